This design comes from an exercise in tuning for small area on the open sky130 flow, not from production work. At most, simulation tests tie the RTL to the original design; equivalence was not proved. The runs stand in the order in which they began. Some may have run side by side, so a run need not build on the results above it, and the first need not be the original design. Some runs may be left out. An edit can pass the tests and still lose a function that they never use. Only the layout flow was run in runs 1 to 3; the RTL was not checked for function there. Power is estimated from default activity; no workload was simulated.

$ cat flow/design.v
module fifo(clk, rst, sft_rst, wr_en, rd_en, data_in, data_out, full, empty);
  input clk, rst, sft_rst, wr_en, rd_en;
  input [7:0] data_in;
  output reg [7:0] data_out;
  output full, empty;
  reg [4:0] ptr;
  reg [7:0] mem [0:15];
  integer i;
  assign empty = ptr[4];
  assign full  = (ptr == 5'd15);
  wire we = wr_en & ~full;
  wire re = rd_en & ~empty;
  always @(posedge clk) begin
    if (!rst || sft_rst)
      ptr <= 5'd31;
    else if (we & ~re)
      ptr <= ptr + 5'd1;
    else if (re & ~we)
      ptr <= ptr - 5'd1;
  end
  always @(posedge clk)
    if (we) begin
      mem[0] <= data_in;
      for (i = 1; i < 16; i = i + 1)
        mem[i] <= mem[i-1];
    end
  always @(posedge clk) begin
    if (!rst || sft_rst)
      data_out <= 8'd0;
    else if (re)
      data_out <= mem[ptr[3:0]];
  end
endmodule
module fsm(clk, rst, pkt_valid, data_in, full_0, full_1, full_2, empty_0, empty_1, empty_2,
           soft_reset_0, soft_reset_1, soft_reset_2, busy, err, write_en, dout);
  input clk, rst, pkt_valid;
  input [7:0] data_in;
  input full_0, full_1, full_2, empty_0, empty_1, empty_2;
  input soft_reset_0, soft_reset_1, soft_reset_2;
  output busy;
  output reg err;
  output [2:0] write_en;
  output reg [7:0] dout;
  localparam DA  = 3'd0, LFD = 3'd1, LD  = 3'd2, FFS = 3'd3,
             LAF = 3'd4, LP  = 3'd5, CPE = 3'd6, WTE = 3'd7;
  reg [2:0] st, nst;
  reg [1:0] addr;
  reg [7:0] ffb, acc;
  reg parity_done, low_packet_valid;
  wire da  = (st == DA);
  wire lfd = (st == LFD);
  wire ld  = (st == LD);
  wire laf = (st == LAF);
  reg fifo_full, fifo_empty, sft;
  always @(*) begin
    case (addr)
      2'd0: begin fifo_full = full_0; fifo_empty = empty_0; sft = soft_reset_0; end
      2'd1: begin fifo_full = full_1; fifo_empty = empty_1; sft = soft_reset_1; end
      2'd2: begin fifo_full = full_2; fifo_empty = empty_2; sft = soft_reset_2; end
      default: begin fifo_full = 1'b0; fifo_empty = 1'b0; sft = 1'b0; end
    endcase
  end
  reg new_empty;
  always @(*) begin
    case (data_in[1:0])
      2'd0: new_empty = empty_0;
      2'd1: new_empty = empty_1;
      2'd2: new_empty = empty_2;
      default: new_empty = 1'b0;
    endcase
  end
  always @(*) begin
    case (st)
      DA:  nst = (pkt_valid && data_in[1:0] != 2'd3) ? (new_empty ? LFD : WTE) : DA;
      LFD: nst = LD;
      LD:  nst = fifo_full ? FFS : (!pkt_valid ? LP : LD);
      FFS: nst = fifo_full ? FFS : LAF;
      LAF: nst = parity_done ? DA : (low_packet_valid ? LP : LD);
      LP:  nst = fifo_full ? LP : CPE;
      CPE: nst = fifo_full ? CPE : DA;
      default: nst = fifo_empty ? LFD : WTE;
    endcase
  end
  always @(posedge clk) begin
    if (!rst || sft)
      st <= DA;
    else
      st <= nst;
  end
  always @(posedge clk)
    if (da)
      addr <= data_in[1:0];
  assign busy = !(da || ld);
  wire wr = ld || laf || (st == LP);
  assign write_en = wr ? {addr == 2'd2, addr == 2'd1, addr == 2'd0} : 3'b000;
  always @(posedge clk) begin
    if (da || (ld && !fifo_full))
      dout <= data_in;
    else if (laf)
      dout <= ffb;
  end
  always @(posedge clk)
    if (ld && fifo_full)
      ffb <= data_in;
  always @(posedge clk) begin
    if (!rst || st == CPE)
      low_packet_valid <= 1'b0;
    else if (ld && !pkt_valid)
      low_packet_valid <= 1'b1;
  end
  wire par_ld  = ld && !pkt_valid && !fifo_full;
  wire par_laf = laf && !parity_done && low_packet_valid;
  always @(posedge clk) begin
    if (!rst || da)
      parity_done <= 1'b0;
    else if (par_ld || par_laf)
      parity_done <= 1'b1;
  end
  always @(posedge clk) begin
    if (da)
      acc <= data_in;
    else if (ld && (pkt_valid || !fifo_full))
      acc <= acc ^ data_in;
    else if (par_laf)
      acc <= acc ^ ffb;
  end
  always @(posedge clk)
    err <= rst && parity_done && (acc != 8'd0);
endmodule
module router_synchronizer(clock, resetn, vld, rd, soft_reset);
  input clock, resetn, vld, rd;
  output soft_reset;
  reg [4:0] count;
  assign soft_reset = &count;
  always @(posedge clock) begin
    if (!resetn || soft_reset || !vld || rd)
      count <= 5'd0;
    else
      count <= count + 5'd1;
  end
endmodule
module router_top(clock,resetn,pkt_valid,read_enb_0,read_enb_1,read_enb_2,data_in,
                  busy,err,vld_out_0,vld_out_1,vld_out_2,data_out_0,data_out_1,data_out_2);
  input [7:0] data_in;
  input pkt_valid, clock, resetn, read_enb_0, read_enb_1, read_enb_2;
  output [7:0] data_out_0, data_out_1, data_out_2;
  output vld_out_0, vld_out_1, vld_out_2, err, busy;
  wire full_0, full_1, full_2, empty_0, empty_1, empty_2;
  wire soft_reset_0, soft_reset_1, soft_reset_2;
  wire [2:0] write_en;
  wire [7:0] d;
  fifo fifo_0(clock, resetn, soft_reset_0, write_en[0], read_enb_0, d, data_out_0, full_0, empty_0);
  fifo fifo_1(clock, resetn, soft_reset_1, write_en[1], read_enb_1, d, data_out_1, full_1, empty_1);
  fifo fifo_2(clock, resetn, soft_reset_2, write_en[2], read_enb_2, d, data_out_2, full_2, empty_2);
  assign vld_out_0 = !empty_0;
  assign vld_out_1 = !empty_1;
  assign vld_out_2 = !empty_2;
  router_synchronizer timeout_0(clock, resetn, vld_out_0, read_enb_0, soft_reset_0);
  router_synchronizer timeout_1(clock, resetn, vld_out_1, read_enb_1, soft_reset_1);
  router_synchronizer timeout_2(clock, resetn, vld_out_2, read_enb_2, soft_reset_2);
  fsm ctrl(clock, resetn, pkt_valid, data_in, full_0, full_1, full_2, empty_0, empty_1, empty_2,
           soft_reset_0, soft_reset_1, soft_reset_2, busy, err, write_en, d);
endmodule
$ cat flow/run.sh
#!/bin/bash
# synth_recipe.tcl (not shown) runs the flow's synth.tcl, then flattens the netlist and writes it again
# the make line also repeats each setting of config.mk as NAME=value (left out here)
make -C /OpenROAD-flow-scripts/flow DESIGN_CONFIG=/design/flow/config.mk WORK_HOME=/design/flow/orfs CLKGATE_MAP_FILE= SYNTH_SCRIPT=/design/flow/synth_recipe.tcl finish
$ cat flow/config.mk
export PLATFORM = sky130hd
export DESIGN_NAME = router_top
export DESIGN_NICKNAME = router_top
export VERILOG_FILES = /design/flow/design.v
export SDC_FILE = /design/flow/constraint.sdc
export NUM_CORES = 4
export LEC_CHECK = 0
export CAP_MARGIN = 20
export CORE_MARGIN = 2
export CORE_UTILIZATION = 40
export SLEW_MARGIN = 20
$ cat flow/constraint.sdc
create_clock -name core_clock -period 5.0 [get_ports {clock}]
set_input_delay 1.0000 -clock core_clock [delete_from_list [all_inputs] [get_ports {clock}]]
set_output_delay 1.0000 -clock core_clock [all_outputs]
set_load 0.01 [all_outputs]
==> results of run 1 <==
power by group:
group | switching [mW] | leakage (nW) | internal (mW) | total (mW)
sequential | 0.346 | 4.22 | 4.94 | 5.29
combinational | 1.19 | 2.64 | 0.660 | 1.85
clock | 1.49 | 0.713 | 1.91 | 3.40
sequential cells by signal (all words and copies together) (netlist names):
register,count
ctrl.acc,8
ctrl.addr,2
ctrl.dout,8
ctrl.err,1
ctrl.ffb,8
ctrl.low_packet_valid,1
ctrl.parity_done,1
ctrl.st,3
fifo_0.data_out,8
fifo_0.mem,128
fifo_0.ptr,5
fifo_1.data_out,8
fifo_1.mem,128
fifo_1.ptr,5
fifo_2.data_out,8
fifo_2.mem,128
fifo_2.ptr,5
timeout_0.count,5
timeout_1.count,5
timeout_2.count,5
per-stage QoR:
| step | hold slack [ps] | util | TNS, ps |
|---|---|---|---|
| after global routing | 446.1 | 0.4612 | 0 |
| after CTS | 443.3 | 0.4606 | 0 |
| final | 440.9 | 0.4612 | 0 |
| after detailed placement | 428.6 | 0.4297 | 0 |
| after global placement | 418.4 | 0.4297 | 0 |
| after floorplan | 416.8 | - | -156740 |
cell type report:
cell class / instances / area [µm²] / share of cell area
inverter: 24 / 90.09 / 0.004082
sequential: 470 / 13520 / 0.6125
timing repair buffer: 63 / 589.3 / 0.02671
multi-input combinational: 807 / 5623 / 0.2548
clock buffer: 66 / 1320 / 0.05982
tap: 615 / 769.5 / 0.03487
clock inverter: 24 / 160.2 / 0.007257
kinds of logic after synthesis:
logic type / Yosys count / share of synthesized area
flip-flops: 470 / 0.6960
AO/OA/AOI/OAI: 333 / 0.1194
multiplexers: 84 / 0.04698
adder cells (fa/ha/maj): 21 / 0.01469
AND/OR/NAND/NOR: 351 / 0.09261
XOR/XNOR: 18 / 0.008120
buffers and inverters: 100 / 0.02223
worst max-delay path: cells and delay by family (launching register included):
| family | cells | cell delay (ps) |
|---|---|---|
| buffers and inverters | 2 | 1420 |
| AND/OR/NAND/NOR | 3 | 770 |
| flip-flops | 1 | 640 |
placed cells by master, fill, tap and decap left out, types with 8 or more instances in the layout:
master           netlist  routed
or3_1                 10      10
nor2_1                69      68
a31oi_1               14      14
nor4_1                 9       8
o21ai_1                4       8
clkbuf_16              0      49
clkinv_1               2       9
edfxtp_1             410     410
a22o_1                23      23
o21ai_0               60      56
nor3_1                25      24
ha_1                  18      13
nand3_1               45      45
buf_4                  2      19
nand2_1               78      78
a32oi_1                8       8
dfxtp_1               60      58
nand2b_1              23      23
clkdlybuf4s50_1        0      42
a22oi_1               26      26
xor2_1                12      12
a32o_1                 8       8
a21oi_1               74      71
and2_1                11      11
nor2b_1               35      35
a211oi_1              13      13
a221oi_1              22      22
clkinv_2               0       8
mux2_2                18      18
mux2i_1               54      54
clkbuf_1              39      14
o211ai_1              12      12
inv_1                 22      19
o22ai_1                8       8
and3_1                14      14
mux2_1                 9       9
worst max-delay path by stage:
| stage | slack (ps) | depth (start not counted) | to | startpoint |
|---|---|---|---|---|
| after floorplan | -2100 | 13 | fifo_0.ptr[4]$_SDFFE_PP1P_ | ctrl.st[2]$_SDFF_PP0_ |
| after global placement | 1280 | 12 | fifo_0.ptr[4]$_SDFFE_PP1P_ | read_enb_0 |
| after detailed placement | 1210 | 12 | fifo_0.ptr[4]$_SDFFE_PP1P_ | read_enb_0 |
| after CTS | 1640 | 5 | fifo_0.mem[11][0]$_DFFE_PP_ | ctrl.st[1]$_SDFF_PP0_ |
| after global routing | 1450 | 5 | fifo_2.mem[13][1]$_DFFE_PP_ | ctrl.st[1]$_SDFF_PP0_ |
| final | 1700 | 5 | fifo_2.mem[15][1]$_DFFE_PP_ | ctrl.st[1]$_SDFF_PP0_ |
layer usage:
layer | GRT usage | vias up | part of all wire
met5 | 0 | - | 0.00027
met4 | 0.05704 | 2 | 0.022
met3 | 0.02547 | 75 | 0.063
met2 | 0.2746 | 414 | 0.46
met1 | 0.2594 | 5977 | 0.46
li1 | - | 5460 | -
==> impl_results.md, run 1 <==
- Hold_sp: fifo_2.mem[0][5]$_DFFE_PP_
- # diodes: 0
- Post-synth ARST share: 0
- WL final: 44600 µm
- Crit path cell chain: nor3b_4 > nor2_4 > nor4bb_4 > buf_4 > buf_4
- Final Net Count: 1449
- Status: no timing/DRC/antenna violations
- CTS root buf: clkbuf_16
- CP required: 5190 ps
- Die W: 224.3 µm
- Die height: roughly 220 µm
- Worst hold-check path type: reg -> reg
- Non-filler instance count after layout: 2069
- Reg2reg setup slack: 1700 ps
- Remaining routing DRC violations: 0
- Fin Clk Skew: 20.12 ps
- DRT antenna net count: 0
- # hold bufs at CTS: 0
- Endpoints failing setup: 0
- Register area share after synthesis: 0.6960
- Worst slack, placed: 1213 ps
- Placement row count: 80
- Distinct cells, synth: 82
- Synthesis warning total: 4
- CP peak stage delay: 870 ps
- CP endpoint kind: register
- Pwr Total: between 10 and 15 mW
- Dominant cell type by area after synthesis: edfxtp_1
- Maximum VDD drop: 0.3428 mV
- Routed WL per cell: 21.56 µm
- Via count: 11928
- Fin. Hold Viols: 0
- First-pass GRT wire length: 69350 µm
- HPWL Detailed: ~28000 µm
- Post-synth EDFFs: between 400 and 500
- Seq cells post-synth: 470
- R2R Path End: fifo_2.mem[15][1]$_DFFE_PP_
- CP Max Fanout: 80
- Initial DRC Count: 1209
- Tmin final: 3297 ps
- Crit Reg-Reg Startpoint: ctrl.st[1]$_SDFF_PP0_
- Yosys top cell area share: 0.6341
- Antenna violations before repair: 1
- Port bufs: 42
- TritonCTS clock tree: done
- Final worst slack: 1703 ps
- RSZ-0062 raised after global routing: false
- Setup bufs post-CTS: 0
- H-tree levels: 2
- Num CTS Buffers: 48
- Area after DPL: 20560 µm²
- CORE AREA: approximately 48000 µm²
- Clock latency on the worst-skew pair: 580 ps
- Hold Crit Depth: 0
- Area grow syn2layout: 13.66%
- Final Cell Area: approximately 22000 µm²
- Layout cells sized above 1: 0.09835
- Io pins: 43
- Pwr/cell area: 477.6 nW/µm²
- Fmax: 303.3 MHz
- Post-synth top cells: edfxtp_1, nand2_1, a21oi_1, nor2_1
- CTS Buffer Depth: 3
- Slew HR: 0.2617
- Most used cell, CP: buf_4
- Largest net degree at the start of global routing: 90
- GRT Overall Usage: 0.1776
- Least-Margin Pin Slew: 1107 ps
- Leakage: 7.575 nW
- R2R depth: 5
- Post_cts resized: 0
- Mapped Cells: 1377
- Most numerous cell in the Yosys netlist: edfxtp_1
- Routability Congestion: 0.8066
- CP Data Arrival Time: 3490 ps
- Gr ovfl total: 0
- Placed insts: 1978
- Clk sinks: 470
- Syn_area_per_cell: 14.10 µm²
- Max_cap viols: 0
- Initial Util: 0.4058
- Crit Path Category: reg -> reg
- Filler Cell Count: 4222
- Slew Viols, Final: 0
- Clk slew on worst S/H paths: 60 ps
- Number of global-route vias before repair: 11848
- Post-Syn Area: 19410 µm²
- Vias per inst: 5.765
- TritonRoute pass-1 iters: 5
- Worst Hold Endpoint: fifo_2.mem[1][5]$_DFFE_PP_
- Die ar.: 50320 µm²
- Syn Nets: around 1400
- Top FF cell, synth: edfxtp_1
- Final worst path period share: 0.6594
- Critical-path cell with the highest stage delay: buf_4
- CP startpoint kind: register
- Main area contributors after synthesis: edfxtp_1, dfxtp_1, mux2i_1, a21oi_1, o21ai_0
==> run 2: changes to the inputs <==
--- a/flow/design.v
+++ b/flow/design.v
@@ -6,6 +6,12 @@
   reg [4:0] ptr;
   reg [7:0] mem [0:15];
   integer i;
+  reg [7:0] rd_mux;
+  always @(*) begin
+    rd_mux = 8'd0;
+    for (i = 0; i < 16; i = i + 1)
+      rd_mux = rd_mux | (mem[i] & {8{ptr[3:0] == i}});
+  end
   assign empty = ptr[4];
   assign full  = (ptr == 5'd15);
   wire we = wr_en & ~full;
@@ -28,7 +34,7 @@
     if (!rst || sft_rst)
       data_out <= 8'd0;
     else if (re)
-      data_out <= mem[ptr[3:0]];
+      data_out <= rd_mux;
   end
 endmodule
 module fsm(clk, rst, pkt_valid, data_in, full_0, full_1, full_2, empty_0, empty_1, empty_2,
--- a/flow/config.mk
+++ b/flow/config.mk
@@ -5,7 +5,9 @@
 export SDC_FILE = /design/flow/constraint.sdc
 export NUM_CORES = 4
 export LEC_CHECK = 0
+export ABC_AREA = 1
 export CAP_MARGIN = 20
 export CORE_MARGIN = 2
 export CORE_UTILIZATION = 40
+export CTS_BUF_LIST = sky130_fd_sc_hd__clkbuf_2 sky130_fd_sc_hd__clkbuf_8
 export SLEW_MARGIN = 20
==> impl_results.md, run 2 <==
- Fin. Hold Viols: 0
- Worst slack, placed: 1588 ps
- CTS Buffer Depth: 3
- TNS Setup: 0 ps
- Pwr/cell area: between 400 and 500 nW/µm²
- Max_cap viols: 0
- Gr ovfl total: 0
- Routability Congestion: 0.8155
- Filler Cell Count: 4085
- CP Data Arrival Time: 3670 ps
- Port bufs: 42
- Syn_area_per_cell: about 12 µm²
- H-tree levels: 3
- Reg area: between 10000 and 15000 µm²
- Routed WL per cell: 19.21 µm
- Via count: 11972
- CP endpoint kind: register
- Crit Path Category: reg -> reg
- Leakage: a little under 8 nW
- Antenna violations before repair: 0
- Largest net degree at the start of global routing: just under 90
- Mapped Cells: around 1500
- Maximum VDD drop: 0.1777 mV
- Vias per inst: 5.260
- Endpoints failing setup: 0
- CP required: 5240 ps
- Number of global-route vias before repair: 12026
- # hold bufs at CTS: 0
- Initial DRC Count: between 1000 and 1500
- Worst hold-check path type: reg -> reg
- Fin Clk Skew: 31.75 ps
- HPWL Detailed: approximately 27000 µm
- Tmin final: 3437 ps
- Register area share after synthesis: 0.7277
- Slew HR: 0.1929
- Placement row count: 78
- Top FF cell, synth: edfxtp_1
- Yosys top cell area share: 0.6630
- Seq cells post-synth: 470
- Main area contributors after synthesis: edfxtp_1, nand2_1, dfxtp_1, nor2_1, a22o_1
- First-pass GRT wire length: 67980 µm
- Fin util: 0.4705
- Final worst slack: 1563 ps
- Largest regs: fifo_0.mem (128), fifo_1.mem (128), fifo_2.mem (128)
- Area after DPL: 19920 µm²
- Post-synth ARST share: 0
- Initial Util: 0.4075
- Final Net Count: ~1700
- Die W: between 200 and 250 µm
- # diodes: 0
- CP Max Fanout: 87
- CORE AREA: between 40000 and 50000 µm²
- Layout cells sized above 1: 0.1199
- GRT Overall Usage: 0.1861
- CP startpoint kind: register
- Post-synth top cells: edfxtp_1, nand2_1, nor2_1, inv_1, nand3_1
- CTS root buf: clkbuf_8
- Dominant cell type by area after synthesis: edfxtp_1
- Fmax: about 290 MHz
- Area of the multi-input gates: approximately 4700 µm²
- Least-Margin Pin Slew: 1206 ps
- Commonest non-fill, non-tap cell in the layout: edfxtp_1
- Io pins: 43
- Clk slew on worst S/H paths: 60 ps
- DRT antenna net count: 0
- Post-synth EDFFs: 410
- Die height: 219.5 µm
- Post-Syn Area: roughly 19000 µm²
- Final Cell Area: 21440 µm²
- Clk sinks: 470
- Synthesis warning total: 4
- Clock latency on the worst-skew pair: 640 ps
- Die ar.: a little under 50000 µm²
- Remaining routing DRC violations: 0
- WL final: 43720 µm
- Syn Nets: approximately 1500
- Most numerous cell in the Yosys netlist: edfxtp_1
- RSZ-0062 raised after global routing: false
- Setup bufs post-CTS: 0
- Status: no timing/DRC/antenna violations
- Area grow syn2layout: 15.47%
- TritonCTS clock tree: done
- Pwr Total: around 9.0 mW
- Commonest cells after routing, fill and taps aside: edfxtp_1, nand2_1, nor2_1, inv_1, clkbuf_8
- Slew Viols, Final: 0
- Num CTS Buffers: 79
- Distinct cells, synth: 47
- TritonRoute pass-1 iters: 5
- Final worst path period share: 0.6875
- Post_cts resized: 0
## run 2: cell count changes after synthesis, sizes merged, moves of 34 or more
cell   previous run  this run
inv              22       112
nand3            45        94
nor2             69       152
nand2            79       380
nor2b            35         1
mux2i            54         0
buf              36         2
## run 2: cell families after synthesis
| family | share of synthesized area |
|---|---|
| and+or+nand+nor | 0.1645 |
| DFF | 0.7277 |
| AOI/OAI and AO/OA | 0.06664 |
| buffers and inverters | 0.02540 |
| adders and majority gates | 0.01536 |
| xor gates and xnor gates | 0.0004717 |
## run 2: area by class of cell
| class | instances | area share |
|---|---|---|
| sequential | 470 | 0.6305 |
| multi-input combinational | 897 | 0.2196 |
| clock buffer | 116 | 0.06220 |
| tap | 600 | 0.03501 |
| timing repair buffer | 55 | 0.02492 |
| inverter | 113 | 0.02001 |
| clock inverter | 25 | 0.007819 |
## run 2: per-layer routing
layer / track usage / vias to the layer above / share of wire
met2: 0.2874 / 392 / 0.46
met5: 0 / - / 0
met4: 0.07905 / 0 / 0.029
met1: 0.2576 / 5916 / 0.44
met3: 0.03616 / 84 / 0.065
li1: - / 5580 / -
## run 2: worst paths after layout
path / slack [ps] / startpoint / to / cells past startpoint
min: 440 / fifo_1.mem[1][4]$_DFFE_PP_ / fifo_1.mem[2][4]$_DFFE_PP_ / 0
min reg2reg: 440 / fifo_1.mem[1][4]$_DFFE_PP_ / fifo_1.mem[2][4]$_DFFE_PP_ / 0
max reg2reg: 1560 / ctrl.st[0]$_SDFF_PP0_ / fifo_1.mem[14][4]$_DFFE_PP_ / 9
max: 1560 / ctrl.st[0]$_SDFF_PP0_ / fifo_1.mem[14][4]$_DFFE_PP_ / 9
## run 2: report_power, final
part           leakage (nW)  total (mW)  internal (mW)  switching, mW
clock                 0.821        3.32           1.80           1.52
sequential             4.22        4.81           4.61          0.197
combinational          2.71       0.826          0.254          0.572
total                  7.74        8.96           6.67           2.29
## run 2: per-stage QoR
stage / instances / hold WS (ps)
after floorplan: 1489 / 417.5
after global placement: 2133 / 427.3
after detailed placement: 2134 / 432.5
after CTS: 2275 / 441.5
after global routing: 2276 / 444.0
final: 2276 / 436.4
## run 2: critical path, stage by stage, from the launching register on
cell       delay (ps)
dfxtp_2           340
inv_2              90
nand2_2            80
nor2_4            390
inv_2             100
nand2_2           110
nor2_4             60
a2111oi_4         370
buf_4             520
buf_4             950
==> run 3: changes to the inputs <==
--- a/flow/config.mk
+++ b/flow/config.mk
@@ -9,5 +9,6 @@
 export CAP_MARGIN = 20
 export CORE_MARGIN = 2
 export CORE_UTILIZATION = 40
-export CTS_BUF_LIST = sky130_fd_sc_hd__clkbuf_2 sky130_fd_sc_hd__clkbuf_8
+export CTS_BUF_LIST = sky130_fd_sc_hd__clkbuf_4
+export CTS_CLUSTER_SIZE = 30
 export SLEW_MARGIN = 20
==> impl_results.md, run 3 <==
- Setup bufs post-CTS: 0
- First-pass GRT wire length: just under 70000 µm
- CP required: 5450 ps
- Fin util: 0.4721
- Commonest non-fill, non-tap cell in the layout: edfxtp_1
- Pwr/cell area: 416.7 nW/µm²
- Gr ovfl total: 0
- Initial Util: 0.4075
- Die W: 219.5 µm
- Max_cap viols: 0
- CORE AREA: 45580 µm²
- Non-filler instance count after layout: roughly 2400
- Final Net Count: 1690
- Slew HR: 0.2140
- TritonRoute pass-1 iters: 5
- Die ar.: 48160 µm²
- CP endpoint kind: register
- # hold bufs at CTS: 0
- Fmax: 292.6 MHz
- Post-synth top cells: edfxtp_1, nand2_1, nor2_1, inv_1, nand3_1
- Dominant cell type by area after synthesis: edfxtp_1
- Yosys top cell area share: 0.6630
- Final worst path period share: 0.6835
- Commonest cells after routing, fill and taps aside: edfxtp_1, nand2_1, clkbuf_4, nor2_1, inv_1
- Area grow syn2layout: 15.87%
- DRT antenna net count: 0
- Distinct cells, synth: 47
- Mapped Cells: 1489
- Synthesis warning total: 4
- Crit Path Category: reg -> reg
- Routability Congestion: 0.8155
- Seq cells post-synth: 470
- Top FF cell, synth: edfxtp_1
- Layout cells sized above 1: 0.1569
- Simple-Gate Fraction of Synth Area: 0.1645
- Largest regs: fifo_0.mem (128), fifo_1.mem (128), fifo_2.mem (128)
- Remaining routing DRC violations: 0
- Post-synth ARST share: 0
- Most numerous cell in the Yosys netlist: edfxtp_1
- Num CTS Buffers: 119
- Syn Nets: 1524
- Complex-gate fraction of the synthesized area: 0.06664
- Routed WL per cell: 18.61 µm
- Post-Syn Area: about 19000 µm²
- Vias per inst: 5.163
- Fin Clk Skew: 41.34 ps
- Maximum VDD drop: 0.1983 mV
- Clock latency on the worst-skew pair: roughly 840 ps
- Number of global-route vias before repair: 12373
- CTS Buffer Depth: 3
- Io pins: between 40 and 50
- HPWL Detailed: 27290 µm
- Initial DRC Count: 1163
- Post-Synth Adder-Cell Area: 0.01536
- Post-synthesis xor/xnor area fraction: 0.0004716
- Register area share after synthesis: 0.7277
- Status: no timing/DRC/antenna violations
- CTS root buf: clkbuf_4
- RSZ-0062 raised after global routing: false
- Syn_area_per_cell: about 12 µm²
- H-tree levels: 3
- TritonCTS clock tree: done
- Endpoints failing setup: 0
- Via count: between 10000 and 15000
- Placement row count: 78
- Fin. Hold Viols: 0
- Largest net degree at the start of global routing: slightly below 90
- Largest family of logic cells by synthesized area: simple AND/OR/NAND/NOR gates
- CP Max Fanout: 87
- Worst hold-check path type: reg -> reg
- Antenna violations before repair: 1
- Tmin final: 3417 ps
- Leakage: 7.876 nW
- Port bufs: 42
- Mux cell area share after synthesis: 0
- Die height: 219.5 µm
- Final Cell Area: around 22000 µm²
- Least-Margin Pin Slew: 1175 ps
- Post_cts resized: 0
- GRT Overall Usage: 0.1866
- Clk slew on worst S/H paths: 70 ps
- Main area contributors after synthesis: edfxtp_1, nand2_1, dfxtp_1, nor2_1, a22o_1
- CP startpoint kind: register
- Slew Viols, Final: 0
- Placed insts: 2134
- Post-synth EDFFs: 410
- WL final: 43930 µm
- Clk sinks: 470
- CP Data Arrival Time: 3870 ps
- Area after DPL: 19920 µm²
-- run 3: cell type report --
class                   count  area, µm²
fillers                  4162      24060
diodes                      1      2.502
clock buffers             197       1479
well taps                 600      750.7
inverters                 113      429.2
multi-input cells         897       4708
repair buffers             54      518.0
clock inverters            28      111.4
flip-flops and latches    470      13520
-- run 3: power breakdown --
part	switching (mW)	internal, mW	leakage, nW
Clock	1.56	1.77	0.959
Sequential	0.197	4.61	4.22
Combinational	0.572	0.252	2.70
-- run 3: worst paths after layout --
kind                               start                          end  slack (ps)  cells after the start
max reg2reg        ctrl.st[0]$_SDFF_PP0_  fifo_1.mem[14][3]$_DFFE_PP_        1580                      9
min          fifo_0.mem[13][7]$_DFFE_PP_  fifo_0.mem[14][7]$_DFFE_PP_         430                      0
max                ctrl.st[0]$_SDFF_PP0_  fifo_1.mem[14][3]$_DFFE_PP_        1580                      9
min reg2reg  fifo_0.mem[13][7]$_DFFE_PP_  fifo_0.mem[14][7]$_DFFE_PP_         430                      0
-- run 3: critical path, stage by stage (launching register included) --
cell	delay, ps
dfxtp_2	340
inv_2	90
nand2_2	80
nor2_4	390
inv_2	100
nand2_2	110
nor2_4	60
a2111oi_4	360
buf_4	520
buf_4	950
-- run 3: kinds of logic (layout without fill, tap and decap cells) --
group,count (synthesis),count (layout)
AO/OA/AOI/OAI,183,183
XOR/XNOR,1,1
adder cells (fa/ha/maj),21,21
buffers and inverters,122,392
flip-flops,470,470
other,0,1
AND/OR/NAND/NOR,692,692
-- run 3: metal layers --
| layer | part of all wire | wire (µm) | GRT usage | up-vias |
|---|---|---|---|---|
| met5 | 0 | 0 | 0 | - |
| met4 | 0.032 | 1427 | 0.08896 | 0 |
| met3 | 0.070 | 3086 | 0.04017 | 92 |
| met2 | 0.46 | 20060 | 0.2856 | 457 |
| met1 | 0.44 | 19350 | 0.2540 | 5891 |
| li1 | - | - | - | 5745 |
-- run 3: per-stage QoR --
| stage | setup TNS, ps | hold WS [ps] | power [mW] | setup WS [ps] |
|---|---|---|---|---|
| after global routing | 0 | 432.9 | 9.394 | 1384 |
| final | 0 | 432.3 | 8.967 | 1583 |
| after CTS | 0 | 422.8 | 9.061 | 1588 |
| after detailed placement | 0 | 432.5 | 5.711 | 1588 |
| after floorplan | -92180 | 417.5 | 5.393 | -1876 |
| after global placement | 0 | 427.3 | 5.686 | 1605 |
==> run 4: changes to the inputs <==
--- a/flow/design.v
+++ b/flow/design.v
@@ -6,18 +6,13 @@
   reg [4:0] ptr;
   reg [7:0] mem [0:15];
   integer i;
-  reg [7:0] rd_mux;
-  always @(*) begin
-    rd_mux = 8'd0;
-    for (i = 0; i < 16; i = i + 1)
-      rd_mux = rd_mux | (mem[i] & {8{ptr[3:0] == i}});
-  end
   assign empty = ptr[4];
   assign full  = (ptr == 5'd15);
+  wire clr = !rst || sft_rst;
   wire we = wr_en & ~full;
   wire re = rd_en & ~empty;
   always @(posedge clk) begin
-    if (!rst || sft_rst)
+    if (clr)
       ptr <= 5'd31;
     else if (we & ~re)
       ptr <= ptr + 5'd1;
@@ -30,12 +25,15 @@
       for (i = 1; i < 16; i = i + 1)
         mem[i] <= mem[i-1];
     end
-  always @(posedge clk) begin
-    if (!rst || sft_rst)
-      data_out <= 8'd0;
-    else if (re)
+  wire [15:0] sel = clr ? 16'd0 : (16'd1 << ptr[3:0]);
+  wire [7:0] rd_mux =
+      (mem[0]  & {8{sel[0]}})  | (mem[1]  & {8{sel[1]}})  | (mem[2]  & {8{sel[2]}})  | (mem[3]  & {8{sel[3]}})  |
+      (mem[4]  & {8{sel[4]}})  | (mem[5]  & {8{sel[5]}})  | (mem[6]  & {8{sel[6]}})  | (mem[7]  & {8{sel[7]}})  |
+      (mem[8]  & {8{sel[8]}})  | (mem[9]  & {8{sel[9]}})  | (mem[10] & {8{sel[10]}}) | (mem[11] & {8{sel[11]}}) |
+      (mem[12] & {8{sel[12]}}) | (mem[13] & {8{sel[13]}}) | (mem[14] & {8{sel[14]}}) | (mem[15] & {8{sel[15]}});
+  always @(posedge clk)
+    if (clr || re)
       data_out <= rd_mux;
-  end
 endmodule
 module fsm(clk, rst, pkt_valid, data_in, full_0, full_1, full_2, empty_0, empty_1, empty_2,
            soft_reset_0, soft_reset_1, soft_reset_2, busy, err, write_en, dout);
@@ -81,7 +79,7 @@
       LFD: nst = LD;
       LD:  nst = fifo_full ? FFS : (!pkt_valid ? LP : LD);
       FFS: nst = fifo_full ? FFS : LAF;
-      LAF: nst = parity_done ? DA : (low_packet_valid ? LP : LD);
+      LAF: nst = low_packet_valid ? LP : LD;    
       LP:  nst = fifo_full ? LP : CPE;
       CPE: nst = fifo_full ? CPE : DA;
       default: nst = fifo_empty ? LFD : WTE;
@@ -115,7 +113,7 @@
       low_packet_valid <= 1'b1;
   end
   wire par_ld  = ld && !pkt_valid && !fifo_full;
-  wire par_laf = laf && !parity_done && low_packet_valid;
+  wire par_laf = laf && low_packet_valid;
   always @(posedge clk) begin
     if (!rst || da)
       parity_done <= 1'b0;
@@ -125,10 +123,8 @@
   always @(posedge clk) begin
     if (da)
       acc <= data_in;
-    else if (ld && (pkt_valid || !fifo_full))
+    else if (ld && !(fifo_full && pkt_valid && low_packet_valid))
       acc <= acc ^ data_in;
-    else if (par_laf)
-      acc <= acc ^ ffb;
   end
   always @(posedge clk)
     err <= rst && parity_done && (acc != 8'd0);
--- a/flow/config.mk
+++ b/flow/config.mk
@@ -9,6 +9,7 @@
 export CAP_MARGIN = 20
 export CORE_MARGIN = 2
 export CORE_UTILIZATION = 40
-export CTS_BUF_LIST = sky130_fd_sc_hd__clkbuf_4
-export CTS_CLUSTER_SIZE = 30
+export CTS_BUF_LIST = sky130_fd_sc_hd__clkbuf_16
+export CTS_CLUSTER_DIAMETER = 60
+export CTS_CLUSTER_SIZE = 32
 export SLEW_MARGIN = 20
==> impl_results.md, run 4 <==
- Status: no timing/DRC/antenna violations
- Routability Congestion: ~0.8
- Commonest cells after routing, fill and taps aside: edfxtp_1, nand2_1, nor2_1, nand3_1, inv_1
- Critical-path cell with the highest stage delay: buf_4
- Max_cap viols: 0
- H-tree levels: 1
- Fin Clk Skew: 33.64 ps
- CTS Buffer Depth: 3
- # hold bufs at CTS: 0
- Dominant cell type by area after synthesis: edfxtp_1
- RSZ-0062 raised after global routing: false
- Post_cts resized: 0
- Non-filler instance count after layout: 2111
- Most numerous cell in the Yosys netlist: edfxtp_1
- Crit path depth: 16
- CP top delay family: buffers and inverters
- Io pins: 43
- Post-synth top cells: edfxtp_1, nand2_1, nor2_1, nand3_1, inv_1
- Final Net Count: 1521
- Routed WL per cell: 18.49 µm
- DRT antenna net count: 0
- Die W: 219.4 µm
- Die height: 219.4 µm
- Final worst path period share: 0.6285
- GRT Overall Usage: 0.1644
- Largest regs: fifo_0.mem (128), fifo_1.mem (128), fifo_2.mem (128)
- Via count: 10816
- Initial Util: 0.4070
- Gr ovfl total: 0
- CP endpoint kind: register
- Seq cells post-synth: 470
- CP required: 5520 ps
- Post-Syn Area: approximately 19000 µm²
- Crit Path Category: reg -> reg
- Area grow syn2layout: 12.88%
- Remaining routing DRC violations: 0
- CTS root buf: clkbuf_16
- Die ar.: 48120 µm²
- # diodes: 0
- HPWL Detailed: 25840 µm
- Synthesis warning total: 4
- Top FF cell, synth: edfxtp_1
- Fin. Hold Viols: 0
- CP Data Arrival Time: 3660 ps
- CP peak stage delay: just under 600 ps
- Tmin final: 3142 ps
- Commonest non-fill, non-tap cell in the layout: edfxtp_1
- Num CTS Buffers: 31
- Main area contributors after synthesis: edfxtp_1, nand2_1, dfxtp_1, nand3_1, nor2_1
- Endpoints failing setup: 0
- Fin util: 0.4595
- Clk slew on worst S/H paths: 100 ps
- Fmax: 318.2 MHz
- Port bufs: 42
- Placement row count: 78
- Leakage: 7.138 nW
- Least-Margin Pin Slew: 1061 ps
- Number of global-route vias before repair: 10455
- Final Cell Area: 20940 µm²
- Slew HR: 0.2925
- CP startpoint kind: register
- Crit path cell chain: nand2_2 > nor2_2 > inv_1 > nand2_2 > a21oi_4 > a211oi_4 > buf_4 > ha_1 > inv_2 > fa_2 > nand2_1 > nand2_1 > a21oi_2 > xor2_1 > nand2_1 > o211ai_1
- CP Max Fanout: 55
- Setup bufs post-CTS: 0
- Slew Viols, Final: 0
- TNS Setup: 0 ps
- Placed insts: 2053
- Yosys top cell area share: 0.7025
- WL final: ~39000 µm
- Register area share after synthesis: 0.7414
- Worst hold-check path type: reg -> reg
- WP buf/inv: 3
- Post-synth ARST share: 0
- Mapped Cells: 1408
- Largest net degree at the start of global routing: 90
- Clock latency on the worst-skew pair: 610 ps
- Maximum VDD drop: 0.4351 mV
- Layout cells sized above 1: 0.1026
- Area after DPL: 19840 µm²
- Most used cell, CP: nand2_1
- Clk sinks: 470
- Initial DRC Count: 1019
- TritonCTS clock tree: done
- First-pass GRT wire length: between 60000 and 70000 µm
- Distinct cells, synth: 41
- Post-synth EDFFs: 434
- Syn Nets: 1443
- R2R depth: 16
- Pwr Total: 9.549 mW
- TritonRoute pass-1 iters: 5
- CORE AREA: 45580 µm²
- Syn_area_per_cell: 13.18 µm²
- Pwr/cell area: 456.0 nW/µm²
- Vias per inst: 5.124
- Antenna violations before repair: 0
- Hold Crit Depth: 0
==> run 4: routing by layer <==
metal / part of all wire / up-vias / track usage
met3: 0.058 / 60 / 0.02273
met2: 0.46 / 299 / 0.2581
met1: 0.46 / 5299 / 0.2394
li1: - / 5158 / -
met4: 0.021 / 0 / 0.04572
met5: 0 / - / 0
==> run 4: layout make-up <==
class                           instances  area [µm²]
Tap cell                              600       750.7
Multi-Input combinational cell        849        4548
Fill cell                            4033       24630
Timing Repair Buffer                   48       469.2
Inverter                               86       325.3
Clock inverter                         27       317.8
Sequential cell                       470       13750
Clock buffer                           31       775.7
==> run 4: stage by stage <==
| step | hold WS, ps | setup WS (ps) |
|---|---|---|
| global placement | 428.6 | 1936 |
| CTS | 443.0 | 1854 |
| global route | 448.5 | 1645 |
| finish | 438.9 | 1858 |
| floorplan | 412.7 | -670.9 |
| detailed placement | 431.9 | 1885 |
==> run 4: power breakdown <==
part           internal, mW  total, mW  switching (mW)
Sequential             4.97       5.33           0.356
Combinational         0.471       1.44           0.966
Clock                  1.33       2.78            1.46
Total                  6.77       9.55            2.78
==> run 4: worst paths after layout <==
kind	startpoint	end	slack, ps
max reg2reg	ctrl.st[1]$_SDFF_PP0_	fifo_2.ptr[4]$_SDFFE_PP1P_	1860
min	fifo_0.mem[9][5]$_DFFE_PP_	fifo_0.mem[10][5]$_DFFE_PP_	440
max	ctrl.st[1]$_SDFF_PP0_	fifo_2.ptr[4]$_SDFFE_PP1P_	1860
min reg2reg	fifo_0.mem[9][5]$_DFFE_PP_	fifo_0.mem[10][5]$_DFFE_PP_	440
==> run 4: cells by family after synthesis <==
group	after synthesis	share of synthesized area
buf+inv	89	0.01868
compound gates	84	0.03109
fa+ha+maj	21	0.01538
flops	470	0.7414
simple gates	725	0.1845
xor+xnor	19	0.008970
==> run 5: changes to the inputs <==
--- a/flow/config.mk
+++ b/flow/config.mk
@@ -10,6 +10,6 @@
 export CORE_MARGIN = 2
 export CORE_UTILIZATION = 40
 export CTS_BUF_LIST = sky130_fd_sc_hd__clkbuf_16
-export CTS_CLUSTER_DIAMETER = 60
-export CTS_CLUSTER_SIZE = 32
+export CTS_CLUSTER_DIAMETER = 80
+export CTS_CLUSTER_SIZE = 25
 export SLEW_MARGIN = 20
==> impl_results.md, run 5 <==
- Post-synth ARST share: 0
- # hold bufs at CTS: 0
- Clock latency on the worst-skew pair: 580 ps
- Routability Congestion: 0.8077
- Number of global-route vias before repair: approximately 10000
- Dominant cell type by area after synthesis: edfxtp_1
- Syn Nets: 1443
- Yosys top cell area share: 0.7025
- # diodes: 0
- Crit Path Category: reg -> reg
- Placement row count: 78
- GRT Overall Usage: 0.1639
- Vias per inst: 5.117
- Leakage: approximately 7.0 nW
- TritonCTS clock tree: done
- Largest regs: fifo_0.mem (128), fifo_1.mem (128), fifo_2.mem (128)
- Worst hold-check path type: reg -> reg
- Post_cts resized: 0
- Filler Cell Count: 4061
- Placed insts: 2053
- Most used cell, CP: nand2_1
- Die ar.: 48120 µm²
- Crit path cell chain: nand2_2 > nor2_2 > inv_1 > nand2_2 > a21oi_4 > a211oi_4 > buf_4 > ha_1 > inv_2 > fa_2 > nand2_1 > nand2_1 > a21oi_2 > xor2_1 > nand2_1 > o211ai_1
- Routed WL per cell: 18.59 µm
- Remaining routing DRC violations: 0
- Final worst path period share: 0.6271
- RSZ-0062 raised after global routing: false
- Clk slew on worst S/H paths: roughly 100 ps
- Register area share after synthesis: 0.7414
- CP Data Arrival Time: around 3600 ps
- Final Net Count: 1515
- Post-Syn Area: 18550 µm²
- CTS Buffer Depth: 3
- Commonest non-fill, non-tap cell in the layout: edfxtp_1
- TritonRoute pass-1 iters: 5
- Slew HR: 0.2938
- CTS root buf: clkbuf_16
- Fmax: 318.9 MHz
- CP Max Fanout: 55
- HPWL Detailed: 25840 µm
- Gr ovfl total: 0
- Layout cells sized above 1: 0.08812
- Pwr/cell area: between 400 and 500 nW/µm²
- R2R depth: 16
- Max_cap viols: 0
- Mapped Cells: around 1400
- Setup bufs post-CTS: 0
- Initial Util: 0.4070
- Most numerous cell in the Yosys netlist: edfxtp_1
- Clk sinks: 470
- Die W: 219.4 µm
- R2R Path End: fifo_2.ptr[4]$_SDFFE_PP1P_
- CP required: 5480 ps
- WL final: 39000 µm
- Post-synth EDFFs: 434
- Distinct cells, synth: 41
- First-pass GRT wire length: 60610 µm
- Area grow syn2layout: 11.14%
- H-tree levels: 1
- Seq cells post-synth: 470
- Largest net degree at the start of global routing: 90
- Critical-path cell with the highest stage delay: buf_4
- Main area contributors after synthesis: edfxtp_1, nand2_1, dfxtp_1, nand3_1, nor2_1
- Port bufs: 42
- Maximum VDD drop: around 0.25 mV
- Synthesis warning total: 4
- Num CTS Buffers: 25
- Fin. Hold Viols: 0
- CP endpoint kind: register
- Non-filler instance count after layout: between 2000 and 2500
- Post-synth top cells: edfxtp_1, nand2_1, nor2_1, nand3_1, inv_1
- Syn_area_per_cell: 13.18 µm²
- Least-Margin Pin Slew: approximately 1100 ps
- CP startpoint kind: register
- Commonest cells after routing, fill and taps aside: edfxtp_1, nand2_1, nor2_1, inv_1, nand3_1
- Endpoints failing setup: 0
- Crit Reg-Reg Startpoint: ctrl.st[1]$_SDFF_PP0_
- Io pins: 43
- Fin Clk Skew: between 30 and 40 ps
- Antenna violations before repair: 0
- Final worst slack: 1864 ps
- Reg2reg setup slack: roughly 1900 ps
- Initial DRC Count: just over 1000
- CP peak stage delay: 590 ps
- Slew Viols, Final: 0
- Die height: 219.4 µm
- Status: no timing/DRC/antenna violations
- WHS: approximately 450 ps
- Via count: 10735
- Worst slack, placed: 1885 ps
- TNS Setup: 0 ps
- CORE AREA: 45580 µm²
- Top FF cell, synth: edfxtp_1
- Tmin final: 3136 ps
- DRT antenna net count: 0
- Hold_sp: fifo_0.mem[10][1]$_DFFE_PP_
- Worst Hold Endpoint: fifo_0.mem[11][1]$_DFFE_PP_
- Hold Crit Depth: 0
-- run 5: where the power goes --
part / leakage, nW / internal [mW] / switching (mW)
logic: 2.33 / 0.471 / 0.969
clock network: 0.420 / 0.956 / 1.29
registers: 4.27 / 4.97 / 0.355
-- run 5: kinds of logic after synthesis --
group                      count (synthesis)  share of synthesized area
and+or+nand+nor                          725                     0.1845
DFF                                      470                     0.7414
buffers and inverters                     89                    0.01868
AOI/OAI and AO/OA                         84                    0.03109
adders and majority gates                 21                    0.01538
xor gates and xnor gates                  19                   0.008970
-- run 5: per-layer routing --
| metal | GRT usage | wire (µm) | part of all wire |
|---|---|---|---|
| met5 | 0 | 0 | 0 |
| met4 | 0.04595 | 835 | 0.021 |
| met3 | 0.02134 | 2101 | 0.054 |
| met2 | 0.2577 | 18000 | 0.46 |
| met1 | 0.2394 | 18060 | 0.46 |
-- run 5: how the worst max path moves through the flow --
stage | startpoint | end | slack (ps) | cells past startpoint
final | ctrl.st[1]$_SDFF_PP0_ | fifo_2.ptr[4]$_SDFFE_PP1P_ | 1860 | 16
after global routing | ctrl.st[1]$_SDFF_PP0_ | fifo_2.ptr[4]$_SDFFE_PP1P_ | 1640 | 16
after CTS | ctrl.st[1]$_SDFF_PP0_ | fifo_2.ptr[4]$_SDFFE_PP1P_ | 1860 | 16
after detailed placement | ctrl.st[0]$_SDFF_PP0_ | fifo_2.ptr[4]$_SDFFE_PP1P_ | 1880 | 17
after global placement | resetn | fifo_2.data_out[5]$_DFFE_PP_ | 1940 | 9
after floorplan | ctrl.st[0]$_SDFF_PP0_ | fifo_1.ptr[4]$_SDFFE_PP1P_ | -670 | 16
-- run 5: worst max-delay path, delay by kind of cell, from the launching register on --
kind	cells	cell delay, ps
XOR/XNOR	1	170
buffers and inverters	3	770
adder cells (fa/ha/maj)	2	680
flip-flops	1	400
AND/OR/NAND/NOR	6	570
AO/OA/AOI/OAI	4	490
-- run 5: area by class of cell --
class,instances,area (µm²),share of cell area
clock buffers,25,625.6,0.03034
multi-input cells,849,4548,0.2206
well taps,600,750.7,0.03641
inverters,86,325.3,0.01578
clock inverters,20,145.1,0.007039
repair buffers,48,469.2,0.02276
flip-flops and latches,470,13750,0.6671
-- run 5: metrics by stage --
step	power [mW]	instance area, µm²	utilization
final	9.009	20620	0.4524
after global routing	9.437	20620	0.4524
after CTS	9.102	20610	0.4523
after detailed placement	6.870	19840	0.4354
after global placement	6.836	19840	0.4354
after floorplan	6.263	18650	-
==> run 6: changes to the inputs <==
--- a/flow/config.mk
+++ b/flow/config.mk
@@ -11,5 +11,6 @@
 export CORE_UTILIZATION = 40
 export CTS_BUF_LIST = sky130_fd_sc_hd__clkbuf_16
 export CTS_CLUSTER_DIAMETER = 80
-export CTS_CLUSTER_SIZE = 25
+export CTS_CLUSTER_SIZE = 30
+export SETUP_SLACK_MARGIN = -0.9
 export SLEW_MARGIN = 20
==> impl_results.md, run 6 <==
- Num CTS Buffers: 21
- Crit Path Category: reg -> reg
- Number of global-route vias before repair: 10361
- TNS Setup: 0 ps
- Clk sinks: 470
- Fin Clk Skew: 36.98 ps
- Status: no timing/DRC/antenna violations
- RSZ-0062 raised after global routing: false
- Post_cts resized: 0
- Largest net degree at the start of global routing: 92
- M1 GR Usage: 0.2315
- CP Data Arrival Time: 3730 ps
- Mapped Cells: 1408
- Commonest non-fill, non-tap cell in the layout: edfxtp_1
- Post-synth ARST share: 0
- Final worst path period share: 0.6487
- Setup bufs post-CTS: 0
- First-pass GRT wire length: 59580 µm
- Leakage: 6.909 nW
- CORE AREA: 45580 µm²
- Final Cell Area: 20430 µm²
- Placement row count: between 70 and 80
- Distinct cells, synth: 41
- Area of the multi-input gates: 4489 µm²
- DRT antenna net count: 0
- Final worst slack: approximately 1800 ps
- Max_cap viols: 0
- Io pins: 43
- CP endpoint kind: register
- CP Max Fanout: 44
- Post-synth top cells: edfxtp_1, nand2_1, nor2_1, nand3_1, inv_1
- Syn Nets: 1443
- Critical-path cell with the highest stage delay: buf_4
- Via count: 10690
- CTS Buffer Depth: 3
- Clk slew on worst S/H paths: 110 ps
- Routability Congestion: 0.8044
- Vias per inst: 5.132
- TritonRoute pass-1 iters: 5
- Register area share after synthesis: 0.7414
- WL final: 38330 µm
- TritonCTS clock tree: done
- Pwr/cell area: 428.0 nW/µm²
- Gr busiest metal: met2
- CP required: 5480 ps
- Fin. Hold Viols: 0
- Post-Syn Area: 18550 µm²
- H-tree levels: 1
- Area after DPL: slightly below 20000 µm²
- Worst slack, placed: 1802 ps
- Reg2reg setup slack: 1760 ps
- HPWL Detailed: 24950 µm
- CP top delay family: buffers and inverters
- WP buf/inv: 4
- Fin util: 0.4482
- Maximum VDD drop: roughly 0.32 mV
- Endpoints failing setup: 0
- # hold bufs at CTS: 0
- Slew HR: 0.2901
- Main area contributors after synthesis: edfxtp_1, nand2_1, dfxtp_1, nand3_1, nor2_1
- Met3 usage: 0.01996
- Most used cell, CP: nand2_1
- Routing usage on met2: 0.2536
- Dominant cell type by area after synthesis: edfxtp_1
- Gr ovfl total: 0
- CP peak stage delay: 500 ps
- # diodes: 0
- CTS root buf: clkbuf_16
- Final Net Count: 1511
- Yosys top cell area share: 0.7025
- CP startpoint kind: register
- Most numerous cell in the Yosys netlist: edfxtp_1
- Die W: ~220 µm
- Routed WL per cell: 18.40 µm
- GRT Overall Usage: 0.1598
- Antenna violations before repair: 0
- Least-Margin Pin Slew: approximately 1100 ps
- Port bufs: 42
- Initial Util: 0.4070
- Top FF cell, synth: edfxtp_1
- Die height: 219.4 µm
- Area grow syn2layout: 10.10%
- Syn_area_per_cell: approximately 13 µm²
- Crit path cell chain: inv_1 > nand2_1 > nor2_1 > inv_1 > nand2_1 > a21oi_1 > a211oi_4 > buf_4 > ha_1 > inv_1 > fa_1 > nand2_1 > nand2_1 > a21oi_1 > xor2_1 > nand2_1 > o211ai_1
- Fmax: around 300 MHz
- Largest regs: fifo_0.mem (128), fifo_1.mem (128), fifo_2.mem (128)
- Commonest cells after routing, fill and taps aside: edfxtp_1, nand2_1, nor2_1, nand3_1, inv_1
- Seq cells post-synth: 470
- Filler Cell Count: 4057
- Worst hold-check path type: reg -> reg
- Post-synth EDFFs: 434
- Slew Viols, Final: 0
- Tmin final: 3244 ps
- Layout cells sized above 1: 0.07283
- Synthesis warning total: 4
- Clock latency on the worst-skew pair: 560 ps
- Die ar.: 48120 µm²
- Reg area: 13750 µm²
- WHS: 440.5 ps
- Remaining routing DRC violations: 0
- Initial DRC Count: 1066
run 6: cells by family (layout without fill, tap and decap cells):
family,after synthesis,in the layout,share of synthesized area
simple gates,725,725,0.1845
flops,470,470,0.7414
buf+inv,89,164,0.01868
compound gates,84,84,0.03109
fa+ha+maj,21,21,0.01538
xor+xnor,19,19,0.008970
run 6: worst paths after layout:
check / start / endpoint / depth (start not counted)
worst max-delay path: ctrl.st[0]$_SDFF_PP0_ / fifo_1.ptr[4]$_SDFFE_PP1P_ / 17
worst min-delay path: fifo_2.mem[4][0]$_DFFE_PP_ / fifo_2.mem[5][0]$_DFFE_PP_ / 0
worst max register to register: ctrl.st[0]$_SDFF_PP0_ / fifo_1.ptr[4]$_SDFFE_PP1P_ / 17
worst min register to register: fifo_2.mem[4][0]$_DFFE_PP_ / fifo_2.mem[5][0]$_DFFE_PP_ / 0
run 6: layer usage:
layer / wire length, µm / vias up
met1: 17610 / 5202
met4: 958 / 0
met5: 0 / -
met2: 17710 / 328
li1: - / 5108
met3: 2057 / 52
run 6: metrics by stage:
stage,std cells,total power [mW]
global route,2083,9.155
global placement,2053,6.806
detailed placement,2053,6.841
CTS,2083,8.845
floorplan,1408,6.247
finish,2083,8.743
run 6: power breakdown:
group	internal (mW)	switching [mW]
clock network	0.804	1.20
logic	0.457	0.961
registers	4.97	0.353
run 6: area by class of cell:
class | instances | share of cell area
sequential | 470 | 0.6733
clock inverter | 9 | 0.005329
inverter | 86 | 0.01593
timing repair buffer | 48 | 0.02315
tap | 600 | 0.03675
clock buffer | 21 | 0.02573
multi-input combinational | 849 | 0.2198
==> run 7: changes to the inputs <==
--- a/flow/config.mk
+++ b/flow/config.mk
@@ -11,6 +11,6 @@
 export CORE_UTILIZATION = 40
 export CTS_BUF_LIST = sky130_fd_sc_hd__clkbuf_16
 export CTS_CLUSTER_DIAMETER = 80
-export CTS_CLUSTER_SIZE = 30
+export CTS_CLUSTER_SIZE = 25
 export SETUP_SLACK_MARGIN = -0.9
 export SLEW_MARGIN = 20
==> impl_results.md, run 7 <==
- Post-synth top cells: edfxtp_1, nand2_1, nor2_1, nand3_1, inv_1
- Pwr Total: between 8 and 9 mW
- CTS Buffer Depth: 3
- Most numerous cell in the Yosys netlist: edfxtp_1
- Tmin final: roughly 3200 ps
- # hold bufs at CTS: 0
- WL final: about 38000 µm
- M1 GR Usage: 0.2328
- Crit Path Category: reg -> reg
- Post-Syn Area: roughly 19000 µm²
- Final worst path period share: 0.6472
- Max_cap viols: 0
- Largest family of logic cells by synthesized area: simple AND/OR/NAND/NOR gates
- CP Launch Point: ctrl.st[0]$_SDFF_PP0_
- Post_cts resized: 0
- Sequential share of power: 0.605
- Fin Clk Skew: slightly below 20 ps
- Die ar.: 48120 µm²
- Fin. Hold Viols: 0
- Clk slew on worst S/H paths: 100 ps
- Post-synthesis xor/xnor area fraction: 0.008970
- Complex-gate fraction of the synthesized area: 0.03109
- Initial Util: 0.4070
- CP startpoint kind: register
- Gr busiest metal: met2
- Simple-Gate Fraction of Synth Area: 0.1845
- Layout cells sized above 1: 0.07358
- Remaining routing DRC violations: 0
- Switching portion of total power: 0.2853
- Crit Reg-Reg Startpoint: ctrl.st[0]$_SDFF_PP0_
- Die height: ~220 µm
- Distinct cells, synth: 41
- DRT antenna net count: 0
- Pwr/cell area: 429.8 nW/µm²
- Commonest cells after routing, fill and taps aside: edfxtp_1, nand2_1, nor2_1, inv_1, nand3_1
- Largest net degree at the start of global routing: 92
- Status: no timing/DRC/antenna violations
- Maximum VDD drop: 0.3028 mV
- TNS Setup: 0 ps
- Worst hold-check path type: reg -> reg
- GRT Overall Usage: 0.1600
- Post-Synth Adder-Cell Area: 0.01538
- Dominant cell type by area after synthesis: edfxtp_1
- Filler Cell Count: 4069
- Non-filler instance count after layout: 2095
- Slew HR: 0.2940
- CTS root buf: clkbuf_16
- Pint: ~6.3 mW
- Vias per inst: 5.090
- Post-synth ARST share: 0
- Least-Margin Pin Slew: 1059 ps
- CP required: between 5000 and 6000 ps
- RSZ-0062 raised after global routing: false
- Mux cell area share after synthesis: 0
- Port bufs: 42
- Num CTS Buffers: 23
- Final Net Count: 1513
- Final worst slack: approximately 1800 ps
- Clock power share: 0.234
- Psw: between 2 and 3 mW
- Commonest non-fill, non-tap cell in the layout: edfxtp_1
- Setup bufs post-CTS: 0
- Via count: approximately 11000
- Post-synth EDFFs: 434
- Io pins: 43
- Routability Congestion: just over 0.8
- Fmax: 309.0 MHz
- Met3 usage: 0.02176
- Placed insts: 2053
- CORE AREA: 45580 µm²
- Endpoints failing setup: 0
- Clock latency on the worst-skew pair: between 500 and 600 ps
- Largest regs: fifo_0.mem (128), fifo_1.mem (128), fifo_2.mem (128)
- TritonCTS clock tree: done
- WHS: between 400 and 500 ps
- Syn_area_per_cell: 13.18 µm²
- First-pass GRT wire length: 59670 µm
- Leakage: between 6 and 7 nW
- Syn Nets: 1443
- Main area contributors after synthesis: edfxtp_1, nand2_1, dfxtp_1, nand3_1, nor2_1
- HPWL Detailed: 24950 µm
- # diodes: 0
- Area of the multi-input gates: 4489 µm²
- Number of global-route vias before repair: 10346
- Register area share after synthesis: 0.7414
- Antenna violations before repair: 0
- Reg area: 13750 µm²
- CP Max Fanout: 44
- Die W: 219.4 µm
- Mapped Cells: 1408
- TritonRoute pass-1 iters: 7
- CP endpoint kind: register
- Hold_sp: fifo_2.mem[3][2]$_DFFE_PP_
- Slew Viols, Final: 0
- Routing usage on met2: 0.2516
- Initial DRC Count: 1102
- Clk sinks: 470
- CP Data Arrival Time: 3730 ps
- Synthesis warning total: 4
- Top FF cell, synth: edfxtp_1
- Seq cells post-synth: 470
- Routed WL per cell: ~18 µm
- Comb power frac: 0.161
- Area grow syn2layout: 10.32%
- Placement row count: 78
- Gr ovfl total: 0
- Worst slack, placed: 1802 ps
- Yosys top cell area share: 0.7025
- H-tree levels: 1
## run 7: cell counts after synthesis
No cell type changed its count.
## run 7: cell families (layout without fill, tap and decap cells)
family                   Yosys count  in the layout
adder cells (fa/ha/maj)           21             21
XOR/XNOR                          19             19
flip-flops                       470            470
AND/OR/NAND/NOR                  725            725
AO/OA/AOI/OAI                     84             84
buffers and inverters             89            176
## run 7: worst paths after layout
check / slack [ps] / endpoint / cells after the start
max: 1760 / fifo_1.ptr[4]$_SDFFE_PP1P_ / 17
min reg2reg: 440 / fifo_2.mem[4][2]$_DFFE_PP_ / 0
max reg2reg: 1760 / fifo_1.ptr[4]$_SDFFE_PP1P_ / 17
min: 440 / fifo_2.mem[4][2]$_DFFE_PP_ / 0
## run 7: area by class of cell
type,count,share of cell area
multi-input combinational,849,0.2194
timing repair buffer,48,0.02311
clock inverter,19,0.004830
tap,600,0.03668
inverter,86,0.01590
clock buffer,23,0.02812
sequential,470,0.6720
## run 7: through the flow
stage / util / cell area (µm²)
after global routing: 0.4490 / 20470
after detailed placement: 0.4341 / 19780
final: 0.4490 / 20470
after floorplan: - / 18570
after global placement: 0.4341 / 19780
after CTS: 0.4489 / 20460
## run 7: power groups by stage
stage	clock network (mW)	registers, mW	logic, mW
2_1_floorplan	0	5.33	0.915
3_3_place_gp	0	5.41	1.39
3_5_place_dp	0	5.42	1.43
4_1_cts	2.13	5.33	1.43
5_1_grt	2.27	5.38	1.58
6_report	2.06	5.32	1.42
## run 7: metal layers
| layer | up-vias | share of wire |
|---|---|---|
| met5 | - | 0 |
| met3 | 51 | 0.053 |
| met2 | 289 | 0.46 |
| met1 | 5197 | 0.47 |
| met4 | 0 | 0.023 |
| li1 | 5127 | - |
## run 7: critical path: stages, from the launching register on
cell      delay (ps)
dfxtp_1          360
inv_1            100
nand2_1           70
nor2_1           220
inv_1            100
nand2_1           80
a21oi_1          150
a211oi_4         220
buf_4            500
ha_1             280
inv_1            110
fa_1             390
nand2_1           90
nand2_1           50
a21oi_1          160
xor2_1           160
nand2_1           60
o211ai_1          70
==> run 8: changes to the inputs <==
--- a/flow/design.v
+++ b/flow/design.v
@@ -133,12 +133,13 @@
   input clock, resetn, vld, rd;
   output soft_reset;
   reg [4:0] count;
-  assign soft_reset = &count;
+  wire low_zero = (count[3:0] == 4'd0);
+  assign soft_reset = count[4] & low_zero;
   always @(posedge clock) begin
     if (!resetn || soft_reset || !vld || rd)
       count <= 5'd0;
     else
-      count <= count + 5'd1;
+      count <= {count[3:0], count[4] ^ count[2] ^ low_zero};
   end
 endmodule
 module router_top(clock,resetn,pkt_valid,read_enb_0,read_enb_1,read_enb_2,data_in,
==> flow/flow/run.sh (new file) <==
#!/bin/bash
# Own layout flow: the standard synthesis, then the combinational logic
# between the (unchanged) registers is mapped again with a stronger ABC
# script, then the standard layout from the new netlist. Ports are
# buffered with the smallest buffer.
set -euo pipefail
HERE=$(pwd)
R=$HERE/orfs/results/$FLOW_PLATFORM/router_top/base
LIB=$FLOW_HOME/platforms/$FLOW_PLATFORM/lib/sky130_fd_sc_hd__tt_025C_1v80.lib
YOSYS=$(command -v yosys || echo "$FLOW_HOME/../tools/install/yosys/bin/yosys")

bash standard.sh synth > synth.log 2>&1

cp "$R/1_2_yosys.v" "$HERE/std_synth.v"
sed -e "s|@LIB@|$LIB|g" -e "s|@IN@|$HERE/std_synth.v|g" -e "s|@OUT@|$HERE/remapped.v|g" \
    -e "s|@ABC@|$HERE/flow/remap.abc|g" flow/remap.ys.in > remap.ys
"$YOSYS" -s remap.ys > remap.log 2>&1

cp "$HERE/remapped.v" "$R/1_2_yosys.v"
rm -f "$R/1_synth.odb" "$R/1_synth.sdc"

export BUFFER_PORTS_ARGS="-buffer_cell sky130_fd_sc_hd__buf_1"
bash standard.sh finish > layout.log 2>&1
==> flow/flow/remap.abc (new file) <==
strash
&get -n
&fraig -x
&put
scorr
dc2
strash
&get -n
&deepsyn -T 60
&dch -f
&nf -R 1000
&put
strash
&get -n
&dch -f
&nf -R 1000
&put
==> flow/flow/remap.ys.in (new file) <==
read_liberty -ignore_miss_func @LIB@
read_verilog @IN@
hierarchy -top router_top
setattr -mod -set keep_hierarchy 1 sky130_fd_sc_hd__df* sky130_fd_sc_hd__edf*
flatten
opt_clean
abc -liberty @LIB@ -dont_use sky130_fd_sc_hd__lpflow_* -dont_use sky130_fd_sc_hd__probe* -script @ABC@
read_liberty -overwrite -lib @LIB@
splitnets
opt_clean -purge router_top
hilomap -singleton -hicell sky130_fd_sc_hd__conb_1 HI -locell sky130_fd_sc_hd__conb_1 LO
insbuf -buf sky130_fd_sc_hd__buf_4 A X
opt_clean -purge router_top
check -assert router_top
rename -hide w:*$func$*
stat -liberty @LIB@ router_top
select router_top
write_verilog -noattr -nohex -nodec -selected @OUT@
==> flow/standard.sh (new file) <==
#!/bin/bash
# synth_recipe.tcl (not shown) runs the flow's synth.tcl, then flattens the netlist and writes it again
# the make line also repeats each setting of config.mk as NAME=value (left out here)
make -C /OpenROAD-flow-scripts/flow DESIGN_CONFIG=/design/flow/config.mk WORK_HOME=/design/flow/orfs CLKGATE_MAP_FILE= SYNTH_SCRIPT=/design/flow/synth_recipe.tcl "${@:-finish}"
removed: flow/run.sh
==> impl_results.md, run 8 <==
- Worst hold-check path type: reg -> reg
- TritonCTS clock tree: done
- DRT antenna net count: 0
- Via count: 9485
- Crit Reg-Reg Startpoint: ctrl.st[2]$_SDFF_PP0_
- Gr busiest metal: met2
- R2R depth: 11
- Leakage: just under 6 nW
- Vias per inst: 5.902
- RSZ-0062 raised after global routing: false
- Syn Nets: 976
- Port bufs: 42
- Initial Util: 0.4040
- Io pins: between 40 and 50
- R2R Path End: fifo_2.ptr[3]$_SDFFE_PP1P_
- Pwr Total: around 10 mW
- Largest net degree at the start of global routing: 93
- Maximum VDD drop: 0.2690 mV
- Fin Clk Skew: 32.26 ps
- CTS root buf: clkbuf_16
- Num CTS Buffers: 24
- M1 GR Usage: 0.2517
- Largest regs: fifo_0.mem (128), fifo_1.mem (128), fifo_2.mem (128)
- TritonRoute pass-1 iters: 6
- Commonest non-fill, non-tap cell in the layout: edfxtp_1
- Max_cap viols: 0
- Mapped Cells: between 900 and 1000
- Area grow syn2layout: 11.03%
- Fmax: 328.0 MHz
- Die height: 209.6 µm
- Die W: approximately 210 µm
- CP Data Arrival Time: 3510 ps
- Met3 usage: 0.02663
- Antenna violations before repair: 0
- Die ar.: 43930 µm²
- Placement row count: 75
- Layout cells sized above 1: 0.06461
- Remaining routing DRC violations: 0
- Setup bufs post-CTS: 0
- Final worst path period share: 0.6097
- GRT Overall Usage: 0.1682
- Post_cts resized: 0
- Reg2reg setup slack: 1950 ps
- # diodes: 0
- Endpoints failing setup: 0
- Slew HR: 0.2524
- Routed WL per cell: ~23 µm
- HPWL Detailed: around 23000 µm
- CTS Buffer Depth: 3
- Slew Viols, Final: 0
- CP endpoint kind: register
- Initial DRC Count: 1233
- First-pass GRT wire length: 56290 µm
- # hold bufs at CTS: 0
- Clock latency on the worst-skew pair: roughly 570 ps
- CP Max Fanout: 71
- Routability Congestion: roughly 0.82
- WHS: between 400 and 500 ps
- H-tree levels: 1
- TNS Setup: 0 ps
- Least-Margin Pin Slew: 1117 ps
- Status: no timing/DRC/antenna violations
- CP startpoint kind: register
- WL final: roughly 38000 µm
- Commonest cells after routing, fill and taps aside: edfxtp_1, nand2_1, a222oi_1, nor2_1, buf_1
- Pwr/cell area: roughly 560 nW/µm²
- Crit Path Category: reg -> reg
- Syn_area_per_cell: 17.58 µm²
- Clk sinks: 470
- Gr ovfl total: 0
- CP Launch Point: ctrl.st[2]$_SDFF_PP0_
- Post-Syn Area: 16910 µm²
- CP required: 5460 ps
- Clk slew on worst S/H paths: 100 ps
- Crit path to: fifo_2.ptr[3]$_SDFFE_PP1P_
- Final Net Count: 1064
- Tmin final: 3049 ps
- Synthesis warning total: 4
- Routing usage on met2: 0.2525
- CORE AREA: 41850 µm²
- Number of global-route vias before repair: 9245
- Fin. Hold Viols: 0
-- run 8: how the worst min path moves through the flow --
stage / start / endpoint / cells after the start / slack, ps
floorplan: ctrl.parity_done$_SDFFE_PP0P_ / ctrl.err$_DFF_P_ / 2 / 420
global placement: fifo_2.mem[9][7]$_DFFE_PP_ / fifo_2.mem[10][7]$_DFFE_PP_ / 0 / 430
detailed placement: fifo_2.mem[13][3]$_DFFE_PP_ / fifo_2.mem[14][3]$_DFFE_PP_ / 0 / 430
CTS: fifo_1.mem[14][2]$_DFFE_PP_ / fifo_1.mem[15][2]$_DFFE_PP_ / 0 / 450
global route: fifo_0.mem[3][1]$_DFFE_PP_ / fifo_0.mem[4][1]$_DFFE_PP_ / 0 / 460
finish: fifo_0.mem[7][1]$_DFFE_PP_ / fifo_0.mem[8][1]$_DFFE_PP_ / 0 / 450
-- run 8: through the flow --
stage	util	instances	setup WS, ps	instance area, µm²
2_1_floorplan	-	962	-2307	16920
3_3_place_gp	0.4292	1561	2022	17960
3_5_place_dp	0.4292	1561	1956	17960
4_1_cts	0.4474	1605	1958	18720
5_1_grt	0.4485	1607	1619	18770
6_report	0.4485	1607	1951	18770
-- run 8: critical path, cell delays in order (launching register included) --
cell and delay, ps:
dfxtp_1 370, nor2_1 250, clkinv_1 170, a21o_1 340
nor3_4 190, buf_4 690, nor2_1 140, a21oi_1 270
nor3_1 100, a21oi_1 230, xnor2_1 140, nand2_1 60
-- run 8: routing by layer --
metal  share of wire  wire length, µm
met1            0.44            16410
met2            0.45            16780
met3           0.092             3447
met4           0.027             1019
met5               0                0
-- run 8: final cells by class --
type / count / area [µm²]
Fill cell: 3609 / 23080
Clock buffer: 26 / 650.6
Multi-Input combinational cell: 484 / 3222
Sequential cell: 470 / 13750
Timing Repair Buffer: 62 / 331.6
Clock inverter: 18 / 110.1
Inverter: 8 / 30.03
Tap cell: 539 / 674.4
-- run 8: power breakdown --
group | total [mW] | internal [mW] | switching, mW | leakage [nW]
Clock | 2.20 | 0.965 | 1.23 | 0.414
Sequential | 6.10 | 5.53 | 0.571 | 4.29
Combinational | 2.13 | 0.679 | 1.45 | 1.11
==> run 9: changes to the inputs <==
--- a/flow/config.mk
+++ b/flow/config.mk
@@ -6,11 +6,12 @@
 export NUM_CORES = 4
 export LEC_CHECK = 0
 export ABC_AREA = 1
-export CAP_MARGIN = 20
+export CAP_MARGIN = 10
 export CORE_MARGIN = 2
-export CORE_UTILIZATION = 40
+export CORE_UTILIZATION = 65
 export CTS_BUF_LIST = sky130_fd_sc_hd__clkbuf_16
 export CTS_CLUSTER_DIAMETER = 80
 export CTS_CLUSTER_SIZE = 25
+export PLACE_DENSITY = 0.75
 export SETUP_SLACK_MARGIN = -0.9
-export SLEW_MARGIN = 20
+export SLEW_MARGIN = 10
==> impl_results.md, run 9 <==
- Status: no timing/DRC/antenna violations
- CP peak stage delay: about 740 ps
- Critical-path cell with the highest stage delay: nor2_4
- Remaining routing DRC violations: 0
- Worst hold-check path type: reg -> reg
- Placed insts: 1361
- Largest net degree at the start of global routing: 132
- Crit Path Category: reg -> reg
- Initial DRC Count: about 1700
- WP buf/inv: 1
- Syn Nets: 976
- Slew HR: 0.2028
- Clk sinks: 470
- CP startpoint kind: register
- Filler Cell Count: approximately 1600
- Crit path cell chain: nor2_1 > clkinv_1 > a21o_1 > nor2_4 > nor2_1 > o21ai_0 > or2_0 > nand2_1 > o22ai_1 > xnor2_1 > nand2_1
- Mapped Cells: 962
- Port bufs: 42
- Final worst slack: around 1700 ps
- Final Net Count: around 1100
- Synthesis warning total: 4
- Fin Clk Skew: approximately 11 ps
- # hold bufs at CTS: 0
- Die ar.: 27320 µm²
- Maximum VDD drop: 0.3766 mV
- CTS Buffer Depth: 3
- Antenna violations before repair: 1
- Gr ovfl total: 0
- Met3 usage: 0.04296
- Routability Congestion: 0.8725
- Vias per inst: 6.927
- WL final: between 30000 and 40000 µm
- Via count: 9712
- CP top delay family: simple AND/OR/NAND/NOR gates
- CTS root buf: clkbuf_16
- Initial Util: 0.6563
- Least-Margin Pin Slew: 1186 ps
- Max_cap viols: 0
- Clock latency on the worst-skew pair: 550 ps
- CP required: 5450 ps
- DRT antenna net count: 0
- Commonest non-fill, non-tap cell in the layout: edfxtp_1
- H-tree levels: 1
- Fmax: 307.3 MHz
- Area grow syn2layout: 8.570%
- CP Max Fanout: 34
- Post-Syn Area: 16910 µm²
- Clk slew on worst S/H paths: 100 ps
- CORE AREA: 25760 µm²
- Number of global-route vias before repair: 9401
- Final worst path period share: 0.6509
- Pwr/cell area: 554.5 nW/µm²
- Worst slack, placed: 1821 ps
- Non-filler instance count after layout: 1402
- Die W: 165.3 µm
- Layout cells sized above 1: 0.04972
- Syn_area_per_cell: 17.58 µm²
- TNS Setup: 0 ps
- Die height: 165.3 µm
- CP Data Arrival Time: 3700 ps
- Pwr Total: 10.18 mW
- HPWL Detailed: about 22000 µm
- WHS: 452.3 ps
- Io pins: 43
- Post_cts resized: 0
- Setup bufs post-CTS: 0
- RSZ-0062 raised after global routing: false
- GRT Overall Usage: 0.2703
- Fin. Hold Viols: 0
- First-pass GRT wire length: between 50000 and 60000 µm
- Commonest cells after routing, fill and taps aside: edfxtp_1, nand2_1, a222oi_1, nor2_1, buf_1
- Largest regs: fifo_0.mem (128), fifo_1.mem (128), fifo_2.mem (128)
- Slew Viols, Final: 0
- Endpoints failing setup: 0
- TritonRoute pass-1 iters: 8
- Placement row count: 59
- Leakage: 5.759 nW
- Routing usage on met2: 0.4165
- Num CTS Buffers: 22
- Tmin final: 3255 ps
- Gr busiest metal: met2
- CP endpoint kind: register
- TritonCTS clock tree: done
- M1 GR Usage: 0.4044
- Routed WL per cell: 25.74 µm
## run 9: path summary, 6_finish.rpt
check	start	endpoint	slack (ps)	cells past startpoint
worst min register to register	fifo_1.mem[7][1]$_DFFE_PP_	fifo_1.mem[8][1]$_DFFE_PP_	450	0
worst min-delay path	fifo_1.mem[7][1]$_DFFE_PP_	fifo_1.mem[8][1]$_DFFE_PP_	450	0
worst max-delay path	ctrl.st[2]$_SDFF_PP0_	fifo_0.ptr[3]$_SDFFE_PP1P_	1750	11
worst max register to register	ctrl.st[2]$_SDFF_PP0_	fifo_0.ptr[3]$_SDFFE_PP1P_	1750	11
## run 9: power breakdown
group          internal, mW  total [mW]  leakage [nW]  switching (mW)
logic                 0.665        2.09          1.10            1.42
clock network         0.842        1.99         0.369            1.15
registers              5.53        6.10          4.29           0.569
## run 9: stage by stage
stage,utilization,cell area [µm²]
global route,0.7124,18350
detailed placement,0.6874,17710
floorplan,-,16920
CTS,0.7124,18350
global placement,0.6874,17710
finish,0.7125,18360
## run 9: metal layers
layer | vias to the layer above | part of all wire
li1 | 4207 | -
met1 | 4775 | 0.39
met2 | 646 | 0.46
met3 | 84 | 0.11
met4 | 0 | 0.032
met5 | - | 0
## run 9: cell type report
class | count | area, µm² | area share
Antenna cell | 1 | 2.502 | 0.0001363
Clock buffer | 23 | 575.6 | 0.03135
Clock inverter | 17 | 67.56 | 0.003681
Inverter | 8 | 30.03 | 0.001636
Multi-Input combinational cell | 484 | 3173 | 0.1729
Sequential cell | 470 | 13750 | 0.7492
Tap cell | 335 | 419.2 | 0.02283
Timing Repair Buffer | 64 | 335.3 | 0.01827
==> run 10: changes to the inputs <==
==> flow/config.mk (replaced) <==
export PLATFORM = sky130hd
export DESIGN_NAME = router_top
export DESIGN_NICKNAME = router_top
export VERILOG_FILES = /design/flow/design.v
export SDC_FILE = /design/flow/constraint.sdc
export NUM_CORES = 4
export LEC_CHECK = 0
export ABC_AREA = 1
export CAP_MARGIN = 20
export CORE_MARGIN = 2
export CORE_UTILIZATION = 40
export CTS_BUF_LIST = sky130_fd_sc_hd__clkbuf_8
export CTS_CLUSTER_DIAMETER = 50
export CTS_CLUSTER_SIZE = 14
export SETUP_SLACK_MARGIN = -0.9
export SLEW_MARGIN = 20
==> impl_results.md, run 10 <==
- Status: no timing/DRC/antenna violations
- Clock power share: 0.230
- HPWL Detailed: about 23000 µm
- Post_cts resized: 0
- Sequential share of power: 0.571
- Psw: around 3.4 mW
- Pwr/cell area: about 560 nW/µm²
- Worst hold-check path type: reg -> reg
- Non-filler instance count after layout: 1648
- Remaining routing DRC violations: 0
- Endpoints failing setup: 0
- CP peak stage delay: slightly below 700 ps
- Switching portion of total power: 0.3169
- Final Net Count: roughly 1100
- Commonest non-fill, non-tap cell in the layout: edfxtp_1
- Largest net degree at the start of global routing: 93
- CORE AREA: around 42000 µm²
- RSZ-0062 raised after global routing: false
- Routability Congestion: 0.8210
- Via count: around 9700
- Reg2reg setup slack: 1990 ps
- Syn_area_per_cell: 17.58 µm²
- Least-Margin Pin Slew: 1088 ps
- Critical-path cell with the highest stage delay: buf_4
- CP startpoint kind: register
- Vias per inst: 5.856
- H-tree levels: 2
- Fin Clk Skew: 52.12 ps
- Mapped Cells: 962
- Area grow syn2layout: 12.15%
- Tmin final: 3010 ps
- Number of global-route vias before repair: around 9400
- CP required: 5550 ps
- WHS: 438.1 ps
- Placed insts: 1561
- Maximum VDD drop: between 0.3 and 0.4 mV
- Layout cells sized above 1: 0.08845
- Post-Syn Area: 16910 µm²
- Clock latency on the worst-skew pair: 660 ps
- Final worst path period share: 0.6021
- Port bufs: 42
- Synthesis warning total: 4
- Initial Util: 0.4040
- CTS root buf: clkbuf_8
- CP top delay family: buffers and inverters
- Fin. Hold Viols: 0
- Die ar.: 43930 µm²
- CP endpoint kind: register
- Crit Path Category: reg -> reg
- Io pins: 43
- Commonest cells after routing, fill and taps aside: edfxtp_1, nand2_1, a222oi_1, nor2_1, clkbuf_8
- Slew HR: 0.2720
- Die W: 209.6 µm
- Max_cap viols: 0
- Placement row count: 75
- Clk sinks: 470
- TritonCTS clock tree: done
- Initial DRC Count: 1380
- Setup bufs post-CTS: 0
- Routed WL per cell: 23.15 µm
- Num CTS Buffers: 45
- DRT antenna net count: 0
- CTS Buffer Depth: 3
- # hold bufs at CTS: 0
- Comb power frac: 0.199
- Slew Viols, Final: 0
- Die height: 209.6 µm
- Clk slew on worst S/H paths: 100 ps
- First-pass GRT wire length: 57180 µm
- Gr ovfl total: 0
- WP buf/inv: 2
- CP Max Fanout: between 70 and 80
- Syn Nets: 976
- GRT Overall Usage: 0.1739
- Fmax: 332.2 MHz
- CP Data Arrival Time: 3560 ps
- Crit path cell chain: nor2_1 > clkinv_1 > a21o_1 > nor3_4 > buf_4 > nor2_1 > a21oi_1 > nor3_1 > a21oi_1 > xnor2_1 > nand2_1
- Largest regs: fifo_0.mem (128), fifo_1.mem (128), fifo_2.mem (128)
- WL final: around 38000 µm
- Pint: 7.304 mW
- Antenna violations before repair: 0
- TritonRoute pass-1 iters: 7
- Leakage: 5.951 nW
-- run 10: power by group through the flow --
| stage | combinational (mW) | sequential, mW | clock, mW |
|---|---|---|---|
| final | 2.13 | 6.10 | 2.46 |
| after global routing | 2.33 | 6.20 | 2.69 |
| after CTS | 2.10 | 6.11 | 2.54 |
| after detailed placement | 2.09 | 6.18 | 0 |
| after global placement | 2.07 | 6.16 | 0 |
| after floorplan | 1.39 | 6.04 | 0 |
-- run 10: per-layer routing --
metal  global-route usage  share of wire
met1               0.2531           0.43
met2               0.2517           0.44
met4              0.07655          0.029
met3              0.03905          0.094
met5                    0              0
-- run 10: layout make-up --
type | instances | area (µm²)
fillers | 3615 | 22890
flip-flops and latches | 470 | 13750
multi-input cells | 484 | 3222
well taps | 539 | 674.4
clock buffers | 45 | 619.3
repair buffers | 62 | 331.6
clock inverters | 39 | 329.1
inverters | 8 | 30.03
diodes | 1 | 2.502
-- run 10: final timing paths --
kind,startpoint,to,cells past startpoint
setup / recovery,ctrl.st[2]$_SDFF_PP0_,fifo_2.ptr[3]$_SDFFE_PP1P_,11
hold / removal,fifo_1.mem[14][3]$_DFFE_PP_,fifo_1.mem[15][3]$_DFFE_PP_,0
setup reg to reg,ctrl.st[2]$_SDFF_PP0_,fifo_2.ptr[3]$_SDFFE_PP1P_,11
hold reg to reg,fifo_1.mem[14][3]$_DFFE_PP_,fifo_1.mem[15][3]$_DFFE_PP_,0
-- run 10: stage by stage --
stage,util,total power [mW],area (µm²),setup WS (ps),TNS [ps]
after detailed placement,0.4292,8.273,17960,1956,0
after global placement,0.4292,8.230,17960,2022,0
after global routing,0.4530,11.21,18960,1631,0
final,0.4531,10.69,18960,1990,0
after floorplan,-,7.432,16920,-2307,-212700
after CTS,0.4519,10.74,18910,1955,0
==> run 11: changes to the inputs <==
==> flow/config.mk (replaced) <==
export PLATFORM = sky130hd
export DESIGN_NAME = router_top
export DESIGN_NICKNAME = router_top
export VERILOG_FILES = /design/flow/design.v
export SDC_FILE = /design/flow/constraint.sdc
export NUM_CORES = 4
export LEC_CHECK = 0
export ABC_AREA = 1
export CAP_MARGIN = 0
export CORE_MARGIN = 2
export CORE_UTILIZATION = 65
export CTS_BUF_LIST = sky130_fd_sc_hd__clkbuf_16
export CTS_CLUSTER_DIAMETER = 80
export CTS_CLUSTER_SIZE = 25
export GPL_ROUTABILITY_DRIVEN = 1
export PLACE_DENSITY = 0.75
export SETUP_SLACK_MARGIN = -0.9
export SLEW_MARGIN = 0
==> impl_results.md, run 11 <==
- Die W: 165.3 µm
- Setup bufs post-CTS: 0
- CORE AREA: between 20000 and 30000 µm²
- Max_cap viols: 0
- Port bufs: 42
- Largest net degree at the start of global routing: around 130
- Final worst path period share: 0.6509
- Final Net Count: 1064
- R2R depth: 11
- Crit path to: fifo_0.ptr[3]$_SDFFE_PP1P_
- Syn_area_per_cell: approximately 18 µm²
- R2R Path End: fifo_0.ptr[3]$_SDFFE_PP1P_
- GRT Overall Usage: 0.2703
- Pwr Total: 10.18 mW
- Initial DRC Count: between 1500 and 2000
- CP Launch Point: ctrl.st[2]$_SDFF_PP0_
- Fmax: 307.3 MHz
- CP endpoint kind: register
- Post_cts resized: 0
- Syn Nets: around 980
- Crit Path Category: reg -> reg
- Leakage: 5.759 nW
- CP startpoint kind: register
- Maximum VDD drop: 0.3766 mV
- Layout cells sized above 1: 0.04972
- Routed WL per cell: between 20 and 30 µm
- Mapped Cells: 962
- Die height: 165.3 µm
- DRT antenna net count: 0
- Worst slack, placed: 1821 ps
- Commonest cells after routing, fill and taps aside: edfxtp_1, nand2_1, a222oi_1, nor2_1, buf_1
- First-pass GRT wire length: 54530 µm
- H-tree levels: 1
- CTS Buffer Depth: 3
- Slew HR: 0.2028
- CP Max Fanout: 34
- Clk sinks: 470
- Placement row count: 59
- Least-Margin Pin Slew: 1186 ps
- Die ar.: 27320 µm²
- Final worst slack: 1745 ps
- Clock latency on the worst-skew pair: between 500 and 600 ps
- Num CTS Buffers: 22
- RSZ-0062 raised after global routing: false
- Status: no timing/DRC/antenna violations
- TritonRoute pass-1 iters: 8
- Vias per inst: 6.927
- Gr ovfl total: 0
- WL final: 36090 µm
- Fin. Hold Viols: 0
- TNS Setup: 0 ps
- Io pins: 43
- HPWL Detailed: 22160 µm
- Initial Util: 0.6563
- CP required: between 5000 and 6000 ps
- Filler Cell Count: 1616
- Reg area: 13750 µm²
- Endpoints failing setup: 0
- Post-Syn Area: 16910 µm²
- Crit Reg-Reg Startpoint: ctrl.st[2]$_SDFF_PP0_
- Fin Clk Skew: between 10 and 15 ps
- Pwr/cell area: 554.5 nW/µm²
- Worst hold-check path type: reg -> reg
- Routability Congestion: between 0.8 and 0.9
- Antenna violations before repair: 1
- Largest regs: fifo_0.mem (128), fifo_1.mem (128), fifo_2.mem (128)
- Number of global-route vias before repair: 9401
- Remaining routing DRC violations: 0
- Area grow syn2layout: 8.570%
- Area of the multi-input gates: 3173 µm²
- Commonest non-fill, non-tap cell in the layout: edfxtp_1
- Slew Viols, Final: 0
- CTS root buf: clkbuf_16
- Clk slew on worst S/H paths: 100 ps
- # hold bufs at CTS: 0
- Tmin final: 3255 ps
- CP Data Arrival Time: 3700 ps
- Synthesis warning total: 4
- TritonCTS clock tree: done
- Via count: 9712
- Reg2reg setup slack: between 1500 and 2000 ps
-- run 11: report_power, final --
part | total (mW) | internal, mW | switching (mW) | leakage [nW]
sequential | 6.10 | 5.53 | 0.569 | 4.29
combinational | 2.09 | 0.665 | 1.42 | 1.10
clock | 1.99 | 0.842 | 1.15 | 0.369
total | 10.2 | 7.04 | 3.14 | 5.76
-- run 11: layer usage --
metal	vias up	track usage	part of all wire
li1	4207	-	-
met1	4775	0.4044	0.39
met2	646	0.4165	0.46
met3	84	0.04296	0.11
met4	0	0.08933	0.032
met5	-	0	0
-- run 11: worst max-delay path: stages, from the launching register on --
cell and delay [ps]:
dfxtp_1 380, nor2_1 270, clkinv_1 200, a21o_1 340, nor2_4 740, nor2_1 120, o21ai_0 260, or2_0 260
nand2_1 130, o22ai_1 220, xnor2_1 160, nand2_1 60
-- run 11: layout make-up --
type | instances | share of cell area
Sequential cell | 470 | 0.7492
Multi-Input combinational cell | 484 | 0.1729
Clock buffer | 23 | 0.03135
Tap cell | 335 | 0.02283
Timing Repair Buffer | 64 | 0.01827
Clock inverter | 17 | 0.003681
Inverter | 8 | 0.001636
Antenna cell | 1 | 0.0001363
-- run 11: how the worst min path moves through the flow --
stage / cells past startpoint / endpoint / slack, ps / from
2_1_floorplan: 2 / ctrl.err$_DFF_P_ / 420 / ctrl.parity_done$_SDFFE_PP0P_
3_3_place_gp: 0 / fifo_2.mem[15][6]$_DFFE_PP_ / 430 / fifo_2.mem[14][6]$_DFFE_PP_
3_5_place_dp: 0 / fifo_0.mem[8][4]$_DFFE_PP_ / 430 / fifo_0.mem[7][4]$_DFFE_PP_
4_1_cts: 0 / fifo_2.mem[14][5]$_DFFE_PP_ / 450 / fifo_2.mem[13][5]$_DFFE_PP_
5_1_grt: 0 / fifo_1.mem[15][2]$_DFFE_PP_ / 460 / fifo_1.mem[14][2]$_DFFE_PP_
6_report: 0 / fifo_1.mem[8][1]$_DFFE_PP_ / 450 / fifo_1.mem[7][1]$_DFFE_PP_
-- run 11: stage by stage --
stage | instance area (µm²) | cells | hold slack, ps | utilization
floorplan | 16920 | 962 | 415.7 | -
global placement | 17710 | 1361 | 429.1 | 0.6874
detailed placement | 17710 | 1361 | 434.3 | 0.6874
CTS | 18350 | 1401 | 449.0 | 0.7124
global route | 18350 | 1401 | 459.0 | 0.7124
finish | 18360 | 1402 | 452.3 | 0.7125
==> run 12: changes to the inputs <==
==> flow/config.mk (replaced) <==
export PLATFORM = sky130hd
export DESIGN_NAME = router_top
export DESIGN_NICKNAME = router_top
export VERILOG_FILES = /design/flow/design.v
export SDC_FILE = /design/flow/constraint.sdc
export NUM_CORES = 4
export LEC_CHECK = 0
export ABC_AREA = 1
export CAP_MARGIN = 10
export CORE_MARGIN = 2
export CORE_UTILIZATION = 55
export CTS_BUF_LIST = sky130_fd_sc_hd__clkbuf_16
export CTS_CLUSTER_DIAMETER = 80
export CTS_CLUSTER_SIZE = 25
export PLACE_DENSITY = 0.7
export SETUP_SLACK_MARGIN = -0.9
export SLEW_MARGIN = 10
==> impl_results.md, run 12 <==
- Die height: 179.3 µm
- TritonCTS clock tree: done
- Final worst path period share: 0.5901
- Antenna violations before repair: 1
- Tmin final: 2951 ps
- CP required: 5440 ps
- # hold bufs at CTS: 0
- Initial DRC Count: 1658
- CP endpoint kind: register
- Hold_sp: fifo_1.mem[6][3]$_DFFE_PP_
- H-tree levels: 1
- Area grow syn2layout: 9.117%
- Clk sinks: 470
- Die ar.: 32160 µm²
- Die W: roughly 180 µm
- Final Net Count: 1069
- Post_cts resized: 0
- Syn Nets: ~1000
- Placement row count: 64
- Io pins: 43
- WL final: 36060 µm
- Crit Path Category: reg -> reg
- Routed WL per cell: 24.59 µm
- Worst Hold Endpoint: fifo_1.mem[7][3]$_DFFE_PP_
- Largest net degree at the start of global routing: 90
- Remaining routing DRC violations: 0
- Post-Syn Area: 16910 µm²
- Commonest cells after routing, fill and taps aside: edfxtp_1, nand2_1, a222oi_1, nor2_1, buf_1
- Fmax: 338.9 MHz
- CP Data Arrival Time: 3390 ps
- DRT antenna net count: 0
- Gr ovfl total: 0
- RSZ-0062 raised after global routing: false
- Final worst slack: 2049 ps
- Pwr/cell area: 551.3 nW/µm²
- Initial Util: 0.5556
- # diodes: 0
- Fin util: 0.6063
- Number of global-route vias before repair: between 9000 and 10000
- Synthesis warning total: 4
- Crit Reg-Reg Startpoint: ctrl.st[2]$_SDFF_PP0_
- GRT Overall Usage: 0.2275
- Slew HR: 0.2348
- Fin. Hold Viols: 0
- Commonest non-fill, non-tap cell in the layout: edfxtp_1
- Slew Viols, Final: 0
- First-pass GRT wire length: 54740 µm
- Reg2reg setup slack: around 2000 ps
- Endpoints failing setup: 0
- Maximum VDD drop: 0.3379 mV
- Clock latency on the worst-skew pair: between 500 and 600 ps
- Setup bufs post-CTS: 0
- Largest regs: fifo_0.mem (128), fifo_1.mem (128), fifo_2.mem (128)
- Fin Clk Skew: between 8 and 9 ps
- TritonRoute pass-1 iters: 9
- CP Max Fanout: 42
- CTS root buf: clkbuf_16
- Leakage: between 5 and 6 nW
- Routability Congestion: 0.8239
- Least-Margin Pin Slew: 1138 ps
- Layout cells sized above 1: 0.05421
- Via count: 9622
- Mapped Cells: 962
- Status: no timing/DRC/antenna violations
- HPWL Detailed: 22300 µm
- Vias per inst: 6.563
- Hold Crit Depth: 0
- Syn_area_per_cell: ~18 µm²
- Worst hold-check path type: reg -> reg
- CP startpoint kind: register
- Clk slew on worst S/H paths: ~100 ps
- TNS Setup: 0 ps
- CORE AREA: 30430 µm²
- Worst slack, placed: roughly 2100 ps
- Port bufs: 42
- R2R Path End: fifo_2.ptr[4]$_SDFFE_PP1P_
- Num CTS Buffers: 22
- R2R depth: 12
- Max_cap viols: 0
- CTS Buffer Depth: 3
-- run 12: final cells by class --
cell class	count	area, µm²
clock buffer	23	575.6
clock inverter	16	63.81
fill	2270	11980
inverter	8	30.03
multi-input combinational	484	3173
sequential	470	13750
tap	396	495.5
timing repair buffer	69	357.8
-- run 12: per-layer routing --
| metal | vias up | share of wire | global-route usage |
|---|---|---|---|
| met2 | 562 | 0.45 | 0.3416 |
| li1 | 4222 | - | - |
| met5 | - | 0 | 0 |
| met1 | 4761 | 0.42 | 0.3445 |
| met4 | 0 | 0.027 | 0.07056 |
| met3 | 77 | 0.10 | 0.04093 |
-- run 12: worst max-delay path: stages, from the launching register on --
cell	delay, ps
dfxtp_1	380
nor2_1	240
clkinv_1	190
a21o_1	340
nor3_4	170
buf_4	470
and2_0	210
nor2b_1	220
a21oi_1	90
nor3_1	220
a21oi_1	110
o22ai_1	150
nand2_1	70
-- run 12: power breakdown --
group | switching, mW | internal, mW | leakage (nW)
registers | 0.559 | 5.53 | 4.29
logic | 1.43 | 0.670 | 1.12
clock network | 1.14 | 0.841 | 0.363
-- run 12: metrics by stage --
step | hold WS [ps] | instances | power, mW | instance area (µm²)
2_1_floorplan | 415.7 | 962 | 7.432 | 16920
3_3_place_gp | 428.1 | 1426 | 8.171 | 17800
3_5_place_dp | 431.7 | 1426 | 8.235 | 17800
4_1_cts | 452.7 | 1465 | 10.19 | 18440
5_1_grt | 460.8 | 1466 | 10.61 | 18450
6_report | 453.1 | 1466 | 10.17 | 18450
-- run 12: worst max-delay path by stage --
stage	cells after the start	start	to
after detailed placement	11	ctrl.st[2]$_SDFF_PP0_	fifo_1.ptr[3]$_SDFFE_PP1P_
after CTS	12	ctrl.st[2]$_SDFF_PP0_	fifo_2.ptr[3]$_SDFFE_PP1P_
after floorplan	11	ctrl.st[2]$_SDFF_PP0_	fifo_2.ptr[3]$_SDFFE_PP1P_
after global placement	12	ctrl.st[2]$_SDFF_PP0_	fifo_2.ptr[3]$_SDFFE_PP1P_
final	12	ctrl.st[2]$_SDFF_PP0_	fifo_2.ptr[4]$_SDFFE_PP1P_
after global routing	12	ctrl.st[2]$_SDFF_PP0_	fifo_2.ptr[3]$_SDFFE_PP1P_
==> run 13: changes to the inputs <==
--- a/flow/config.mk
+++ b/flow/config.mk
@@ -11,7 +11,7 @@
 export CORE_UTILIZATION = 55
 export CTS_BUF_LIST = sky130_fd_sc_hd__clkbuf_16
 export CTS_CLUSTER_DIAMETER = 80
-export CTS_CLUSTER_SIZE = 25
+export CTS_CLUSTER_SIZE = 28
 export PLACE_DENSITY = 0.7
-export SETUP_SLACK_MARGIN = -0.9
+export SETUP_SLACK_MARGIN = -2
 export SLEW_MARGIN = 10
==> impl_results.md, run 13 <==
- Status: no timing/DRC/antenna violations
- Commonest cells after routing, fill and taps aside: edfxtp_1, nand2_1, a222oi_1, nor2_1, buf_1
- Maximum VDD drop: 0.3806 mV
- Fmax: 340.0 MHz
- Synthesis warning total: 4
- Fin. Hold Viols: 0
- CP Data Arrival Time: 3380 ps
- Antenna violations before repair: 1
- Worst hold-check path type: reg -> reg
- CP startpoint kind: register
- Layout cells sized above 1: 0.05253
- Non-filler instance count after layout: 1462
- Critical-path cell with the highest stage delay: buf_4
- Num CTS Buffers: 20
- Vias per inst: 6.519
- Worst slack, placed: 2104 ps
- Setup bufs post-CTS: 0
- H-tree levels: 1
- Pwr/cell area: 548.4 nW/µm²
- Final Net Count: 1067
- Slew HR: 0.2415
- CP required: 5440 ps
- CTS root buf: clkbuf_16
- Leakage: 5.745 nW
- CP endpoint kind: register
- Tmin final: 2941 ps
- Fin Clk Skew: 13.22 ps
- Endpoints failing setup: 0
- Hold_sp: fifo_2.mem[14][6]$_DFFE_PP_
- Die ar.: 32160 µm²
- GRT Overall Usage: 0.2273
- RSZ-0062 raised after global routing: false
- Initial DRC Count: 1716
- Crit Reg-Reg Startpoint: ctrl.st[2]$_SDFF_PP0_
- Io pins: 43
- Crit Path Category: reg -> reg
- Gr ovfl total: 0
- CORE AREA: 30430 µm²
- Least-Margin Pin Slew: 1128 ps
- Clk slew on worst S/H paths: ~100 ps
- Routability Congestion: 0.8239
- Routed WL per cell: ~25 µm
- CP peak stage delay: 470 ps
- Die height: approximately 180 µm
- CTS Buffer Depth: 3
- Mapped Cells: 962
- HPWL Detailed: 22300 µm
- Largest regs: fifo_0.mem (128), fifo_1.mem (128), fifo_2.mem (128)
- Crit path cell chain: nor2_1 > clkinv_1 > a21o_1 > nor3_4 > buf_4 > and2_0 > nor2b_1 > a21oi_1 > nor3_1 > a21oi_1 > xnor2_1 > nand2_1
- Commonest non-fill, non-tap cell in the layout: edfxtp_1
- TritonCTS clock tree: done
- Syn_area_per_cell: approximately 18 µm²
- Post_cts resized: 0
- Via count: 9531
- Port bufs: 42
- Pwr Total: 10.09 mW
- Final worst slack: 2059 ps
- # diodes: 0
- Initial Util: 0.5556
- CP Max Fanout: 42
- CP top delay family: simple AND/OR/NAND/NOR gates
- Worst Hold Endpoint: fifo_2.mem[15][6]$_DFFE_PP_
- Clk sinks: 470
- Filler Cell Count: 2264
- First-pass GRT wire length: about 55000 µm
- Largest net degree at the start of global routing: 90
- R2R depth: 12
- Post-Syn Area: 16910 µm²
- Final worst path period share: 0.5882
- Number of global-route vias before repair: 9292
- DRT antenna net count: 0
- Area grow syn2layout: 8.784%
- Clock latency on the worst-skew pair: 550 ps
- R2R Path End: fifo_2.ptr[3]$_SDFFE_PP1P_
- Slew Viols, Final: 0
- Die W: 179.3 µm
- WL final: roughly 36000 µm
- Final Cell Area: about 18000 µm²
- Reg2reg setup slack: 2060 ps
- Most used cell, CP: a21oi_1
- # hold bufs at CTS: 0
- Placed insts: 1426
- Remaining routing DRC violations: 0
- TritonRoute pass-1 iters: 9
- Area after DPL: 17800 µm²
- Max_cap viols: 0
- Placement row count: 64
- Hold Crit Depth: 0
- WP buf/inv: 2
- Syn Nets: 976
-- run 13: worst register-to-register path, delay by kind of cell, from the launching register on --
family	cells	cell delay, ps
and+or+nand+nor	6	1110
xor gates and xnor gates	1	160
DFF	1	380
AOI/OAI and AO/OA	3	530
buffers and inverters	2	660
-- run 13: layer usage --
layer | vias up | wire length [µm] | GRT usage
li1 | 4211 | - | -
met1 | 4717 | 14990 | 0.3449
met2 | 532 | 16310 | 0.3434
met3 | 69 | 3718 | 0.04219
met4 | 2 | 914 | 0.06284
met5 | - | 13 | 0
-- run 13: final cells by class --
type | instances | area, µm² | share of cell area
Sequential cell | 470 | 13750 | 0.7478
Inverter | 8 | 30.03 | 0.001633
Tap cell | 396 | 495.5 | 0.02694
Multi-Input combinational cell | 484 | 3173 | 0.1725
Timing Repair Buffer | 69 | 357.8 | 0.01946
Clock inverter | 14 | 57.56 | 0.003129
Clock buffer | 21 | 525.5 | 0.02857
-- run 13: worst max path at each step --
stage | startpoint | end | slack (ps) | cells past startpoint
floorplan | ctrl.st[2]$_SDFF_PP0_ | fifo_2.ptr[3]$_SDFFE_PP1P_ | -2310 | 11
detailed placement | ctrl.st[2]$_SDFF_PP0_ | fifo_1.ptr[3]$_SDFFE_PP1P_ | 2100 | 11
global route | ctrl.st[2]$_SDFF_PP0_ | fifo_2.ptr[3]$_SDFFE_PP1P_ | 1670 | 12
global placement | ctrl.st[2]$_SDFF_PP0_ | fifo_2.ptr[3]$_SDFFE_PP1P_ | 2210 | 12
CTS | ctrl.st[2]$_SDFF_PP0_ | fifo_2.ptr[3]$_SDFFE_PP1P_ | 2080 | 12
finish | ctrl.st[2]$_SDFF_PP0_ | fifo_2.ptr[3]$_SDFFE_PP1P_ | 2060 | 12
-- run 13: where the power goes --
| group | switching [mW] | internal [mW] |
|---|---|---|
| Combinational | 1.42 | 0.670 |
| Sequential | 0.559 | 5.53 |
| Clock | 1.13 | 0.773 |
-- run 13: stage by stage --
| step | hold WS [ps] | TNS, ps | utilization |
|---|---|---|---|
| finish | 452.5 | 0 | 0.6044 |
| global route | 463.6 | 0 | 0.6044 |
| CTS | 451.6 | 0 | 0.6043 |
| detailed placement | 431.7 | 0 | 0.5851 |
| global placement | 428.1 | 0 | 0.5851 |
| floorplan | 415.7 | -212700 | - |
==> run 14: changes to the inputs <==
--- a/flow/flow/remap.abc
+++ b/flow/flow/remap.abc
@@ -15,3 +15,13 @@
 &dch -f
 &nf -R 1000
 &put
+strash
+&get -n
+&dch -f
+&nf -R 1000
+&put
+strash
+&get -n
+&dch -f
+&nf -R 1000
+&put
==> impl_results.md, run 14 <==
- Most used cell, CP: nand2_1
- Fmax: 315.3 MHz
- CP startpoint kind: register
- Via count: 9524
- Syn Nets: 967
- Final Net Count: 1048
- Num CTS Buffers: 21
- Status: no timing/DRC/antenna violations
- CP endpoint kind: register
- Final worst slack: 1829 ps
- Fin util: 0.6039
- H-tree levels: 1
- Pwr/cell area: approximately 550 nW/µm²
- # hold bufs at CTS: 0
- Layout cells sized above 1: 0.04866
- Critical-path cell with the highest stage delay: nor2_4
- Synthesis warning total: 4
- Initial DRC Count: 1711
- WHS: about 450 ps
- Antenna violations before repair: 0
- Die height: 179.1 µm
- CP Data Arrival Time: 3610 ps
- Filler Cell Count: 2231
- Routed WL per cell: 24.85 µm
- Crit Path Category: reg -> reg
- CP peak stage delay: approximately 700 ps
- GRT Overall Usage: 0.2254
- Reg2reg setup slack: roughly 1800 ps
- TritonCTS clock tree: done
- CP Launch Point: ctrl.st[2]$_SDFF_PP0_
- Tmin final: 3171 ps
- Post-Syn Area: 16850 µm²
- R2R Path End: fifo_0.ptr[4]$_SDFFE_PP1P_
- Worst slack, placed: around 1900 ps
- Die W: 179.1 µm
- Pwr Total: 10.07 mW
- Leakage: 5.716 nW
- CP required: 5430 ps
- Number of global-route vias before repair: 9148
- WL final: approximately 36000 µm
- Slew HR: 0.1921
- Placement row count: 64
- First-pass GRT wire length: between 50000 and 60000 µm
- Slew Viols, Final: 0
- Die ar.: 32060 µm²
- Fin. Hold Viols: 0
- Remaining routing DRC violations: 0
- Worst hold-check path type: reg -> reg
- Mapped Cells: 953
- RSZ-0062 raised after global routing: false
- Crit path cell chain: nor2_1 > clkinv_1 > a21o_1 > nor2_4 > nor2_1 > o21ai_0 > or2_0 > nand2_1 > o22ai_1 > nand2_1 > o21ai_0 > nand2_1
- Gr ovfl total: 0
- CTS Buffer Depth: 3
- Clock latency on the worst-skew pair: 540 ps
- CTS root buf: clkbuf_16
- Io pins: 43
- Vias per inst: 6.596
- Final worst path period share: 0.6342
- TNS Setup: 0 ps
- Syn_area_per_cell: between 15 and 20 µm²
- Post_cts resized: 0
- Commonest cells after routing, fill and taps aside: edfxtp_1, a222oi_1, nand2_1, nor2_1, buf_1
- Crit path to: fifo_0.ptr[4]$_SDFFE_PP1P_
- Clk sinks: 470
- TritonRoute pass-1 iters: 7
- Least-Margin Pin Slew: approximately 1200 ps
- Endpoints failing setup: 0
- DRT antenna net count: 0
- Largest regs: fifo_0.mem (128), fifo_1.mem (128), fifo_2.mem (128)
- Largest net degree at the start of global routing: 109
- Port bufs: 42
- CP Max Fanout: 29
- HPWL Detailed: 21790 µm
- CORE AREA: 30350 µm²
- Routability Congestion: ~0.84
- Clk slew on worst S/H paths: 110 ps
- Fin Clk Skew: 15.38 ps
- Max_cap viols: 0
- Setup bufs post-CTS: 0
- Commonest non-fill, non-tap cell in the layout: edfxtp_1
- Crit Reg-Reg Startpoint: ctrl.st[2]$_SDFF_PP0_
- # diodes: 0
- Area grow syn2layout: 8.738%
- Maximum VDD drop: 0.4719 mV
- Initial Util: 0.5553
- R2R depth: 12
## run 14: cell type report
| cell class | instances | area (µm²) | share of cell area |
|---|---|---|---|
| clock inverter | 16 | 86.33 | 0.004711 |
| tap | 396 | 495.5 | 0.02704 |
| multi-input combinational | 476 | 3137 | 0.1712 |
| timing repair buffer | 58 | 302.8 | 0.01652 |
| sequential | 470 | 13750 | 0.7505 |
| clock buffer | 21 | 525.5 | 0.02867 |
| inverter | 7 | 26.28 | 0.001434 |
## run 14: worst min path at each step
stage	start	endpoint	slack [ps]	depth (start not counted)
3_5_place_dp	fifo_2.mem[3][4]$_DFFE_PP_	fifo_2.mem[4][4]$_DFFE_PP_	430	0
2_1_floorplan	ctrl.parity_done$_SDFFE_PP0P_	ctrl.err$_DFF_P_	420	2
5_1_grt	fifo_2.mem[9][0]$_DFFE_PP_	fifo_2.mem[10][0]$_DFFE_PP_	460	0
4_1_cts	fifo_2.mem[2][4]$_DFFE_PP_	fifo_2.mem[3][4]$_DFFE_PP_	450	0
6_report	fifo_0.mem[1][5]$_DFFE_PP_	fifo_0.mem[2][5]$_DFFE_PP_	450	0
3_3_place_gp	fifo_0.mem[8][1]$_DFFE_PP_	fifo_0.mem[9][1]$_DFFE_PP_	430	0
## run 14: routing by layer
layer	share of wire	track usage	up-vias
li1	-	-	4173
met1	0.42	0.3365	4766
met2	0.45	0.3375	520
met3	0.10	0.04877	65
met4	0.022	0.06707	0
met5	0	0	-
## run 14: stage by stage
stage / cell area, µm² / std cells
6_report: 18330 / 1444
5_1_grt: 18330 / 1444
4_1_cts: 18320 / 1444
3_5_place_dp: 17710 / 1407
3_3_place_gp: 17710 / 1407
2_1_floorplan: 16860 / 953
## run 14: report_power, final
group / internal (mW) / leakage, nW / switching, mW
logic: 0.644 / 1.09 / 1.40
clock network: 0.790 / 0.340 / 1.16
registers: 5.53 / 4.29 / 0.555
total: 6.96 / 5.72 / 3.11
## run 14: critical path: cells and delay by family, from the launching register on
family | cells | cell delay, ps
flops | 1 | 390
compound gates | 4 | 870
simple gates | 7 | 1620
buf+inv | 1 | 190

## re-timing with driven ports
No port has a modelled driver above. Below, the same layouts with a new extraction and two added sets of constraints.
Step 1 (the two cells are an assumption about what drives the block):
set clk [get_ports {clock}]
set_driving_cell -lib_cell sky130_fd_sc_hd__clkbuf_16 $clk
set_driving_cell -lib_cell sky130_fd_sc_hd__buf_2 [delete_from_list [all_inputs] $clk]
Step 2 adds t to the input delays and takes it off the output delays; t is the mean of the earliest and latest rising clock arrival at the registers after step 1. Input paths then give back, and output paths get back, about the clock's delay inside the block.
Three values: no drivers, after step 1, after step 2; two values: the first two.
run	t (ns)	setup WS [ns]	latest minus earliest clock arrival (ns)	slew at the worst register clock pin (ns)
run 1	0.630	1.703 / 1.703 / 1.102	0.026 / 0.026	0.07 / 0.07
run 2	0.668	1.563 / 1.563 / 1.563	0.032 / 0.032	0.06 / 0.06
run 3	0.873	1.583 / 1.583 / 1.553	0.048 / 0.048	0.08 / 0.08
run 4	0.650	1.858 / 1.858 / 1.858	0.036 / 0.036	0.10 / 0.10
run 5	0.620	1.864 / 1.864 / 1.864	0.036 / 0.036	0.10 / 0.10
run 6	0.590	1.756 / 1.756 / 1.756	0.038 / 0.038	0.12 / 0.12
run 7	0.605	1.764 / 1.764 / 1.764	0.020 / 0.020	0.10 / 0.10
run 8	0.605	1.951 / 1.951 / 1.951	0.040 / 0.039	0.10 / 0.10
run 9	0.591	1.745 / 1.745 / 1.745	0.012 / 0.013	0.10 / 0.10
run 10	0.681	1.990 / 1.990 / 1.990	0.056 / 0.055	0.10 / 0.10
run 11	0.591	1.745 / 1.745 / 1.745	0.012 / 0.013	0.10 / 0.10
run 12	0.583	2.049 / 2.049 / 2.049	0.011 / 0.011	0.10 / 0.10
run 13	0.591	2.059 / 2.059 / 2.059	0.017 / 0.017	0.11 / 0.11
run 14	0.585	1.829 / 1.829 / 1.829	0.017 / 0.017	0.11 / 0.11
After both steps setup and hold are still met in every run listed. For run 1, which loses most, drivers alone change the setup slack by 0.000 ns; drivers and shift together by -0.601 ns.
